Background: an optimization exercise with open tools, aiming at small area and a short achievable clock period. Do not read the settings as production practice.
Where RTL was checked, it was by simulation tests only, not by an equivalence proof against the original.
Order is by start time. A run may have started before the one above it ended, and the first run may already hold edits.
The series may have gaps, and a smaller design here may also do less where the tests do not look.
Only the layout flow was run in run 2; the RTL was not checked for function there.
The clock port is modelled as an ideal driver; clocking choices that lean on that would not hold on a real chip.
No activity file was given, so power comes from the tool's default toggle rates.

## flow/config.mk

```make
export PLATFORM = sky130hd
export DESIGN_NAME = rv32i_irq_core
export DESIGN_NICKNAME = rv32i_irq_core
export VERILOG_FILES = /design/flow/design.v
export SDC_FILE = /design/flow/constraint.sdc
export NUM_CORES = 4
export LEC_CHECK = 0
export CAP_MARGIN = 20
export CELL_PAD_IN_SITES_DETAIL_PLACEMENT = 2
export CELL_PAD_IN_SITES_GLOBAL_PLACEMENT = 4
export CORE_MARGIN = 2
export CORE_UTILIZATION = 30
export SLEW_MARGIN = 20
```

## flow/constraint.sdc

```tcl
create_clock -name core_clock -period 12.0 [get_ports {clk_i}]
set_input_delay 2.4000 -clock core_clock [delete_from_list [all_inputs] [get_ports {clk_i}]]
set_output_delay 2.4000 -clock core_clock [all_outputs]
set_load 0.01 [all_outputs]
```

## flow/design.v

```verilog
package RISC_V_pac; 
  localparam logic [ 4 : 0 ] ALU_ADD  = 5'b0_0_000;
  localparam logic [ 4 : 0 ] ALU_SUB  = 5'b0_1_000;
  localparam logic [ 4 : 0 ] ALU_SLL  = 5'b0_0_001;
  localparam logic [ 4 : 0 ] ALU_SLT  = 5'b0_0_010;
  localparam logic [ 4 : 0 ] ALU_SLTU = 5'b0_0_011;
  localparam logic [ 4 : 0 ] ALU_XOR  = 5'b0_0_100;
  localparam logic [ 4 : 0 ] ALU_SRL  = 5'b0_0_101;
  localparam logic [ 4 : 0 ] ALU_SRA  = 5'b0_1_101;
  localparam logic [ 4 : 0 ] ALU_OR   = 5'b0_0_110;
  localparam logic [ 4 : 0 ] ALU_AND  = 5'b0_0_111;
  localparam logic [ 4 : 0 ] ALU_BEQ  = 5'b1_1_000;
  localparam logic [ 4 : 0 ] ALU_BNE  = 5'b1_1_001;
  localparam logic [ 4 : 0 ] ALU_BLT  = 5'b1_1_100;
  localparam logic [ 4 : 0 ] ALU_BGE  = 5'b1_1_101;
  localparam logic [ 4 : 0 ] ALU_BLTU = 5'b1_1_110;
  localparam logic [ 4 : 0 ] ALU_BGEU = 5'b1_1_111;
  localparam logic [ 2 : 0 ] LDST_B  = 3'd0;
  localparam logic [ 2 : 0 ] LDST_H  = 3'd1;
  localparam logic [ 2 : 0 ] LDST_W  = 3'd2;
  localparam logic [ 2 : 0 ] LDST_BU = 3'd4;
  localparam logic [ 2 : 0 ] LDST_HU = 3'd5;
endpackage
import RISC_V_pac::*;
module RISCV_ALU #( parameter N = 32 )
(
  input        [ N - 1 : 0 ] A_i,
  input        [ N - 1 : 0 ] B_i,
  input        [ 4 : 0 ]     ALUOp_i,
  output logic [ N - 1 : 0 ] Result_o,
  output logic               Flag_o
    );
  always_comb
    case ( ALUOp_i )
      ALU_ADD : begin Result_o <= A_i + B_i;                Flag_o   <= 0; end
      ALU_SUB : begin Result_o <= A_i - B_i;                Flag_o   <= 0; end
      ALU_SLL : begin Result_o <= A_i << B_i[4:0];             Flag_o   <= 0; end
      ALU_SLT : begin Result_o <= $signed( A_i ) < $signed( B_i );   Flag_o   <= 0; end
      ALU_SLTU: begin Result_o <= A_i < B_i;                Flag_o   <= 0; end
      ALU_XOR : begin Result_o <= A_i ^ B_i;                Flag_o   <= 0; end
      ALU_SRL : begin Result_o <= A_i >> B_i[4:0];             Flag_o   <= 0; end
      ALU_SRA : begin Result_o <= $signed( A_i ) >>> B_i[4:0];   Flag_o   <= 0; end
      ALU_OR  : begin Result_o <= A_i | B_i;                Flag_o   <= 0; end
      ALU_AND : begin Result_o <= A_i & B_i;                Flag_o   <= 0; end
      ALU_BEQ : begin Flag_o   <= A_i == B_i;               Result_o <= 0; end
      ALU_BNE : begin Flag_o   <= A_i != B_i;               Result_o <= 0; end
      ALU_BLT : begin Flag_o   <= $signed( A_i ) < $signed( B_i );   Result_o <= 0; end
      ALU_BGE : begin Flag_o   <= $signed( A_i ) >= $signed( B_i );    Result_o <= 0; end
      ALU_BLTU: begin Flag_o   <= ( A_i < B_i );            Result_o <= 0; end
      ALU_BGEU: begin Flag_o   <= ( A_i >= B_i );           Result_o <= 0; end
      default : begin Result_o <= 0;                        Flag_o   <= 0; end
  endcase
endmodule
module Register_file #( parameter DEPTH = 32, WIDTH = 32 )
(
  input                              CLK,
  input                              WE3,
  input  [ $clog2( DEPTH ) - 1 : 0 ] A1,
  input  [ $clog2( DEPTH ) - 1 : 0 ] A2,
  input  [ $clog2( DEPTH ) - 1 : 0 ] A3,
  input  [ WIDTH - 1 : 0 ]           WD3,
  output [ WIDTH - 1 : 0 ]           RD1,
  output [ WIDTH - 1 : 0 ]           RD2
  );
  logic [ WIDTH - 1 : 0 ] RAM [ 0 : DEPTH - 1 ];
  assign RD1 = ( A1 ) ? ( RAM[ A1 ] ) : 0;
  assign RD2 = ( A2 ) ? ( RAM[ A2 ] ) : 0;
  always_ff @( posedge CLK ) 
    RAM[ A3 ] = ( WE3 && ( A3 != 0 ) ) ? ( WD3 ) : ( RAM[ A3 ] );
endmodule
import RISC_V_pac::*;
module Main_decoder(
    input          [31:0]  fetched_instr_i,     
    input                  INT_o,
    output  logic          INT_o_RST,
    output  logic  [1:0]   ex_op_a_sel_o,       
    output  logic  [2:0]   ex_op_b_sel_o,       
    output  logic  [4:0]   alu_op_o,            
    output  logic  [2:0]   CSRop,
    output  logic          csr,
    output  logic          mem_req_o,           
    output  logic          mem_we_o,            
    output  logic  [2:0]   mem_size_o,          
    output  logic          gpr_we_a_o,          
    output  logic          wb_src_sel_o,        
    output  logic          illegal_instr_o,     
    output  logic          branch_o,            
    output  logic          jal_o,               
    output  logic  [1:0]   jalr_o               
    );
    always_comb begin
        alu_op_o <= ALU_ADD;
        case ( fetched_instr_i[6:0] )  
            7'b0110011: begin  
                ex_op_a_sel_o <= 2'd0;
                ex_op_b_sel_o <= 3'd0;
                wb_src_sel_o <= 1'b0;
                gpr_we_a_o <= 1'b1;
                mem_we_o <= 1'b0;
                mem_req_o <= 1'b0;         
                mem_size_o <= LDST_B;            
                branch_o <= 1'b0;
                jal_o <= 1'b0; 
                jalr_o <= 2'b00;
                CSRop <= 3'b000;
                csr <= 1'b0;
                INT_o_RST <= 1'b0;
                illegal_instr_o <= 1'b0;
                case ( {fetched_instr_i[31:25], fetched_instr_i[14:12]} )
                    10'h000: alu_op_o <= ALU_ADD;
                    10'h100: alu_op_o <= ALU_SUB;
                    10'h004: alu_op_o <= ALU_XOR;
                    10'h006: alu_op_o <= ALU_OR;
                    10'h007: alu_op_o <= ALU_AND;
                    10'h001: alu_op_o <= ALU_SLL;
                    10'h005: alu_op_o <= ALU_SRL;
                    10'h105: alu_op_o <= ALU_SRA;
                    10'h002: alu_op_o <= ALU_SLT;
                    10'h003: alu_op_o <= ALU_SLTU;
                    default: begin
                        illegal_instr_o <= 1'b1;
                        mem_req_o <= 1'b0;
                        gpr_we_a_o <= 1'b0;
                        alu_op_o <= ALU_ADD;
                    end 
                endcase
                if ( INT_o ) begin
                    jalr_o <= 2'b11;
                    CSRop <= 3'b100;
                end
            end
            7'b0010011: begin  
                ex_op_a_sel_o <= 2'd0;
                ex_op_b_sel_o <= 3'd1;
                wb_src_sel_o <= 1'b0;
                gpr_we_a_o <= 1'b1;
                mem_we_o <= 1'b0;
                mem_req_o <= 1'b0;         
                mem_size_o <= LDST_B;            
                branch_o <= 1'b0;
                jal_o <= 1'b0; 
                jalr_o <= 2'b00;
                CSRop <= 3'b000;
                csr <= 1'b0;
                INT_o_RST <= 1'b0;
                illegal_instr_o <= 1'b0;
                case ( fetched_instr_i[14:12] )
                    3'b000: alu_op_o <= ALU_ADD;
                    3'b100: alu_op_o <= ALU_XOR;
                    3'b110: alu_op_o <= ALU_OR;
                    3'b111: alu_op_o <= ALU_AND;
                    3'b010: alu_op_o <= ALU_SLT;
                    3'b011: alu_op_o <= ALU_SLTU;
                    3'b001: 
                        if ( fetched_instr_i[31:25] == 7'd0)
                            alu_op_o <= ALU_SLL;
                        else begin 
                            illegal_instr_o <= 1'b1;
                            mem_req_o <= 1'b0;
                            gpr_we_a_o <= 1'b0;
                        end 
                    3'b101:
                        if ( fetched_instr_i[31:25] == 7'd0)
                            alu_op_o <= ALU_SRL;
                        else if ( fetched_instr_i[31:25] == 7'b0100000)
                            alu_op_o <= ALU_SRA;
                        else begin
                            illegal_instr_o <= 1'b1;
                            mem_req_o <= 1'b0;
                            gpr_we_a_o <= 1'b0;
                        end 
                    default: begin
                        illegal_instr_o <= 1'b1;
                        mem_req_o <= 1'b0;
                        gpr_we_a_o <= 1'b0;
                    end
                endcase     
                if ( INT_o ) begin
                    jalr_o <= 2'b11;
                    CSRop <= 3'b100;
                end
            end
            7'b0000011: begin  
                ex_op_a_sel_o <= 2'd0;
                ex_op_b_sel_o <= 3'd1;
                alu_op_o <= ALU_ADD;
                mem_req_o <= 1'b1;
                wb_src_sel_o <= 1'b1;
                gpr_we_a_o <= 1'b1;
                mem_we_o <= 1'b0;
                branch_o <= 1'b0;
                jal_o <= 1'b0; 
                jalr_o <= 2'b00;
                CSRop <= 3'b000;
                csr <= 1'b0;
                INT_o_RST <= 1'b0;
                illegal_instr_o <= 1'b0;  
                case ( fetched_instr_i[14:12] )
                    4'h0: mem_size_o <= LDST_B;
                    4'h1: mem_size_o <= LDST_H;
                    4'h2: mem_size_o <= LDST_W;
                    4'h4: mem_size_o <= LDST_BU;
                    4'h5: mem_size_o <= LDST_HU;
                    default: begin
                        illegal_instr_o <= 1'b1;
                        mem_req_o <= 1'b0;
                        gpr_we_a_o <= 1'b0;
                        mem_size_o <= 0;
                    end
                endcase
                if ( INT_o ) begin
                    jalr_o <= 2'b11;
                    CSRop <= 3'b100;
                end
            end
            7'b0100011: begin  
                ex_op_a_sel_o <= 2'd0;
                ex_op_b_sel_o <= 3'd3;
                alu_op_o <= ALU_ADD;
                wb_src_sel_o <= 1'b0;
                gpr_we_a_o <= 1'b0;
                mem_req_o <= 1'b1;
                mem_we_o <= 1'b1;
                branch_o <= 1'b0;
                jal_o <= 1'b0; 
                jalr_o <= 2'b00;
                CSRop <= 3'b000;
                csr <= 1'b0;
                INT_o_RST <= 1'b0;
                illegal_instr_o <= 1'b0;
                case ( fetched_instr_i[14:12] )
                    4'h0: mem_size_o <= LDST_B;
                    4'h1: mem_size_o <= LDST_H;
                    4'h2: mem_size_o <= LDST_W;
                    default: begin
                        illegal_instr_o <= 1'b1;
                        mem_req_o <= 1'b0;
                        gpr_we_a_o <= 1'b0;
                        mem_size_o <= 0;
                    end
                endcase
                if ( INT_o ) begin
                    jalr_o <= 2'b11;
                    CSRop <= 3'b100;
                end
            end
            7'b1100011: begin  
                ex_op_a_sel_o <= 2'd0;
                ex_op_b_sel_o <= 3'd0;
                wb_src_sel_o <= 1'b0;
                gpr_we_a_o <= 1'b0;
                mem_req_o <= 1'b0;
                mem_size_o <= LDST_B;
                mem_we_o <= 1'b0;
                branch_o <= 1'b1;
                jal_o <= 1'b0;
                jalr_o <= 2'b00;
                CSRop <= 3'b000;
                csr <= 1'b0;
                INT_o_RST <= 1'b0;
                illegal_instr_o <= 1'b0;
                case ( fetched_instr_i[14:12] )
                    3'b000: alu_op_o <= ALU_BEQ;
                    3'b001: alu_op_o <= ALU_BNE;
                    3'b100: alu_op_o <= ALU_BLT;
                    3'b101: alu_op_o <= ALU_BGE;
                    3'b110: alu_op_o <= ALU_BLTU;
                    3'b111: alu_op_o <= ALU_BGEU;
                    default: begin
                        illegal_instr_o <= 1'b1; 
                        mem_req_o <= 1'b0;  
                        gpr_we_a_o <= 1'b0; 
                        branch_o <= 1'b0;
                    end
                endcase
                if ( INT_o ) begin
                    jalr_o <= 2'b11;
                    CSRop <= 3'b100;
                end
            end
            7'b1101111: begin  
                ex_op_a_sel_o <= 2'd1;
                ex_op_b_sel_o <= 3'd4;
                alu_op_o <= ALU_ADD;
                wb_src_sel_o <= 1'b0;
                gpr_we_a_o <= 1'b1;
                mem_size_o <= LDST_B;
                mem_req_o <= 1'b0;
                mem_we_o <= 1'b0;
                branch_o <= 1'b0;
                jal_o <= 1'b1;             
                jalr_o <= 2'b00;
                CSRop <= 3'b000;
                csr <= 1'b0;
                INT_o_RST <= 1'b0;
                illegal_instr_o <= 1'b0;
                if ( INT_o ) begin
                    jalr_o <= 2'b11;
                    CSRop <= 3'b100;
                end
            end
            7'b1100111: begin  
                mem_size_o <= LDST_B;
                mem_req_o <= 1'b0;
                mem_we_o <= 1'b0;
                ex_op_a_sel_o <= 2'd1;
                ex_op_b_sel_o <= 3'd4;
                alu_op_o <= ALU_ADD;
                wb_src_sel_o <= 1'b0;
                jal_o <= 1'b0;
                branch_o <= 1'b0;
                CSRop <= 3'b000;
                csr <= 1'b0;
                INT_o_RST <= 1'b0;
                if ( fetched_instr_i[14:12] == 3'd0 ) begin  
                    gpr_we_a_o <= 1'b1;
                    jalr_o <= 2'b01;
                    illegal_instr_o <= 1'b0;
                end else begin
                    illegal_instr_o <= 1'b1;
                    gpr_we_a_o <= 1'b0;
                    jalr_o <= 2'b00;
                end
                if ( INT_o ) begin
                    jalr_o <= 2'b11;
                    CSRop <= 3'b100;
                end
            end
            7'b0110111: begin  
                ex_op_a_sel_o <= 2'd2;
                ex_op_b_sel_o <= 3'd2;
                alu_op_o <= ALU_ADD;
                wb_src_sel_o <= 1'b0;
                gpr_we_a_o <= 1'b1;
                mem_size_o <= LDST_B;
                mem_req_o <= 1'b0;
                mem_we_o <= 1'b0;
                branch_o <= 1'b0;
                jal_o <= 1'b0;
                jalr_o <= 2'b00;
                CSRop <= 3'b000;
                csr <= 1'b0;
                INT_o_RST <= 1'b0;
                illegal_instr_o <= 1'b0;
                if ( INT_o ) begin
                    jalr_o <= 2'b11;
                    CSRop <= 3'b100;
                end
            end
            7'b0010111: begin  
                ex_op_a_sel_o <= 2'd1;
                ex_op_b_sel_o <= 3'd2;
                alu_op_o <= ALU_ADD;
                wb_src_sel_o <= 1'b0;
                gpr_we_a_o <= 1'b1;
                mem_size_o <= LDST_B;
                mem_req_o <= 1'b0;
                mem_we_o <= 1'b0;
                branch_o <= 1'b0;
                jal_o <= 1'b0;
                jalr_o <= 1'b0;
                CSRop <= 3'b000;
                csr <= 1'b0;
                INT_o_RST <= 1'b0;
                illegal_instr_o <= 1'b0;
                if ( INT_o ) begin
                    jalr_o <= 2'b11;
                    CSRop <= 3'b100;
                end
            end
            7'b1110011: begin  
                ex_op_a_sel_o <= 2'd0;
                ex_op_b_sel_o <= 3'd4;
                alu_op_o <= ALU_ADD;
                wb_src_sel_o <= 1'b0;
                gpr_we_a_o <= 1'b0;
                mem_size_o <= LDST_B;
                mem_req_o <= 1'b0;
                mem_we_o <= 1'b0;
                branch_o <= 1'b0;
                jal_o <= 1'b0; 
                jalr_o <= 2'b00;
                CSRop <= fetched_instr_i[14:12];
                csr <= 1'b1;
                gpr_we_a_o <= 1'b1;
                INT_o_RST <= 1'b0;
                illegal_instr_o <= 1'b0;
                if ( fetched_instr_i[14:12] == 3'b000) begin
                        jalr_o <= 2'b10;
                        csr <= 1'b0;
                        gpr_we_a_o <= 1'b0;
                        INT_o_RST <= 1'b1;
                end else if ( fetched_instr_i[14:12] > 3'b011 ) begin
                    gpr_we_a_o <= 1'b0;
                    illegal_instr_o <= 1'b1;
                end
            end
            7'b0001111: begin  
                ex_op_a_sel_o <= 2'd2;
                ex_op_b_sel_o <= 3'd4;
                alu_op_o <= ALU_ADD;
                wb_src_sel_o <= 1'b0;
                gpr_we_a_o <= 1'b0;
                mem_size_o <= LDST_B;
                mem_req_o <= 1'b0;
                mem_we_o <= 1'b0;
                branch_o <= 1'b0;
                jal_o <= 1'b0;
                jalr_o <= 2'b00;
                CSRop <= 3'b000;
                csr <= 1'b0;
                INT_o_RST <= 1'b0;
                illegal_instr_o <= 1'b0;
                if ( INT_o ) begin
                    jalr_o <= 2'b11;
                    CSRop <= 3'b100;
                end
            end
            default: begin
                ex_op_a_sel_o <= 2'd2;
                ex_op_b_sel_o <= 3'd4;
                alu_op_o <= ALU_ADD;
                wb_src_sel_o <= 1'b0;
                gpr_we_a_o <= 1'b0;
                mem_size_o <= LDST_B;
                mem_req_o <= 1'b0;
                mem_we_o <= 1'b0;
                branch_o <= 1'b0;
                jal_o <= 1'b0;
                jalr_o <= 2'b00;
                CSRop <= 3'b000;
                csr <= 1'b0;
                INT_o_RST <= 1'b0;
                illegal_instr_o <= 1'b1;  
            end
        endcase
    end
endmodule
import RISC_V_pac::*;
module Load_Store_Unit(
    input clk_i,   
    input arstn_i,  
    input [31:0] lsu_addr_i,  
    input lsu_we_i,          
    input [2:0] lsu_size_i,  
    input [31:0] lsu_data_i,  
    input lsu_req_i,          
    output logic lsu_stall_req_o,   
    output logic [31:0] lsu_data_o,  
    input [31:0] data_rdata_i,        
    output logic data_req_o,          
    output logic data_we_o,           
    output logic [3:0] data_be_o,     
    output logic [31:0] data_addr_o,  
    output logic [31:0] data_wdata_o  
    );
    parameter IDLE = 2'b00;
    parameter WRITE = 2'b01;
    parameter READ = 2'b10;
    logic [1:0] state;
    assign lsu_stall_req_o = (state == IDLE) && lsu_req_i;
    always_comb begin
        lsu_data_o <= 0;
        case ( lsu_size_i )
                                LDST_B: case ( lsu_addr_i[1:0] )
                                    2'd0: lsu_data_o <= { {24{data_rdata_i[7]}}, data_rdata_i[7:0] };
                                    2'd1: lsu_data_o <= { {24{data_rdata_i[15]}}, data_rdata_i[15:8] };
                                    2'd2: lsu_data_o <= { {24{data_rdata_i[23]}}, data_rdata_i[23:16] };
                                    2'd3: lsu_data_o <= { {24{data_rdata_i[31]}}, data_rdata_i[31:24] };
                                endcase
                                LDST_H: case ( lsu_addr_i[1:0] ) 
                                    2'd0: lsu_data_o <= { {16{data_rdata_i[15]}}, data_rdata_i[15:0] };
                                    2'd2: lsu_data_o <= { {16{data_rdata_i[31]}}, data_rdata_i[31:16] };
                                endcase
                                LDST_W: lsu_data_o <= data_rdata_i;
                                LDST_BU: case ( lsu_addr_i[1:0] )
                                    2'd0: lsu_data_o <= { 24'd0, data_rdata_i[7:0] };
                                    2'd1: lsu_data_o <= { 24'd0, data_rdata_i[15:8] };
                                    2'd2: lsu_data_o <= { 24'd0, data_rdata_i[23:16] };
                                    2'd3: lsu_data_o <= { 24'd0, data_rdata_i[31:24] };
                                endcase
                                LDST_HU: case ( lsu_addr_i[1:0] ) 
                                    2'd0: lsu_data_o <= { 16'd0, data_rdata_i[15:0] };
                                    2'd2: lsu_data_o <= { 16'd0, data_rdata_i[31:16] };
                                endcase
                            endcase
    end
    always_ff @( posedge clk_i ) begin
        if ( !arstn_i ) begin 
           state <= IDLE; 
           data_req_o <= 1'b0;
           data_we_o <= 1'b0;
        end else
            case ( state )
                IDLE: begin
                    if ( lsu_req_i ) begin
                        data_req_o <= lsu_req_i;
                        data_addr_o <= lsu_addr_i;
                        data_we_o <= lsu_we_i;
                        if ( lsu_we_i ) begin
                            data_we_o <= lsu_we_i;
                            case ( lsu_size_i )
                                LDST_B: begin
                                    data_wdata_o <= {4{lsu_data_i[7:0]}};
                                    case ( lsu_addr_i[1:0] )
                                        2'd0: data_be_o <= 4'b0001;
                                        2'd1: data_be_o <= 4'b0010;
                                        2'd2: data_be_o <= 4'b0100;
                                        2'd3: data_be_o <= 4'b1000;
                                    endcase
                                end
                                LDST_H: begin
                                    data_wdata_o <= { 2{lsu_data_i[15:0]} };
                                    case ( lsu_addr_i[1:0] )
                                        2'd0: data_be_o <= 4'b0011;
                                        2'd2: data_be_o <= 4'b1100;
                                        default: data_be_o <= 4'b0011;
                                    endcase
                                end
                                LDST_W: begin
                                    data_wdata_o <= lsu_data_i;
                                    data_be_o <= 4'b1111;
                                end
                            endcase
                            state <= WRITE;
                         end else begin
                            state <= READ;
                         end
                    end else begin
                      state <= IDLE;
                      data_req_o <= 1'b0;
                      data_we_o <= 1'b0;
                     end
                end
                WRITE: begin
                    data_we_o <= lsu_we_i; 
                    data_req_o <= lsu_req_i;  
                    state <= IDLE;
                end 
                READ: begin
                    data_req_o <= lsu_req_i;
                    state <= IDLE;
                end
            endcase 
    end
endmodule
module Control_Status_Registers (
    input CLK,
    input arstn_i,
    input [ 31 : 0 ] PC,
    input [2:0]  OP,
    input [11:0] A,
    input [31:0] WD,
    input [31:0] mcause,
    output [31:0] mie,
    output [31:0] mtvec,
    output [31:0] mepc,
    output logic [31:0] RD
    );
    logic [31:0] CSRop;
    logic mie_en;
    logic mtvec_en;
    logic mepc_en;
    logic mscratch_en;
    logic mcause_en;
    logic [31:0] mie_reg;
    logic [31:0] mtvec_reg;
    logic [31:0] mepc_reg;
    logic [31:0] mscratch_reg;
    logic [31:0] mcause_reg;
    assign mie = mie_reg;
    assign mtvec = mtvec_reg;
    assign mepc = mepc_reg;
    always_comb begin
        case ( A )
            12'h304: RD <= mie_reg;
            12'h305: RD <= mtvec_reg;
            12'h340: RD <= mscratch_reg;
            12'h341: RD <= mepc_reg;
            12'h342: RD <= mcause_reg;
            default: RD <= 32'd0;
        endcase
        case ( OP[1:0] )
            2'd0: CSRop <= 32'd0;
            2'd1: CSRop <= WD;
            2'd2: CSRop <= WD | RD;
            2'd3: CSRop <= ~WD & RD;
        endcase
        mie_en <= 1'b0;
        mtvec_en <= 1'b0;
        mscratch_en <= 1'b0;
        mepc_en <= 1'b0;
        mcause_en <= 1'b0;
        case ( A )
                12'h304: mie_en <= OP[1] | OP[0];
                12'h305: mtvec_en <= OP[1] | OP[0];
                12'h340: mscratch_en <= OP[1] | OP[0];
                12'h341: mepc_en <= OP[1] | OP[0];
                12'h342: mcause_en <= OP[1] | OP[0];
            endcase
       if (OP[2]) begin
            mepc_en <= 1;
            mcause_en <= 1;
       end
    end
    always_ff @( posedge CLK ) begin
        if ( !arstn_i ) begin
            mie_reg <= 32'd0;
            mtvec_reg <= 32'd0;
            mepc_reg <= 32'd0;
            mscratch_reg <= 32'd0;
            mcause_reg <= 32'd0;
        end else begin
            if ( mie_en ) begin
                mie_reg <= CSRop;
            end
            if ( mtvec_en ) begin
                mtvec_reg <= CSRop;
            end
            if ( mscratch_en ) begin
                mscratch_reg <= CSRop;
            end
            if ( mepc_en ) begin
                if ( OP[2] )
                    mepc_reg <= PC;
                else
                    mepc_reg <= CSRop;
            end
            if ( mcause_en ) begin
                if ( OP[2] )
                    mcause_reg <= mcause;
                else
                    mcause_reg <= CSRop;
            end
        end                    
    end   
endmodule
module Interrupt_Controller(
    input CLK,
    input arstn_i,
    input [31:0] mie,
    input [31:0] int_req,
    input INT_RST,
    output [31:0] mcause,
    output logic [31:0] int_fin,
    output logic INT_o
    );
    logic [4:0] count;
    logic buffer;
    logic interrupt;
    assign mcause = { 27'h4000000, count };
    assign interrupt = mie[count] & int_req[count];
    always_ff @( posedge CLK ) begin
        if ( !arstn_i ) begin
            count <= 5'd0;
            buffer <= 1'd0;
            int_fin <= 32'd0;  
            INT_o <= 1'b0;
        end else
        if ( INT_RST ) begin
            int_fin[count] <= interrupt & INT_RST;
            count <= 5'd0;
            buffer <= 1'd0;
        end else begin  
            if ( !interrupt ) 
                count <= count + 1'b1;
            else begin     
                INT_o <= buffer ^ interrupt;
                buffer <= interrupt;
            end
        end
    end
endmodule
module RISC_V_Processor(
    input clk_i,
    input arstn_i,
    input  [31:0] instr_rdata_i,
    output [31:0] instr_addr_o,
    input  [31:0] data_rdata_i,
    output data_req_o,
    output data_we_o,
    output [3:0] data_be_o,
    output [31:0] data_addr_o,
    output [31:0] data_wdata_o,
    input INT_o,
    input [31:0] mcause,
    output INT_RST,
    output [31:0] mie
    );
    logic  [1:0]   ex_op_a_sel;      
    logic  [2:0]   ex_op_b_sel;       
    logic  [4:0]   alu_op;            
    logic  [2:0]   CSRop;
    logic          csr;
    logic          mem_req;           
    logic          mem_we;            
    logic  [2:0]   mem_size;          
    logic          gpr_we_a;          
    logic          wb_src_sel;        
    logic          illegal_instr;     
    logic          branch;            
    logic          jal;               
    logic  [1:0]   jalr;
    Main_decoder MD (
        .fetched_instr_i( instr_rdata_i ),
        .INT_o( INT_o ),
        .INT_o_RST( INT_RST ),
        .ex_op_a_sel_o( ex_op_a_sel ),      
        .ex_op_b_sel_o( ex_op_b_sel ),      
        .alu_op_o( alu_op ),
        .CSRop( CSRop ),
        .csr( csr ),
        .mem_req_o( mem_req ),
        .mem_we_o( mem_we ),           
        .mem_size_o( mem_size ),       
        .gpr_we_a_o( gpr_we_a ),         
        .wb_src_sel_o( wb_src_sel ),       
        .illegal_instr_o( illegal_instr ),
        .branch_o( branch ),      
        .jal_o( jal ),             
        .jalr_o( jalr )
    );
    logic [31:0] PC;
    assign instr_addr_o = PC;
    logic [31:0] RD1, RD2;
    logic [31:0] Source_selected_1, Source_selected_2;
    Register_file RF (
        .CLK( clk_i ),
        .WE3( gpr_we_a ),
        .A1( instr_rdata_i[19:15] ),
        .A2( instr_rdata_i[24:20] ),
        .A3( instr_rdata_i[11:7] ),
        .WD3( Source_selected_2 ),
        .RD1( RD1 ),
        .RD2( RD2 )
    );
    logic [31:0] A_selected, B_selected;
    logic [31:0] ALU_result;
    logic Comparison;
    RISCV_ALU ALU (
    .A_i( A_selected ),
    .B_i( B_selected ),
    .ALUOp_i( alu_op ),
    .Result_o( ALU_result ),
    .Flag_o( Comparison )
    );
    logic [31:0] RD;
    logic lsu_stall_req;  
    Load_Store_Unit LSU (
        .clk_i( clk_i ),
        .arstn_i( arstn_i ),
        .lsu_addr_i( ALU_result ),
        .lsu_we_i( mem_we ),
        .lsu_size_i( mem_size ),
        .lsu_data_i( RD2 ),
        .lsu_req_i( mem_req ),
        .lsu_stall_req_o( lsu_stall_req ),
        .lsu_data_o( RD ),
        .data_rdata_i( data_rdata_i ),
        .data_req_o( data_req_o ),
        .data_we_o( data_we_o ),
        .data_be_o( data_be_o ),
        .data_addr_o( data_addr_o ),
        .data_wdata_o( data_wdata_o )
    );
    logic [31:0] mtvec, mepc;
    logic [31:0] CSR_RD;
    Control_Status_Registers CSR (
        .CLK( clk_i ),
        .arstn_i( arstn_i ),
        .PC( PC ),
        .OP( CSRop ),
        .A( instr_rdata_i[31:20] ),
        .WD( RD1 ),
        .mcause( mcause ),
        .mie( mie ),
        .mtvec( mtvec ),
        .mepc( mepc),
        .RD( CSR_RD )
    ); 
    logic [31:0] imm_I, imm_S, imm_J, imm_B;
    assign imm_I = { { 20{ instr_rdata_i[31] } }, instr_rdata_i[31:20] };
    assign imm_S = { { 20{ instr_rdata_i[31] } }, instr_rdata_i[31:25], instr_rdata_i[11:7] };
    assign imm_J = { { 12{ instr_rdata_i[31] } }, instr_rdata_i[31], instr_rdata_i[19:12], instr_rdata_i[20], instr_rdata_i[30:21] };
    assign imm_B = { { 19{ instr_rdata_i[31] } }, instr_rdata_i[31], instr_rdata_i[7], instr_rdata_i[30:25], instr_rdata_i[11:8], 1'b0 };
    always_comb begin
        case ( ex_op_a_sel )
            2'd0: A_selected <= RD1;
            2'd1: A_selected <= PC;
            2'd2: A_selected <= 32'd0;
            default: A_selected <= 32'd0;
        endcase
        case ( ex_op_b_sel )
            3'd0: B_selected <= RD2;
            3'd1: B_selected <= imm_I;
            3'd2: B_selected <= { instr_rdata_i[31:12], 12'd0 };
            3'd3: B_selected <= imm_S;
            3'd4: B_selected <= 32'd4;
            default: B_selected <= 32'd0;
        endcase
        if ( wb_src_sel ) Source_selected_1 <= RD;
        else              Source_selected_1 <= ALU_result;
        if ( csr ) Source_selected_2 <= CSR_RD;
        else       Source_selected_2 <= Source_selected_1;
    end
    always_ff @( posedge clk_i )
        if ( !arstn_i ) PC <= 32'd0; 
        else 
            if ( !lsu_stall_req )
                case ( jalr )
                    2'd0: 
                        if ( jal | Comparison & branch )
                            if ( branch ) PC <= PC + imm_B;
                            else          PC <= PC + imm_J;
                        else PC <= PC + 32'd4;
                     2'd1: PC <= RD1 + imm_I;
                     2'd2: PC <= mepc;
                     2'd3: PC <= mtvec;
                endcase
            else PC <= PC + 32'd0; 
endmodule
module rv32i_irq_core (
  input         clk_i,
  input         rst_n_i,
  output [31:0] instr_addr_o,
  input  [31:0] instr_rdata_i,
  input  [31:0] data_rdata_i,
  output        data_req_o,
  output        data_we_o,
  output [3:0]  data_be_o,
  output [31:0] data_addr_o,
  output [31:0] data_wdata_o,
  input  [31:0] int_req_i,
  output [31:0] int_fin_o
);
  logic  [31:0]  mie;
  logic  [31:0]  mcause;
  logic          INT_o;
  logic          INT_RST;
  RISC_V_Processor core (
    .clk_i         ( clk_i         ),
    .arstn_i       ( rst_n_i       ),
    .instr_rdata_i ( instr_rdata_i ),
    .instr_addr_o  ( instr_addr_o  ),
    .data_rdata_i  ( data_rdata_i  ),
    .data_req_o    ( data_req_o    ),
    .data_we_o     ( data_we_o     ),
    .data_be_o     ( data_be_o     ),
    .data_addr_o   ( data_addr_o   ),
    .data_wdata_o  ( data_wdata_o  ),
    .INT_o         ( INT_o         ),
    .mcause        ( mcause        ),
    .INT_RST       ( INT_RST       ),
    .mie           ( mie           )
  );
  Interrupt_Controller IC (
    .CLK     ( clk_i     ),
    .arstn_i ( rst_n_i   ),
    .mie     ( mie       ),
    .int_req ( int_req_i ),
    .INT_RST ( INT_RST   ),
    .mcause  ( mcause    ),
    .int_fin ( int_fin_o ),
    .INT_o   ( INT_o     )
  );
endmodule
```

## flow/run.sh

```bash
#!/bin/bash
# synth_recipe.tcl (not shown) runs the flow's synth.tcl, then flattens the netlist and writes it again
# the make line also repeats each setting of config.mk as NAME=value (left out here)
make -C /OpenROAD-flow-scripts/flow DESIGN_CONFIG=/design/flow/config.mk WORK_HOME=/design/flow/orfs CLKGATE_MAP_FILE= SYNTH_SCRIPT=/design/flow/synth_recipe.tcl finish
```

==> results of run 1 <==
[layout by cell type, fill, tap and decap left out, types with 68 or more instances in the layout]
cell type and n:
a22oi_1 611, o21ai_0 226, edfxtp_1 1092, a211oi_1 179, nand4_1 184, buf_4 515
xnor2_1 85, a22o_1 324, mux2i_1 216, o211ai_1 68, a221oi_1 411, inv_1 149
clkdlybuf4s50_1 220, nor2_1 655, and3_1 322, nand2_1 494, ha_1 187, a21oi_1 449
nor2_4 94, clkbuf_16 170, a2111oi_0 90, dfxtp_1 234, nand3_1 262, nor3_1 130
[synthesized netlist by cell type, types with 14 or more instances]
library cell and instances:
xor2_1 37, a31oi_1 32, o221ai_1 24, nor2_1 744
dfxtp_1 235, o21ai_1 41, mux2i_1 216, a22o_1 324
nand3_1 264, nand4_1 184, a221o_1 14, o31ai_1 36
o21a_1 22, or3_1 42, o211ai_1 68, inv_1 152
a211oi_1 179, nand2b_1 44, clkbuf_1 471, nor4_1 61
or2_2 24, a2111oi_0 91, o21ai_0 228, xnor2_1 85
mux2_2 33, buf_4 14, a311oi_1 28, nand3b_1 24
a22oi_1 611, edfxtp_1 1092, o32a_1 20, nor3_1 147
buf_2 95, o22ai_1 45, nand2_1 500, nor2b_1 32
a21o_1 39, and2_1 26, buf_1 56, a221oi_1 413
ha_1 188, a32oi_1 14, o21bai_1 18, a21oi_1 451
and3_1 325
[logic make-up after synthesis]
family / synth area share [%]
AO/OA/AOI/OAI: 25.9
XOR/XNOR: 1.33
adder cells (fa/ha/maj): 3.06
buffers and inverters: 4.14
flip-flops: 46.8
multiplexers: 3.44
AND/OR/NAND/NOR: 15.3
[metrics by stage]
stage / std cells / utilization [%] / total power [uW]
6_report: 12047 / 36.1 / 12400
5_1_grt: 12019 / 36.1 / 12600
4_1_cts: 12011 / 36.0 / 12300
3_5_place_dp: 11714 / 34.0 / 7170
3_3_place_gp: 11711 / 34.0 / 7140
2_1_floorplan: 8035 / - / 6110
[area by class of cell]
cell class	count	share of cell area, %
diodes	32	0.0836
clock buffers	212	4.69
clock inverters	85	0.900
inverters	157	0.627
multi-input cells	5901	42.5
flip-flops and latches	1327	39.1
well taps	3533	4.61
repair buffers	800	7.49
[worst max-delay path by stage]
stage	slack [ns]	from	depth (start not counted)	endpoint
2_1_floorplan	2.18	instr_rdata_i[24]	28	core.RF.RAM[0][11]
3_3_place_gp	-0.01	instr_rdata_i[18]	27	core.RF.RAM[31][28]
3_5_place_dp	0.34	instr_rdata_i[18]	27	core.RF.RAM[21][28]
4_1_cts	1.12	instr_rdata_i[18]	27	core.RF.RAM[16][28]
5_1_grt	0.48	instr_rdata_i[18]	27	core.RF.RAM[10][28]
6_report	0.67	instr_rdata_i[18]	27	core.RF.RAM[10][28]
[per-layer routing]
metal	track usage [%]	wire length [um]	vias to the layer above
li1	-	-	32766
met1	53.7	232000	44266
met2	63.4	253000	6217
met3	10.9	62100	1850
met4	30.3	51400	16
met5	0	126	-
[worst max-delay path, cell delays in order]
cell and delay [ns]:
buf_2 0.63, buf_4 0.32, and3b_2 0.50, buf_4 0.37, and3_1 0.23, a2111oi_0 0.40, nand3_1 0.20, nor4_2 0.81
buf_4 0.30, o21ai_1 0.07, buf_4 0.19, ha_1 0.45, inv_1 0.13, a21oi_1 0.30, nor3b_1 0.41, inv_1 0.11
o31ai_1 0.55, o211ai_1 0.38, a311oi_1 0.58, o31ai_1 0.28, nand4_1 0.17, mux2i_1 0.20, o22ai_1 0.11, a211o_1 0.50
a221oi_1 0.66, a22oi_1 0.14, buf_4 0.29
[power breakdown]
group	switching, uW	internal (uW)	leakage, uW
clock	2250	2940	0.00259
combinational	1430	495	0.0191
sequential	76.4	5190	0.0119
==> results.txt, run 1 <==
* Yosys cell types at 107
* Largest net degree at the start of global routing at 83
* Vias in the first global route at 83,875
* Routability congestion estimate at 1.01
* Clk pin slew, worst setup/hold paths at 0.06 ns
* Vias at 85,115
* Crit path kind: in -> reg
* CTS tree: done
* Slew @ Worst Pin at 1.31 ns
* Share of the synthesized area in the top cell type at 40.9%
* H-tree levels at 4
* Sequential Area at 0.0375 mm^2
* Worst Slack Setup Final at 0.671 ns
* Post-Route WL at 598 mm
* Maximum fanout along the worst path at 32
* Clk root buf: clkbuf_16
* Inserted Clock Buffers at 166
* Core ar. at 0.265 mm^2
* Avg Inst Size Synth at 9.97 um^2
* Setup slack at placement at 0.345 ns
* Min-delay src: core.LSU.data_we_o
* Largest register FFs at 1,024
* Final hold viol count at 0
* Area occupied by multi-input gates at 0.0407 mm^2
* Syn Inst Count at 8,035
* Ranking of synthesized cells by area: edfxtp_1 (41%), dfxtp_1 (5.9%), a22oi_1 (5.7%), a221oi_1 (4.5%), a22o_1 (3.5%)
* RSZ-0062 raised after global routing: no
* Layout cells sized above 1 at 13.3%
* Row cnt at 189
* Hold Path Class: reg -> reg
* Arrival time at the worst endpoint at 11.86 ns
* Wire length per cell at 49.7 um
* Post-Syn Area at 0.0801 mm^2
* Leading area contributor after synthesis: edfxtp_1
* Final period utilization at 94.4%
* Drt drc at 0
* Initial Util at 30.2%
* Max Cap Viol at 0
* Fin area at 0.0958 mm^2
* Yosys warns at 8
* Nets at 8,644
* RR Startpoint: core.RF.RAM[16][17]
* Io pins at 232
* Final min period at 11.33 ns
* Worst Setup End Kind: register
* Fmax at 0.0883 GHz
* Die Y at 521 um
* Final setup violating endpoints at 0
* Max clock buf depth at 4
* Synth Register Bits at 1,327
* Grt ovf at 0
* Synth Net Count at 8,326
* HPWL Detailed at 420 mm
* CP required at 12.53 ns
* I/O Buffers at 231
* Relative slew slack at 12.3%
* CTS sink count at 1,327
* Post-DP Area at 0.0903 mm^2
* Startpoint Class: input pin
* Hold depth at 2
* P per Cell Area at 129 mW/mm^2
* Initial DRC count at 12,766
* Post-cts repair resize count at 0
* Fill cells at 28,282
* First-pass GRT wire length at 792 mm
* Remaining antenna violation count at 0
* Hold path endpoint: core.LSU.data_we_o
* Setup TNS at 0 ns
* Reg2reg path depth at 25
* Register area share after synthesis at 46.8%
* Die X at 521 um
* Skew final at 0.119 ns
* Initial antenna violation count at 63
* Syn-to-layout area delta at 19.6%
* Synth Flop Type: edfxtp_1
* Status: finished clean
* Post CTS Setup Buffer Count at 0
* EDFF count, synth at 1,092
* Static leakage at 0.0336 uW
* Hold_ws at 0.457 ns
* Post-DR vias/cell at 7.07
* Global Route Usage Sum at 42.6%
* Die area at 0.271 mm^2
* Max VDD drop at 0.000121 V
* Reg2reg setup slack at 3.50 ns
* Reg-to-Reg End: core.RF.RAM[1][3]
* # hold bufs at CTS at 0
* Asr flop ratio synth at 0%
* Pins Over Slew Limit at 0
* Drt pass-1 iters at 6
* Worst skew pair latency at 0.91 ns
==> run 2, diff against run 1 <==
==> flow/design.v (replaced) <==
module rv32i_irq_core (
  input         clk_i,
  input         rst_n_i,
  output [31:0] instr_addr_o,
  input  [31:0] instr_rdata_i,
  input  [31:0] data_rdata_i,
  output        data_req_o,
  output        data_we_o,
  output [3:0]  data_be_o,
  output [31:0] data_addr_o,
  output [31:0] data_wdata_o,
  input  [31:0] int_req_i,
  output [31:0] int_fin_o
);
  logic [31:0] pc;
  logic [31:0] mie, mtvec, mscratch, mepc, mcause;
  logic [1:0]  lsu_state;           
  logic        req_q, we_q;
  logic [3:0]  be_q;
  logic [31:0] addr_q, wdata_q;
  logic [4:0]  irq_cnt;
  logic        irq_buf, irq_o;
  logic [31:0] fin_q;
  assign instr_addr_o = pc;
  assign data_req_o   = req_q;
  assign data_we_o    = we_q;
  assign data_be_o    = be_q;
  assign data_addr_o  = addr_q;
  assign data_wdata_o = wdata_q;
  assign int_fin_o    = fin_q;
  wire [31:0] ir  = instr_rdata_i;
  wire [6:0]  op  = ir[6:0];
  wire [2:0]  f3  = ir[14:12];
  wire [6:0]  f7  = ir[31:25];
  wire [4:0]  rd  = ir[11:7];
  wire [4:0]  rs1 = ir[19:15];
  wire [4:0]  rs2 = ir[24:20];
  wire is_r     = op == 7'b0110011;
  wire is_i     = op == 7'b0010011;
  wire is_ld    = op == 7'b0000011;
  wire is_st    = op == 7'b0100011;
  wire is_br    = op == 7'b1100011;
  wire is_jal   = op == 7'b1101111;
  wire is_jalr  = op == 7'b1100111;
  wire is_lui   = op == 7'b0110111;
  wire is_auipc = op == 7'b0010111;
  wire is_sys   = op == 7'b1110011;
  wire is_fence = op == 7'b0001111;
  wire f7_zero = f7 == 7'b0000000;
  wire f7_alt  = f7 == 7'b0100000;
  wire r_ok   = f7_zero | (f7_alt & (f3 == 3'd0 || f3 == 3'd5));
  wire i_ok   = (f3 == 3'd1) ? f7_zero : (f3 == 3'd5) ? (f7_zero | f7_alt) : 1'b1;
  wire ld_ok  = f3 != 3'd3 && f3 != 3'd6 && f3 != 3'd7;
  wire st_ok  = f3 == 3'd0 || f3 == 3'd1 || f3 == 3'd2;
  wire br_ok  = f3 != 3'd2 && f3 != 3'd3;
  wire f3_z   = f3 == 3'd0;
  wire int_take = irq_o & (is_r | is_i | is_ld | is_st | is_br | is_jal |
                           is_jalr | is_lui | is_auipc | is_fence);
  wire mret     = is_sys & f3_z;
  wire mem_req  = (is_ld & ld_ok) | (is_st & st_ok);
  wire stall    = (lsu_state == 2'd0) & mem_req;
  wire gpr_we   = (is_r & r_ok) | (is_i & i_ok) | (is_ld & ld_ok) | is_jal |
                  (is_jalr & f3_z) | is_lui | is_auipc |
                  (is_sys & (f3 == 3'd1 || f3 == 3'd2 || f3 == 3'd3));
  wire [31:0] imm_i = {{20{ir[31]}}, ir[31:20]};
  wire [31:0] imm_s = {{20{ir[31]}}, ir[31:25], ir[11:7]};
  wire [31:0] imm_b = {{20{ir[31]}}, ir[7], ir[30:25], ir[11:8], 1'b0};
  wire [31:0] imm_j = {{13{ir[31]}}, ir[19:12], ir[20], ir[30:21]};
  wire [31:0] imm_u = {ir[31:12], 12'd0};
  logic [31:0] gpr [1:31];
  logic [31:0] wb;
  wire [1023:0] gpr_flat;
  assign gpr_flat[31:0] = 32'd0;
  genvar g;
  generate
    for (g = 1; g < 32; g = g + 1) begin : g_gpr
      assign gpr_flat[g*32 +: 32] = gpr[g];
      always_ff @(posedge clk_i)
        if (gpr_we && rd == g) gpr[g] <= wb;
    end
  endgenerate
  wire [31:0] rd1 = gpr_flat[rs1*32 +: 32];
  wire [31:0] rd2 = gpr_flat[rs2*32 +: 32];
  wire use_rs2 = is_r | is_br;
  wire [31:0] b_op = use_rs2 ? rd2 : (is_st ? imm_s : imm_i);
  wire sub = is_br | ((is_r | is_i) & (f3 == 3'd2 || f3 == 3'd3)) |
             (is_r & f3_z & f7[5]);
  wire [33:0] sum_x = {1'b0, rd1, 1'b1} + {1'b0, b_op ^ {32{sub}}, sub};
  wire [31:0] sum   = sum_x[32:1];
  wire        cout  = sum_x[33];
  wire ltu = ~cout;
  wire lt  = (rd1[31] ^ b_op[31]) ? rd1[31] : sum[31];
  wire eq  = rd1 == rd2;
  wire [4:0]  shamt  = is_r ? rd2[4:0] : rs2;
  wire        sh_left = ~f3[2];
  wire        sh_arith = f7[5];
  logic [31:0] sh_in, sh_out, sh_res;
  always_comb
    for (int k = 0; k < 32; k++) sh_in[k] = sh_left ? rd1[31-k] : rd1[k];
  wire [32:0] sh_ext = {sh_arith & ~sh_left & rd1[31], sh_in};
  assign sh_out = 32'($signed(sh_ext) >>> shamt);
  always_comb
    for (int k = 0; k < 32; k++) sh_res[k] = sh_left ? sh_out[31-k] : sh_out[k];
  logic [31:0] alu;
  always_comb
    case (f3)
      3'd0: alu = sum;
      3'd1: alu = sh_res;
      3'd2: alu = {31'd0, lt};
      3'd3: alu = {31'd0, ltu};
      3'd4: alu = rd1 ^ b_op;
      3'd5: alu = sh_res;
      3'd6: alu = rd1 | b_op;
      default: alu = rd1 & b_op;
    endcase
  logic br_cond;
  always_comb
    case (f3)
      3'd0: br_cond = eq;
      3'd1: br_cond = ~eq;
      3'd4: br_cond = lt;
      3'd5: br_cond = ~lt;
      3'd6: br_cond = ltu;
      3'd7: br_cond = ~ltu;
      default: br_cond = 1'b0;
    endcase
  wire [31:0] pc4    = {pc[31:2] + 30'd1, pc[1:0]};
  wire [31:0] pc_off = is_br ? imm_b : (is_jal ? imm_j : imm_u);
  wire [31:0] pc_imm = pc + pc_off;
  logic [7:0] ld_b8;
  always_comb
    case (sum[1:0])
      2'd0: ld_b8 = data_rdata_i[7:0];
      2'd1: ld_b8 = data_rdata_i[15:8];
      2'd2: ld_b8 = data_rdata_i[23:16];
      default: ld_b8 = data_rdata_i[31:24];
    endcase
  wire [15:0] ld_h16 = sum[1] ? data_rdata_i[31:16] : data_rdata_i[15:0];
  logic [31:0] ld_data;
  always_comb
    case (f3)
      3'd0, 3'd4: ld_data = {{24{ld_b8[7] & ~f3[2]}}, ld_b8};
      3'd1, 3'd5: ld_data = sum[0] ? 32'd0 : {{16{ld_h16[15] & ~f3[2]}}, ld_h16};
      3'd2: ld_data = data_rdata_i;
      default: ld_data = 32'd0;
    endcase
  wire [11:0] csr_a = ir[31:20];
  wire a_mie = csr_a == 12'h304;
  wire a_mtvec = csr_a == 12'h305;
  wire a_mscratch = csr_a == 12'h340;
  wire a_mepc = csr_a == 12'h341;
  wire a_mcause = csr_a == 12'h342;
  wire [31:0] csr_rd = ({32{a_mie}} & mie) | ({32{a_mtvec}} & mtvec) |
                       ({32{a_mscratch}} & mscratch) | ({32{a_mepc}} & mepc) |
                       ({32{a_mcause}} & mcause);
  logic [31:0] csr_wv;
  always_comb
    case (f3[1:0])
      2'd0: csr_wv = 32'd0;
      2'd1: csr_wv = rd1;
      2'd2: csr_wv = rd1 | csr_rd;
      default: csr_wv = ~rd1 & csr_rd;
    endcase
  wire csr_wr   = is_sys & (f3[1] | f3[0]);
  wire csr_trap = is_sys ? f3[2] : int_take;    
  always_comb
    if (is_r | is_i)         wb = alu;
    else if (is_ld)          wb = ld_data;
    else if (is_sys)         wb = csr_rd;
    else if (is_jal|is_jalr) wb = pc4;
    else if (is_lui)         wb = imm_u;
    else                     wb = pc_imm;
  always_ff @(posedge clk_i)
    if (!rst_n_i) pc <= 32'd0;
    else if (!stall) begin
      if (int_take)                 pc <= mtvec;
      else if (mret)                pc <= mepc;
      else if (is_jalr & f3_z)      pc <= sum;
      else if (is_jal | (is_br & br_ok & br_cond)) pc <= pc_imm;
      else                          pc <= pc4;
    end
  always_ff @(posedge clk_i)
    if (!rst_n_i) begin
      mie <= 32'd0; mtvec <= 32'd0; mscratch <= 32'd0;
      mepc <= 32'd0; mcause <= 32'd0;
    end else begin
      if (csr_wr & a_mie)      mie <= csr_wv;
      if (csr_wr & a_mtvec)    mtvec <= csr_wv;
      if (csr_wr & a_mscratch) mscratch <= csr_wv;
      if (csr_trap)            mepc <= pc;
      else if (csr_wr & a_mepc) mepc <= csr_wv;
      if (csr_trap)            mcause <= {1'b1, 26'd0, irq_cnt};
      else if (csr_wr & a_mcause) mcause <= csr_wv;
    end
  always_ff @(posedge clk_i)
    if (!rst_n_i) begin
      lsu_state <= 2'd0;
      req_q <= 1'b0;
      we_q <= 1'b0;
    end else
      case (lsu_state)
        2'd0:
          if (mem_req) begin
            req_q <= 1'b1;
            we_q <= is_st;
            lsu_state <= is_st ? 2'd1 : 2'd2;
          end else begin
            req_q <= 1'b0;
            we_q <= 1'b0;
          end
        2'd1: begin
          req_q <= mem_req;
          we_q <= is_st;
          lsu_state <= 2'd0;
        end
        default: begin
          req_q <= mem_req;
          lsu_state <= 2'd0;
        end
      endcase
  always_ff @(posedge clk_i)
    if (rst_n_i && lsu_state == 2'd0 && mem_req) begin
      addr_q <= sum;
      if (is_st) begin
        case (f3[1:0])
          2'd0: begin
            wdata_q <= {4{rd2[7:0]}};
            be_q <= 4'b0001 << sum[1:0];
          end
          2'd1: begin
            wdata_q <= {2{rd2[15:0]}};
            be_q <= (sum[1:0] == 2'd2) ? 4'b1100 : 4'b0011;
          end
          default: begin
            wdata_q <= rd2;
            be_q <= 4'b1111;
          end
        endcase
      end
    end
  wire [31:0] irq_pend = mie & int_req_i;
  wire irq_hit = irq_pend[irq_cnt];
  always_ff @(posedge clk_i)
    if (!rst_n_i) begin
      irq_cnt <= 5'd0;
      irq_buf <= 1'b0;
      irq_o <= 1'b0;
      fin_q <= 32'd0;
    end else if (mret) begin
      fin_q[irq_cnt] <= irq_hit;
      irq_cnt <= 5'd0;
      irq_buf <= 1'b0;
    end else if (!irq_hit)
      irq_cnt <= irq_cnt + 5'd1;
    else begin
      irq_o <= ~irq_buf;
      irq_buf <= 1'b1;
    end
endmodule
==> results.txt, run 2 <==
* Status: finished clean
* Max clock buf depth at 3
* Core ar. at 0.243 mm^2
* Setup TNS at 0 ns
* Vias in the first global route at 61,314
* Final period utilization at 82.4%
* Mux cell area share after synthesis at 18.6%
* Commonest non-fill, non-tap cell in the layout: edfxtp_1
* Hold Path Class: reg -> reg
* CTS sink count at 1,295
* I/O Buffers at 231
* RSZ-0062 raised after global routing: no
* Vias at 58,679
* Initial DRC count at 5,581
* Fill cells at 24,989
* Worst skew pair latency at 0.85 ns
* Io pins at 232
* CP required at 12.69 ns
* Synth Net Count at 6,152
* Synth Register Bits at 1,295
* Avg Inst Size Synth at 12.3 um^2
* Post-Syn Area at 0.0731 mm^2
* Grt ovf at 0
* CP dominant cell by count: buf_4
* Post-synthesis compound-gate area fraction at 15.1%
* Worst Setup End Kind: register
* Fmax at 0.101 GHz
* Largest net degree at the start of global routing at 78
* Ranking of synthesized cells by area: edfxtp_1 (44%), mux4_2 (14%), dfxtp_1 (6.4%), mux2i_1 (3.3%), a21oi_1 (2.5%)
* Clk root buf: clkbuf_16
* Register area share after synthesis at 50.0%
* Post-synthesis simple-gate area fraction at 8.43%
* Clock network power share at 41.6%
* Initial Util at 30.1%
* Dpl cells at 9,241
* Final setup violating endpoints at 0
* Drt drc at 0
* # hold bufs at CTS at 0
* Final hold viol count at 0
* Syn-to-layout area delta at 18.0%
* Sequential share of power at 40.4%
* Leading area contributor after synthesis: edfxtp_1
* Crit path kind: in -> reg
* Routability congestion estimate at 0.956
* Share of the synthesized area in the top cell type at 43.5%
* Die X at 498 um
* Combinational Power Share at 18.1%
* Arrival time at the worst endpoint at 10.57 ns
* Non-filler cells in the finished layout at 9,546
* Post-DR vias/cell at 6.15
* Post-Synth XOR/XNOR Area at 1.81%
* Synth cell count leaders: edfxtp_1 (1,060), nand2_1 (471), mux4_2 (441), nor2_1 (389), a21oi_1 (366)
* Power Internal at 8470 uW
* Drt pass-1 iters at 6
* Sw power at 3750 uW
* Row cnt at 181
* CTS tree: done
* Initial antenna violation count at 33
* Global Route Usage Sum at 32.9%
* Most common cell in the netlist: edfxtp_1
* Hold_ws at 0.490 ns
* Top Metal Used: met5
* Nets at 6,438
* Skew final at 0.0898 ns
* Relative slew slack at 17.8%
* Clk pin slew, worst setup/hold paths at 0.05 ns
* Die Y at 498 um
* HPWL Detailed at 297 mm
* Largest register FFs at 992
* Pins Over Slew Limit at 0
* Slew @ Worst Pin at 1.23 ns
* Inserted Clock Buffers at 163
* Static leakage at 0.0298 uW
* WL met2 at 205 mm
* Synth Area in Adders at 2.30%
* Worst stage delay on the critical path at 0.85 ns
* Max VDD drop at 0.000159 V
* Startpoint Class: input pin
* Maximum fanout along the worst path at 39
* H-tree levels at 4
* Commonest cells after routing, fill and taps aside: edfxtp_1 (1,060), nand2_1 (468), mux4_2 (441), a21oi_1 (362), buf_4 (354)
* Synth Flop Type: edfxtp_1
* Post-cts repair resize count at 0
* Final min period at 9.88 ns
* Max Cap Viol at 0
* Yosys warns at 2
* Largest family of logic cells by synthesized area: multiplexers
* Met1 wire length at 169 mm
* Wire length per cell at 43.5 um
* Post-Route WL at 416 mm
* Post CTS Setup Buffer Count at 0
* Sw Share at 30.7%
* Syn Inst Count at 5,920
* EDFF count, synth at 1,060
* Remaining antenna violation count at 0
* Die area at 0.248 mm^2
* First-pass GRT wire length at 560 mm
* Slowest cell on the critical path: nor4_1
* P per Cell Area at 142 mW/mm^2
* Yosys cell types at 101
* Asr flop ratio synth at 0%
* Layout cells sized above 1 at 20.8%
* Met3 wire len at 20.3 mm
-- run 2: stage by stage --
step	instance area [um^2]	util, %	total power (uW)	setup slack (ns)
3_3_place_gp	80700	33.2	7200	1.41
3_5_place_dp	80700	33.2	7200	1.46
5_1_grt	86200	35.5	12600	1.87
6_report	86200	35.5	12200	2.12
2_1_floorplan	73100	-	6060	3.31
4_1_cts	86200	35.5	12300	2.30
-- run 2: worst max-delay path, delay by kind of cell --
family          cells  cell delay (ns)
buf+inv             7             1.92
xor+xnor            1             0.24
simple gates        8             2.87
compound gates      9             2.51
fa+ha+maj           1             0.41
-- run 2: power groups by stage --
stage	Combinational [uW]	Clock, uW	Sequential (uW)
2_1_floorplan	1030	0	5030
3_3_place_gp	2170	0	5030
3_5_place_dp	2170	0	5030
4_1_cts	2180	5200	4940
5_1_grt	2260	5360	4930
6_report	2210	5080	4940
-- run 2: cells by family after synthesis --
group                      Yosys count
AOI/OAI and AO/OA                 1591
and+or+nand+nor                   1353
DFF                               1295
muxes                              790
buffers and inverters              606
xor gates and xnor gates           151
adders and majority gates          134
-- run 2: path summary, 6_finish.rpt --
check	start	end	slack, ns	cells after the start
min	irq_buf	irq_buf	0.49	2
max reg2reg	gpr[7][4]	pc[12]	4.58	23
max	instr_rdata_i[22]	pc[12]	2.12	26
min reg2reg	irq_buf	irq_buf	0.49	2
-- run 2: routing by layer --
layer / vias to the layer above / GRT usage [%]
met4: 14 / 14.2
li1: 24001 / -
met2: 2055 / 56.5
met1: 31989 / 41.7
met5: - / 0
met3: 620 / 3.81
-- run 2: layout make-up --
class                   instances  area, um^2  share of cell area, %
clock inverters                82        1100                   1.27
diodes                          7        17.5                 0.0203
multi-input cells            4019       34500                   40.0
inverters                     131         495                  0.575
flip-flops and latches       1295       36500                   42.4
well taps                    3202        4010                   4.65
clock buffers                 214        4350                   5.05
repair buffers                596        5250                   6.08
==> run 3, diff against run 2 <==
--- a/flow/design.v
+++ b/flow/design.v
@@ -71,4 +71,26 @@
   logic [31:0] wb;
-  wire [1023:0] gpr_flat;
-  assign gpr_flat[31:0] = 32'd0;
+  logic [31:0] wq_data;
+  logic [4:0]  wq_rd;
+  logic        wq_en;
+  always_ff @(posedge clk_i) begin
+    wq_en   <= gpr_we & (rd != 5'd0);
+    wq_rd   <= rd;
+    wq_data <= wb;
+  end
+  logic [31:0] gx [0:31];
+  always_comb begin
+    gx[0] = 32'd0;
+    for (int k = 1; k < 32; k++) gx[k] = gpr[k];
+  end
+  logic [31:0] rf1, rf2;
+  always_comb begin
+    rf1 = 32'd0;
+    rf2 = 32'd0;
+    for (int j = 0; j < 8; j++) begin
+      rf1 = rf1 | ({32{rs1[4:2] == j}} & gx[4*j + rs1[1:0]]);
+      rf2 = rf2 | ({32{rs2[4:2] == j}} & gx[4*j + rs2[1:0]]);
+    end
+  end
+  wire [31:0] rd1 = (wq_en && wq_rd == rs1) ? wq_data : rf1;
+  wire [31:0] rd2 = (wq_en && wq_rd == rs2) ? wq_data : rf2;
   genvar g;
@@ -76,9 +98,6 @@
     for (g = 1; g < 32; g = g + 1) begin : g_gpr
-      assign gpr_flat[g*32 +: 32] = gpr[g];
       always_ff @(posedge clk_i)
-        if (gpr_we && rd == g) gpr[g] <= wb;
+        if (wq_en && wq_rd == g) gpr[g] <= wq_data;
     end
   endgenerate
-  wire [31:0] rd1 = gpr_flat[rs1*32 +: 32];
-  wire [31:0] rd2 = gpr_flat[rs2*32 +: 32];
   wire use_rs2 = is_r | is_br;
@@ -87,8 +106,45 @@
              (is_r & f3_z & f7[5]);
-  wire [33:0] sum_x = {1'b0, rd1, 1'b1} + {1'b0, b_op ^ {32{sub}}, sub};
-  wire [31:0] sum   = sum_x[32:1];
-  wire        cout  = sum_x[33];
+  wire [31:0] ka = rd1;
+  wire [31:0] kb = b_op ^ {32{sub}};
+  wire [31:0] kp = ka ^ kb;
+  logic [31:0] kg_l [0:5];
+  logic [31:0] kp_l [0:5];
+  always_comb begin
+    kg_l[0] = ka & kb;
+    kg_l[0][0] = (ka[0] & kb[0]) | (kp[0] & sub);
+    kp_l[0] = kp;
+    for (int l = 0; l < 5; l++)
+      for (int k = 0; k < 32; k++)
+        if (k >= (1 << l)) begin
+          kg_l[l+1][k] = kg_l[l][k] | (kp_l[l][k] & kg_l[l][k - (1 << l)]);
+          kp_l[l+1][k] = kp_l[l][k] & kp_l[l][k - (1 << l)];
+        end else begin
+          kg_l[l+1][k] = kg_l[l][k];
+          kp_l[l+1][k] = kp_l[l][k];
+        end
+  end
+  wire [31:0] kc  = {kg_l[5][30:0], sub};      
+  wire [31:0] sum = kp ^ kc;
+  wire        cout = kg_l[5][31];
   wire ltu = ~cout;
   wire lt  = (rd1[31] ^ b_op[31]) ? rd1[31] : sum[31];
-  wire eq  = rd1 == rd2;
+  logic [30:0] cl_l [0:5];
+  logic [30:0] ce_l [0:5];
+  always_comb begin
+    cl_l[0] = ~rd1[30:0] & rd2[30:0];
+    ce_l[0] = ~(rd1[30:0] ^ rd2[30:0]);
+    for (int l = 0; l < 5; l++)
+      for (int k = 0; k < 31; k++)
+        if (k >= (1 << l)) begin
+          cl_l[l+1][k] = cl_l[l][k] | (ce_l[l][k] & cl_l[l][k - (1 << l)]);
+          ce_l[l+1][k] = ce_l[l][k] & ce_l[l][k - (1 << l)];
+        end else begin
+          cl_l[l+1][k] = cl_l[l][k];
+          ce_l[l+1][k] = ce_l[l][k];
+        end
+  end
+  wire eq31   = ~(rd1[31] ^ rd2[31]);
+  wire eq     = eq31 & ce_l[5][30];
+  wire br_ltu = (~rd1[31] & rd2[31]) | (eq31 & cl_l[5][30]);
+  wire br_lt  = (rd1[31] & ~rd2[31]) | (eq31 & cl_l[5][30]);
   wire [4:0]  shamt  = is_r ? rd2[4:0] : rs2;
@@ -120,6 +176,6 @@
       3'd1: br_cond = ~eq;
-      3'd4: br_cond = lt;
-      3'd5: br_cond = ~lt;
-      3'd6: br_cond = ltu;
-      3'd7: br_cond = ~ltu;
+      3'd4: br_cond = br_lt;
+      3'd5: br_cond = ~br_lt;
+      3'd6: br_cond = br_ltu;
+      3'd7: br_cond = ~br_ltu;
       default: br_cond = 1'b0;
@@ -172,11 +228,14 @@
     else                     wb = pc_imm;
+  wire br_taken = ~int_take & is_br & br_ok & br_cond;
+  logic [31:0] npc_other;
+  always_comb
+    if (int_take)                npc_other = mtvec;
+    else if (mret)               npc_other = mepc;
+    else if (is_jalr & f3_z)     npc_other = sum;
+    else if (is_jal)             npc_other = pc_imm;
+    else                         npc_other = pc4;
+  wire [31:0] npc = br_taken ? pc_imm : npc_other;
   always_ff @(posedge clk_i)
     if (!rst_n_i) pc <= 32'd0;
-    else if (!stall) begin
-      if (int_take)                 pc <= mtvec;
-      else if (mret)                pc <= mepc;
-      else if (is_jalr & f3_z)      pc <= sum;
-      else if (is_jal | (is_br & br_ok & br_cond)) pc <= pc_imm;
-      else                          pc <= pc4;
-    end
+    else if (!stall) pc <= npc;
   always_ff @(posedge clk_i)
==> flow/flow/run.sh (new file) <==
#!/bin/bash
# Own layout flow: the standard ORFS flow (standard.sh, unchanged synthesis
# script and registers) with these ORFS variables changed:
#  - ADDER_MAP_FILE empty: Yosys does not extract full/half adder cells before
#    ABC, so ABC maps the adders together with the logic around them;
#  - CTS_ARGS: ORFS's default clock_tree_synthesis arguments plus
#    -dont_use_dummy_load (no dummy load cells in the clock tree);
#  - BUFFER_PORTS_ARGS: every input and output port still gets a buffer, a
#    sky130_fd_sc_hd__buf_1 instead of the default pick (repair_timing
#    resizes the ones on critical paths);
set -euo pipefail
bash standard.sh \
  ADDER_MAP_FILE= \
  "CTS_ARGS=-sink_clustering_enable -repair_clock_nets -dont_use_dummy_load" \
  "BUFFER_PORTS_ARGS=-buffer_cell sky130_fd_sc_hd__buf_1" \
  SETUP_SLACK_MARGIN=6 \
  finish > flow_make.log 2>&1
==> flow/standard.sh (new file) <==
#!/bin/bash
# synth_recipe.tcl (not shown) runs the flow's synth.tcl, then flattens the netlist and writes it again
# the make line also repeats each setting of config.mk as NAME=value (left out here)
make -C /OpenROAD-flow-scripts/flow DESIGN_CONFIG=/design/flow/config.mk WORK_HOME=/design/flow/orfs CLKGATE_MAP_FILE= SYNTH_SCRIPT=/design/flow/synth_recipe.tcl "${@:-finish}"
--- a/flow/config.mk
+++ b/flow/config.mk
@@ -8,6 +8,8 @@
 export CAP_MARGIN = 20
-export CELL_PAD_IN_SITES_DETAIL_PLACEMENT = 2
-export CELL_PAD_IN_SITES_GLOBAL_PLACEMENT = 4
+export CELL_PAD_IN_SITES_DETAIL_PLACEMENT = 1
+export CELL_PAD_IN_SITES_GLOBAL_PLACEMENT = 2
 export CORE_MARGIN = 2
-export CORE_UTILIZATION = 30
+export CORE_UTILIZATION = 35
+export SETUP_SLACK_MARGIN = 5
 export SLEW_MARGIN = 20
+export TNS_END_PERCENT = 10
removed: flow/run.sh
==> results.txt, run 3 <==
* Worst setup path startpoint: instr_rdata_i[15]
* Initial Util at 35.1%
* Maximum fanout along the worst path at 8
* Max VDD drop at 0.000171 V
* CTS sink count at 1,333
* Remaining antenna violation count at 0
* Power Internal at 8380 uW
* Synth Flop Type: edfxtp_1
* Worst Slack Setup Final at 5.15 ns
* Die area at 0.224 mm^2
* Global Route Usage Sum at 39.1%
* Largest net degree at the start of global routing at 83
* Layout cells sized above 1 at 21.9%
* Asr flop ratio synth at 0%
* Final period utilization at 57.1%
* Nets at 7,588
* Sw power at 3940 uW
* Die X at 473 um
* EDFF count, synth at 1,060
* Min-delay src: fin_q[9]
* Clk pin slew, worst setup/hold paths at 0.05 ns
* Setup TNS at 0 ns
* Grt ovf at 0
* Yosys warns at 7
* Post-DR vias/cell at 6.68
* Status: finished clean
* Leading area contributor after synthesis: edfxtp_1
* Final hold viol count at 0
* Post-DP Area at 0.0819 mm^2
* Fmax at 0.146 GHz
* Vias in the first global route at 67,500
* Die Y at 473 um
* Post-Route WL at 450 mm
* RR Startpoint: pc[6]
* Wire length per cell at 43.3 um
* Io pins at 232
* Vias at 69,303
* First-pass GRT wire length at 600 mm
* CTS tree: done
* Yosys cell types at 125
* Avg Inst Size Synth at 11.0 um^2
* Final setup violating endpoints at 0
* Final min period at 6.85 ns
* Drt pass-1 iters at 7
* Clock network power share at 34.6%
* Relative slew slack at 20.4%
* Max Cap Viol at 0
* Arrival time at the worst endpoint at 7.56 ns
* Row cnt at 172
* CP required at 12.71 ns
* Synth cell count leaders: edfxtp_1 (1,060), mux2i_1 (747), nor2_1 (702), nand2_1 (434), a21oi_1 (366)
* Static leakage at 0.0322 uW
* Commonest non-fill, non-tap cell in the layout: edfxtp_1
* Sw Share at 32.0%
* Register area share after synthesis at 48.5%
* Commonest cells after routing, fill and taps aside: edfxtp_1 (1,060), mux2i_1 (723), nor2_1 (645), buf_4 (500), nand2_1 (425)
* Sequential share of power at 42.3%
* Most common cell in the netlist: edfxtp_1
* Util after Layout at 42.5%
* Syn Inst Count at 7,018
* Syn-to-layout area delta at 21.0%
* P per Cell Area at 132 mW/mm^2
* Startpoint Class: input pin
* Post-Syn Area at 0.0769 mm^2
* Routability congestion estimate at 0.982
* Synth Register Bits at 1,333
* Initial antenna violation count at 24
* Share of the synthesized area in the top cell type at 41.4%
* Drt drc at 0
* Pins Over Slew Limit at 0
* Synth Net Count at 7,116
* Skew final at 0.0862 ns
* Combinational Power Share at 23.1%
* Initial DRC count at 8,862
* HPWL Detailed at 297 mm
* Inserted Clock Buffers at 162
* Ranking of synthesized cells by area: edfxtp_1 (41%), mux2i_1 (9.7%), dfxtp_1 (7.1%), mux4_2 (5.3%), nor2_1 (3.4%)
* RSZ-0062 raised after global routing: yes
* Slew @ Worst Pin at 1.19 ns
* Fin area at 0.0931 mm^2
* Crit path kind: in -> reg
* Hold Path Class: reg -> reg
* Worst skew pair latency at 0.86 ns
* Worst Setup End Kind: register
* I/O Buffers at 231
* Setup slack at placement at 2.14 ns
* Core ar. at 0.219 mm^2
* Largest register FFs at 992
==> run 3: changes by cell type after synthesis, moves of 60 or more <==
cell,delta
a211oi_1,+119
a22oi_1,-97
ha_1,-133
inv_1,-70
mux2i_1,+504
mux4_2,-261
nor2_1,+313
o21ai_0,+63
o22ai_1,+275
xnor2_1,+60
==> run 3: final timing paths <==
check / endpoint / slack [ns] / cells past startpoint
worst max-delay path: pc[4] / 5.15 / 21
worst min-delay path: fin_q[9] / 0.47 / 2
worst max register to register: wq_data[31] / 6.07 / 15
worst min register to register: fin_q[9] / 0.47 / 2
==> run 3: final cells by class <==
class                   instances  area [um^2]
clock buffers                 162         4050
inverters                      59          238
repair buffers                907         8280
well taps                    2871         3590
fillers                     23260       126000
multi-input cells            5027        39500
flip-flops and latches       1333        37300
diodes                         17         42.5
==> run 3: per-layer routing <==
metal	up-vias	track usage, %	share of wire, %
li1	28173	-	-
met1	36228	48.8	39
met2	3774	61.1	45
met3	1122	7.30	7.8
met4	6	27.7	8.5
met5	-	0	0.0085
==> run 3: power by group through the flow <==
stage / sequential (uW) / clock, uW / combinational, uW
6_report: 5220 / 4270 / 2840
5_1_grt: 5220 / 4480 / 2880
4_1_cts: 5210 / 4330 / 2690
3_5_place_dp: 5300 / 0 / 2330
3_3_place_gp: 5300 / 0 / 2320
2_1_floorplan: 5270 / 0 / 1230
==> run 3: kinds of logic (layout without fill, tap and decap cells) <==
| family | after synthesis | after routing | synth area share, % |
|---|---|---|---|
| xor gates and xnor gates | 225 | 225 | 2.57 |
| buffers and inverters | 660 | 1128 | 4.36 |
| other | 0 | 17 | 0 |
| DFF | 1333 | 1333 | 48.5 |
| muxes | 986 | 986 | 15.9 |
| adders and majority gates | 43 | 43 | 0.564 |
| and+or+nand+nor | 1855 | 1857 | 11.5 |
| AOI/OAI and AO/OA | 1916 | 1916 | 16.7 |
==> run 3: what timing repair did <==
| action | in CTS | in global routing |
|---|---|---|
| gates resized for setup | 609 | 129 |
| setup endpoints to repair | 284 | 88 |
| pin swaps | 112 | 63 |
| hold buffers | 0 | 0 |
| buffers inserted | 224 | 55 |
| gates cloned | 34 | 2 |
==> run 3: worst max-delay path, stage by stage <==
cell,delay [ns]
clkbuf_16,0.18
buf_16,0.18
buf_12,0.12
mux4_2,0.49
a222oi_1,0.97
nand3_2,0.17
buf_8,0.20
nor3_4,0.19
o21ai_2,0.10
nand4bb_4,0.16
nand3_2,0.11
buf_4,0.16
nor4_4,0.31
and4_4,0.30
nor2_2,0.05
or4b_4,0.50
o2111a_2,0.23
buf_12,0.17
buf_4,0.14
mux2_4,0.29
o21ai_1,0.11
==> run 3: stage by stage <==
| stage | power [uW] | hold WS (ns) | std cells |
|---|---|---|---|
| finish | 12300 | 0.466 | 10376 |
| global route | 12600 | 0.480 | 10366 |
| CTS | 12200 | 0.466 | 10302 |
| detailed placement | 7630 | 0.458 | 9882 |
| global placement | 7620 | 0.446 | 9874 |
| floorplan | 6500 | 0.433 | 7018 |
==> run 4, diff against run 3 <==
--- a/flow/flow/run.sh
+++ b/flow/flow/run.sh
@@ -6,3 +6,4 @@
 #  - CTS_ARGS: ORFS's default clock_tree_synthesis arguments plus
-#    -dont_use_dummy_load (no dummy load cells in the clock tree);
+#    -dont_use_dummy_load (no dummy load cells in the clock tree) and larger
+#    sink clusters (up to 30 sinks, 100 um), so fewer leaf clock buffers;
 #  - BUFFER_PORTS_ARGS: every input and output port still gets a buffer, a
@@ -13,3 +14,3 @@
   ADDER_MAP_FILE= \
-  "CTS_ARGS=-sink_clustering_enable -repair_clock_nets -dont_use_dummy_load" \
+  "CTS_ARGS=-sink_clustering_enable -repair_clock_nets -dont_use_dummy_load -sink_clustering_size 30 -sink_clustering_max_diameter 100" \
   "BUFFER_PORTS_ARGS=-buffer_cell sky130_fd_sc_hd__buf_1" \
==> results.txt, run 4 <==
* Status: finished clean
* Syn-to-layout area delta at 20.4%
* Register area share after synthesis at 48.5%
* Skew final at 0.142 ns
* Setup TNS at 0 ns
* Asr flop ratio synth at 0%
* Post-Syn Area at 0.0769 mm^2
* Inserted Clock Buffers at 77
* CTS tree: done
* Remaining antenna violation count at 0
* Met1 Use GR at 49.1%
* Crit path kind: in -> reg
* Max Cap Viol at 0
* Fill cells at 23,299
* Initial antenna violation count at 19
* Slowest cell on the critical path: a222oi_1
* Worst stage delay on the critical path at 1.01 ns
* Row cnt at 172
* Pins Over Slew Limit at 0
* Die area at 0.224 mm^2
* Grt ovf at 0
* Synth Flop Type: edfxtp_1
* Final hold viol count at 0
* Final setup violating endpoints at 0
* Synth Register Bits at 1,333
* Synth Net Count at 7,116
* Routability congestion estimate at 0.982
* Hold_ws at 0.463 ns
* I/O Buffers at 231
* Post-DR vias/cell at 6.70
* Clk pin slew, worst setup/hold paths at 0.07 ns
* Startpoint Class: input pin
* Met3 Usage GRT at 6.61%
* Initial DRC count at 8,889
* Die Y at 473 um
* Final min period at 6.87 ns
* Leading area contributor after synthesis: edfxtp_1
* Wire length per cell at 43.5 um
* Drt drc at 0
* EDFF count, synth at 1,060
* Io pins at 232
* HPWL Detailed at 297 mm
* Hold Path Class: reg -> reg
* Final period utilization at 57.2%
* P per Cell Area at 119 mW/mm^2
* Most common cell in the netlist: edfxtp_1
* Commonest cells after routing, fill and taps aside: edfxtp_1 (1,060), mux2i_1 (711), nor2_1 (636), buf_4 (542), nand2_1 (420)
* Die X at 473 um
* Post-Route WL at 451 mm
* Worst Setup End Kind: register
* Largest register FFs at 992
* Arrival time at the worst endpoint at 7.47 ns
* Max VDD drop at 0.000110 V
* Slew @ Worst Pin at 1.25 ns
* # hold bufs at CTS at 0
* Vias in the first global route at 67,307
* GRT busiest layer: met2
* Synth cell count leaders: edfxtp_1 (1,060), mux2i_1 (747), nor2_1 (702), nand2_1 (434), a21oi_1 (366)
* Fmax at 0.146 GHz
* Vias at 69,447
* Global Route Usage Sum at 39.2%
* Nets at 7,580
* Commonest non-fill, non-tap cell in the layout: edfxtp_1
* CTS sink count at 1,333
* RSZ-0062 raised after global routing: yes
* Maximum fanout along the worst path at 8
* Initial Util at 35.1%
* Static leakage at 0.0318 uW
* Share of the synthesized area in the top cell type at 41.4%
* Largest net degree at the start of global routing at 83
* CP required at 12.60 ns
* Syn Inst Count at 7,018
* First-pass GRT wire length at 601 mm
* CP cell instances: clkbuf_16, buf_16, mux4_2, a222oi_1, nand3_2, buf_8, buf_4, buf_4, mux2i_4, mux4_2, mux2_2, mux2i_1, nor2_1, a21oi_1, o21ai_0, a211oi_2, a21oi_1, o21ai_0, o21ai_0, a21oi_1
* Layout cells sized above 1 at 23.0%
* Met2 Usage GRT at 61.6%
* Core ar. at 0.219 mm^2
* Relative slew slack at 16.0%
* Worst skew pair latency at 0.82 ns
* Avg Inst Size Synth at 11.0 um^2
* Yosys warns at 7
* Drt pass-1 iters at 9
* Ranking of synthesized cells by area: edfxtp_1 (41%), mux2i_1 (9.7%), dfxtp_1 (7.1%), mux4_2 (5.3%), nor2_1 (3.4%)
* Yosys cell types at 125
run 4: cell counts after synthesis:
No cell type changed its count.
run 4: cell families (layout without fill, tap and decap cells):
family / Yosys count / in the layout / share of synthesized area (%)
adders and majority gates: 43 / 43 / 0.564
xor gates and xnor gates: 225 / 225 / 2.57
and+or+nand+nor: 1855 / 1857 / 11.5
buffers and inverters: 660 / 1120 / 4.36
muxes: 986 / 986 / 15.9
other: 0 / 9 / 0
DFF: 1333 / 1333 / 48.5
AOI/OAI and AO/OA: 1916 / 1916 / 16.7
run 4: path summary, 6_finish.rpt:
path | endpoint | startpoint | cells after the start | slack, ns
setup / recovery | wq_data[6] | instr_rdata_i[15] | 20 | 5.13
hold / removal | fin_q[1] | fin_q[1] | 2 | 0.46
setup reg to reg | wq_data[31] | pc[6] | 15 | 5.98
hold reg to reg | fin_q[1] | fin_q[1] | 2 | 0.46
run 4: layout make-up:
class	count	area, um^2	share of cell area [%]
flip-flops and latches	1333	37300	40.3
inverters	59	238	0.257
clock buffers	77	1930	2.08
repair buffers	984	9290	10.0
diodes	9	22.5	0.0243
multi-input cells	5027	40200	43.4
well taps	2871	3590	3.88
run 4: repair_timing:
action,CTS,global route
pin swaps,141,52
setup endpoints to repair,309,87
cloned,45,2
buffers inserted,280,65
resized for setup,775,139
run 4: worst max-delay path: cells and delay by family:
family          cells  cell delay (ns)
compound gates      8             2.40
mux                 5             1.53
buf+inv             5             0.80
simple gates        2             0.28
run 4: layer usage:
layer	share of wire [%]	wire length (um)
met4	8.5	38400
met3	8.2	37200
met1	38	172000
met2	45	203000
met5	0.018	82
run 4: through the flow:
step / utilization (%) / total power [uW] / cell area, um^2 / instances / setup WS (ns)
2_1_floorplan: - / 6500 / 77200 / 7018 / 5.54
3_3_place_gp: 37.3 / 7620 / 81800 / 9874 / 2.10
3_5_place_dp: 37.4 / 7630 / 81900 / 9882 / 2.14
4_1_cts: 41.7 / 10800 / 91300 / 10284 / 5.43
5_1_grt: 42.3 / 11200 / 92600 / 10354 / 5.25
6_report: 42.3 / 11000 / 92600 / 10360 / 5.13
run 4: power by group:
part / leakage [uW] / total (uW) / internal, uW / switching (uW)
Combinational: 0.0190 / 2960 / 1010 / 1950
Clock: 0.000949 / 2800 / 1140 / 1660
Sequential: 0.0118 / 5210 / 5090 / 114
==> run 5, diff against run 4 <==
--- a/flow/config.mk
+++ b/flow/config.mk
@@ -14,2 +14,2 @@
 export SLEW_MARGIN = 20
-export TNS_END_PERCENT = 10
+export TNS_END_PERCENT = 3
==> results.txt, run 5 <==
* Status: finished clean
* Routability congestion estimate at 0.982
* Inserted Clock Buffers at 77
* Largest register FFs at 992
* Total chip power at 10,900 uW
* Clk pin slew, worst setup/hold paths at 0.08 ns
* Grt ovf at 0
* Initial DRC count at 9,136
* Leading area contributor after synthesis: edfxtp_1
* Yosys cell types at 125
* Max Cap Viol at 0
* Drt pass-1 iters at 8
* RSZ-0062 raised after global routing: yes
* Remaining antenna violation count at 0
* Die Y at 473 um
* I/O Buffers at 231
* CP required at 12.67 ns
* First-pass GRT wire length at 597 mm
* Startpoint Class: input pin
* Worst skew pair latency at 0.80 ns
* Final min period at 6.88 ns
* Synth cell count leaders: edfxtp_1 (1,060), mux2i_1 (747), nor2_1 (702), nand2_1 (434), a21oi_1 (366)
* Syn-to-layout area delta at 18.0%
* Initial Util at 35.1%
* Nets at 7,496
* Relative slew slack at 20.5%
* Skew final at 0.143 ns
* CTS tree: done
* Wire length per cell at 43.7 um
* Core ar. at 0.219 mm^2
* Post-DR vias/cell at 6.72
* Maximum fanout along the worst path at 17
* Worst Setup End Kind: register
* Max VDD drop at 0.000111 V
* Slew @ Worst Pin at 1.18 ns
* Avg Inst Size Synth at 11.0 um^2
* Fmax at 0.145 GHz
* Vias at 69,120
* Final setup violating endpoints at 0
* Final period utilization at 57.3%
* Dpl cells at 9,882
* Die area at 0.224 mm^2
* Setup TNS at 0 ns
* Initial antenna violation count at 21
* Final hold viol count at 0
* Synth Register Bits at 1,333
* Static leakage at 0.0311 uW
* Reg2reg setup slack at 6.05 ns
* Register area share after synthesis at 48.5%
* Vias in the first global route at 66,767
* Row cnt at 172
* Layout cells sized above 1 at 20.9%
* CTS sink count at 1,333
* P per Cell Area at 120 mW/mm^2
* Asr flop ratio synth at 0%
* Ranking of synthesized cells by area: edfxtp_1 (41%), mux2i_1 (9.7%), dfxtp_1 (7.1%), mux4_2 (5.3%), nor2_1 (3.4%)
* Syn Inst Count at 7,018
* Synth Flop Type: edfxtp_1
* Reg2reg path depth at 15
* Pins Over Slew Limit at 0
* Global Route Usage Sum at 38.9%
* Die X at 473 um
* Non-filler cells in the finished layout at 10,279
* Commonest cells after routing, fill and taps aside: edfxtp_1 (1,060), mux2i_1 (716), nor2_1 (645), buf_4 (493), nand2_1 (423)
* Io pins at 232
* Post-Route WL at 449 mm
* Hold Path Class: reg -> reg
* Arrival time at the worst endpoint at 7.55 ns
* EDFF count, synth at 1,060
* Most common cell in the netlist: edfxtp_1
* Hold depth at 2
* HPWL Detailed at 297 mm
* Drt drc at 0
* Commonest non-fill, non-tap cell in the layout: edfxtp_1
* Largest net degree at the start of global routing at 83
* # hold bufs at CTS at 0
* Post-Syn Area at 0.0769 mm^2
* Yosys warns at 7
* Synth Net Count at 7,116
* Share of the synthesized area in the top cell type at 41.4%
* Crit path kind: in -> reg
* Hold_ws at 0.464 ns
[run 5: cell counts after synthesis]
No cell type changed its count.
[run 5: layout make-up]
cell class              instances  area, um^2
multi-input cells            5027       39500
flip-flops and latches       1333       37300
inverters                      59         238
diodes                         12        30.0
repair buffers                900        8210
fillers                     23417      128000
well taps                    2871        3590
clock buffers                  77        1930
[run 5: worst paths after layout]
kind	start	endpoint
min reg2reg	fin_q[1]	fin_q[1]
min	fin_q[1]	fin_q[1]
max	instr_rdata_i[24]	pc[30]
max reg2reg	pc[6]	wq_data[31]
[run 5: metal layers]
metal	vias up	track usage, %	wire length, um
met1	36103	49.0	173000
met2	3947	61.3	202000
met5	-	0	40
met3	1105	6.30	36000
li1	27959	-	-
met4	6	26.5	37600
[run 5: cells by family (layout without fill, tap and decap cells)]
family	Yosys count	count (layout)	share of synthesized area (%)
other	0	12	0
XOR/XNOR	225	225	2.57
AO/OA/AOI/OAI	1916	1916	16.7
adder cells (fa/ha/maj)	43	43	0.564
buffers and inverters	660	1036	4.36
multiplexers	986	986	15.9
AND/OR/NAND/NOR	1855	1857	11.5
flip-flops	1333	1333	48.5
[run 5: repair_timing]
action                                  CTS  global route
pin swaps                               120            36
endpoints found under the setup margin  309            88
buffers inserted                        209            57
gates cloned                             39             3
gates resized for setup                 636            79
[run 5: stage by stage]
| stage | setup WS [ns] | utilization, % | cell area (um^2) |
|---|---|---|---|
| after floorplan | 5.54 | - | 77200 |
| after global placement | 2.10 | 37.3 | 81800 |
| after detailed placement | 2.14 | 37.4 | 81900 |
| after CTS | 5.40 | 41.0 | 89900 |
| after global routing | 5.21 | 41.4 | 90800 |
| final | 5.12 | 41.4 | 90800 |
[run 5: critical path: stages]
cell       delay, ns
buf_16          0.15
buf_12          0.18
or4b_4          0.60
buf_6           0.17
buf_12          0.17
o22ai_1         0.14
nor2_1          0.06
nand4_1         0.08
buf_4           0.19
nor2_1          0.09
a21oi_1         0.63
maj3_1          0.29
a21oi_1         0.09
o2bb2ai_2       0.36
a211o_1         0.31
a21o_1          0.22
mux2_4          0.19
o2111a_2        0.35
buf_12          0.19
nand2_1         0.08
or3_1           0.37
o22ai_1         0.12
[run 5: power breakdown]
| group | switching [uW] | internal, uW | total (uW) |
|---|---|---|---|
| sequential | 116 | 5090 | 5210 |
| clock | 1650 | 1140 | 2790 |
| combinational | 1910 | 937 | 2850 |

static timing again, ports no longer ideal:
No port has a modelled driver above. Below, the same layouts with a new extraction and two added sets of constraints.
Step 1 assumes that a clkbuf_16 drives the clock port and a buf_2 every other input.
Step 2, shift: input delay + t, output delay - t, t = (earliest + latest rising clock arrival at the registers) / 2. This alone moves slack from input paths to output paths.
Slacks: ideal ports / drivers / drivers and shift; pairs: ideal ports / drivers.
run | t (ns) | setup WS [ns] | worst setup path at the end | slew at the worst register clock pin (ns) | pins driven straight from the clock port
run 1 | 0.957 | 0.671 / 0.745 / -0.212 | input to register | 0.07 / 0.07 | 1
run 2 | 0.905 | 2.116 / 2.188 / 1.283 | input to register | 0.07 / 0.07 | 1
run 3 | 0.910 | 5.151 / 5.018 / 4.108 | input to register | 0.07 / 0.07 | 1
run 4 | 0.843 | 5.131 / 4.991 / 4.148 | input to register | 0.12 / 0.12 | 1
run 5 | 0.828 | 5.121 / 4.848 / 4.021 | input to register | 0.12 / 0.12 | 1
Met with ideal ports but missed after step 2: setup timing in run 1. The setup slack of run 5, which loses most, moves by -0.273 ns with the drivers and by -1.100 ns with both steps.
